From an optimization exercise on the open Yosys and OpenROAD flow, aimed at small area; shortcuts taken in it are not production practice. Function was checked by simulation only, so behaviour that the tests miss may differ from the original. Runs are listed by start time; runs that overlapped did not see each other's results, and the first one shown may already differ from the original design. Some runs may be left out. An edit can pass the tests and still lose a function that they never use. Power figures rest on the tool's default switching activity, not on a simulated workload.

**flow/run.sh**
```bash
#!/bin/bash
# synth_recipe.tcl (not shown) runs the flow's synth.tcl, then flattens the netlist and writes it again
# the make line also repeats each setting of config.mk as NAME=value (left out here)
make -C /OpenROAD-flow-scripts/flow DESIGN_CONFIG=/design/flow/config.mk WORK_HOME=/design/flow/orfs CLKGATE_MAP_FILE= SYNTH_SCRIPT=/design/flow/synth_recipe.tcl finish
```
**flow/config.mk**
```make
export PLATFORM = sky130hd
export DESIGN_NAME = MRAM_IP
export DESIGN_NICKNAME = MRAM_IP
export VERILOG_FILES = /design/flow/design.v
export SDC_FILE = /design/flow/constraint.sdc
export NUM_CORES = 4
export LEC_CHECK = 0
export CAP_MARGIN = 20
export CORE_MARGIN = 2
export CORE_UTILIZATION = 40
export SLEW_MARGIN = 20
```
**flow/constraint.sdc**
```tcl
create_clock -name core_clock -period 10.0 [get_ports {CLK}]
set_input_delay 2.0000 -clock core_clock [delete_from_list [all_inputs] [get_ports {CLK}]]
set_output_delay 2.0000 -clock core_clock [all_outputs]
set_load 0.01 [all_outputs]
```
**flow/design.v**
```verilog
`timescale 1ns/1ps
module MRAM_IP(
  input BIST_EN,
  input BIST_HOLD_L,
  input DEBUG_Z,
  input TEST_MODE,
  output BIST_DONE,
  output BIST_FAIL,
  output SCAN_OUT_FAIL,
  input CLK,
  input RST_N,
  input [16:0] A,
  input [1:0]  NVR,
  input WEb,
  input CEb,
  input ECCBYPS,
  input [3:0] BEN,
  input [31:0] DIN,
  output [31:0] DOUT,
  output [3:0]  UE,
  output [3:0]  ERRF,
  output WRC,
  input  [51:0]  BK_DOUT,
  input  [4:0]   BK_WRC,
  output [9:0]   BK_ADDR,
  output [129:0] BK_CEB,
  output         BK_WEB,
  output [3:0]   BK_BEN,
  output [51:0]  BK_DIN
);
  localparam T_START = 3'd0, T_WUP = 3'd1, T_RWRIU = 3'd3, T_RWRU = 3'd2,
             T_RWRID = 3'd6, T_RWRD = 3'd7, T_RD = 3'd5, T_DONE = 3'd4;
  reg         bist_en_1, bist_en_2;
  reg  [2:0]  tstate;
  reg  [2:0]  rw_state;
  reg  [17:0] addr_reg;
  reg         tst_done_reg;
  reg         rslt_reg;
  reg         fail_mon;
  reg         hold_update_reg;
  localparam CS_IDLE = 3'd0, CS_SCAN = 3'd1, CS_HSCAN = 3'd2, CS_FF2 = 3'd3,
             CS_KEEP = 3'd4, CS_HKEEP = 3'd5, CS_HREC = 3'd6, CS_REC = 3'd7;
  localparam DS_IDLE = 3'd0, DS_FINAL = 3'd1, DS_SHIFT = 3'd2, DS_END1 = 3'd3,
             DS_END2 = 3'd4, DS_START2 = 3'd5;
  reg  [2:0]  cont_state;
  reg         start_diag, start_diag_1, start_diag_2;
  reg         diag_done, diag_done_1, diag_done_2;
  reg  [2:0]  diag_state;
  reg  [5:0]  shift_count;
  reg         dout_tmp;
  reg  [52:0] scan_sig;
  wire st_start = (tstate == T_START);
  wire st_w     = (tstate == T_WUP);
  wire st_r     = (tstate == T_RD);
  wire st_rwr   = tstate[1];
  wire st_done  = (tstate == T_DONE);
  wire pat      = (tstate == T_RWRIU) | (tstate == T_RWRID);
  wire dir_up   = ~tstate[2] & (tstate[1] | tstate[0]);
  wire dir_dn   =  tstate[2] & (tstate[1] | tstate[0]);
  wire wen_state = st_w | (st_rwr & (rw_state == 3'd3));
  wire cen_state = ~st_start;
  reg  [16:0] latch_a1;
  reg  [1:0]  latch_nvr;
  reg         latch_web, latch_ceb, latch_bypass;
  reg  [3:0]  latch_ben;
  reg  [31:0] latch_d;
  always @(posedge CLK or negedge RST_N) begin
    if (!RST_N) begin
      latch_a1     <= 17'd0;
      latch_nvr    <= 2'd0;
      latch_web    <= 1'b0;
      latch_ceb    <= 1'b0;
      latch_bypass <= 1'b0;
      latch_ben    <= 4'd0;
      latch_d      <= 32'd0;
    end else begin
      latch_a1     <= BIST_EN ? addr_reg[16:0] : A;
      latch_nvr    <= BIST_EN ? {addr_reg[17], addr_reg[10]} : NVR;
      latch_web    <= BIST_EN ? ~wen_state : WEb;
      latch_ceb    <= BIST_EN ? ~cen_state : CEb;
      latch_d      <= BIST_EN ? {32{pat}} : DIN;
      latch_bypass <= ECCBYPS;
      latch_ben    <= ~BEN;
    end
  end
  function [4:0] ecc_enc;    
    input [7:0] d;
    input       byp;
    reg   [4:1] p;
    begin
      p[1] = d[0]^d[1]^d[3]^d[4]^d[6];
      p[2] = d[0]^d[2]^d[3]^d[5]^d[6];
      p[3] = d[1]^d[2]^d[3]^d[7];
      p[4] = d[4]^d[5]^d[6]^d[7];
      ecc_enc = byp ? 5'd0 : {p[4:1], d[0]^d[1]^d[2]^d[4]^d[5]^d[7]};
    end
  endfunction
  wire [4:0] pe0 = ecc_enc(latch_d[7:0],   latch_bypass);
  wire [4:0] pe1 = ecc_enc(latch_d[15:8],  latch_bypass);
  wire [4:0] pe2 = ecc_enc(latch_d[23:16], latch_bypass);
  wire [4:0] pe3 = ecc_enc(latch_d[31:24], latch_bypass);
  assign BK_DIN  = {latch_d[24], pe3[3:0], pe2, pe1, pe0,
                    latch_d[31:25], pe3[4], latch_d[23:0]};
  assign BK_ADDR = latch_a1[9:0];
  assign BK_WEB  = latch_web;
  assign BK_BEN  = latch_ben;
  wire main_en = ~latch_ceb & ~latch_nvr[1];
  wire nvr_en  = ~latch_ceb &  latch_nvr[1];
  wire [7:0]  dec_lo;
  wire [15:0] dec_hi;
  genvar gi;
  generate
    for (gi = 0; gi < 8; gi = gi + 1) begin : g_lo
      assign dec_lo[gi] = main_en & (latch_a1[12:10] == gi);
    end
    for (gi = 0; gi < 16; gi = gi + 1) begin : g_hi
      assign dec_hi[gi] = (latch_a1[16:13] == gi);
    end
    for (gi = 0; gi < 128; gi = gi + 1) begin : g_ceb
      assign BK_CEB[gi] = ~(dec_hi[gi/8] & dec_lo[gi%8]);
    end
  endgenerate
  assign BK_CEB[128] = ~(nvr_en & ~latch_nvr[0]);
  assign BK_CEB[129] = ~(nvr_en &  latch_nvr[0]);
  assign WRC = dec_hi[0] & |(BK_WRC & dec_lo[4:0]);
  wire rd_en = ~latch_ceb & latch_web;
  function [9:0] ecc_dec;
    input [7:0] d;
    input [4:0] p;
    input       byp;
    reg   [3:0] s;
    reg         e1, e0;
    reg   [7:0] c;
    begin
      s[0] = (~byp & p[1]) ^ d[0]^d[1]^d[3]^d[4]^d[6];
      s[1] = (~byp & p[2]) ^ d[0]^d[2]^d[3]^d[5]^d[6];
      s[2] = (~byp & p[3]) ^ d[1]^d[2]^d[3]^d[7];
      s[3] = (~byp & p[4]) ^ d[4]^d[5]^d[6]^d[7];
      e1   = ~byp & (^{p, d});
      e0   = |s;
      c[0] = (s == 4'd3);
      c[1] = (s == 4'd5);
      c[2] = (s == 4'd6);
      c[3] = (s == 4'd7);
      c[4] = (s == 4'd9);
      c[5] = (s == 4'd10);
      c[6] = (s == 4'd11);
      c[7] = (s == 4'd12);
      ecc_dec = {~e1 & e0, e1 | e0, d ^ (c & {8{e1}})};
    end
  endfunction
  wire [9:0] dl0 = ecc_dec(BK_DOUT[7:0],   BK_DOUT[36:32], latch_bypass);
  wire [9:0] dl1 = ecc_dec(BK_DOUT[15:8],  BK_DOUT[41:37], latch_bypass);
  wire [9:0] dl2 = ecc_dec(BK_DOUT[23:16], BK_DOUT[46:42], latch_bypass);
  wire [9:0] dl3 = ecc_dec({BK_DOUT[31:25], BK_DOUT[51]},
                           {BK_DOUT[24], BK_DOUT[50:47]}, latch_bypass);
  wire [3:0] lane_en = {4{rd_en}} & latch_ben;
  wire [31:0] rd_data = {dl3[7:0] & {8{lane_en[3]}}, dl2[7:0] & {8{lane_en[2]}},
                         dl1[7:0] & {8{lane_en[1]}}, dl0[7:0] & {8{lane_en[0]}}};
  assign ERRF = lane_en & {dl3[8], dl2[8], dl1[8], dl0[8]};
  assign UE   = lane_en & {dl3[9], dl2[9], dl1[9], dl0[9]};
  wire [31:0] bp_reg;
  assign bp_reg[3:0]  = latch_a1[3:0];
  generate
    for (gi = 0; gi < 6; gi = gi + 1) begin : g_bpa
      assign bp_reg[4+gi] = latch_a1[4+2*gi] ^ latch_a1[5+2*gi];
    end
    for (gi = 0; gi < 12; gi = gi + 1) begin : g_bpd
      assign bp_reg[19+gi] = latch_d[8+2*gi] ^ latch_d[9+2*gi];
    end
  endgenerate
  assign bp_reg[10]    = latch_a1[16];
  assign bp_reg[18:11] = latch_d[7:0];
  assign bp_reg[31]    = latch_web ^ latch_ceb;
  assign DOUT = TEST_MODE ? bp_reg : rd_data;
  wire hold_flag = (cont_state == CS_SCAN) | (cont_state == CS_HSCAN) |
                   (cont_state == CS_KEEP) | (cont_state == CS_HKEEP);
  wire recovery  = (cont_state == CS_HREC) | (cont_state == CS_REC);
  wire int_hold  = DEBUG_Z & (cont_state != CS_IDLE) & (cont_state != CS_FF2);
  wire hold_update = BIST_HOLD_L & ~int_hold;
  wire is_cmp   = ((st_r | st_rwr) & (rw_state == 3'd1)) | (st_rwr & (rw_state == 3'd5));
  wire exp_ones = st_rwr & (((rw_state == 3'd1) & ~pat) | ((rw_state == 3'd5) & pat));
  wire mismatch = exp_ones ? ~(&DOUT) : (|DOUT);
  wire failure  = bist_en_2 & is_cmp & mismatch;
  wire step     = bist_en_2 & ~st_done & hold_update;
  wire end_addr = st_start | st_w | (st_r & (rw_state == 3'd2)) | (st_rwr & (rw_state == 3'd6));
  wire last     = st_start | (dir_up & addr_reg[17] & (&addr_reg[10:0])) |
                  (dir_dn & ~(|addr_reg));
  wire start_hi = (tstate == T_RWRU) | (tstate == T_RWRID) | (tstate == T_RWRD);
  reg  [2:0] next_t;
  always @(*) begin
    case (tstate)
      T_START: next_t = T_WUP;
      T_WUP:   next_t = T_RWRIU;
      T_RWRIU: next_t = T_RWRU;
      T_RWRU:  next_t = T_RWRID;
      T_RWRID: next_t = T_RWRD;
      T_RWRD:  next_t = T_RD;
      default: next_t = T_DONE;
    endcase
  end
  wire [17:0] addr_step = dir_up ? addr_reg + 18'd1 : addr_reg - 18'd1;
  wire upd      = bist_en_2 & ~st_done & hold_update_reg;
  wire upd_b    = upd & (is_cmp | st_w);
  always @(posedge CLK or negedge RST_N) begin
    if (!RST_N) begin
      bist_en_1       <= 1'b0;
      bist_en_2       <= 1'b0;
      tstate          <= T_START;
      rw_state        <= 3'd0;
      addr_reg        <= 18'h207ff;
      tst_done_reg    <= 1'b0;
      rslt_reg        <= 1'b0;
      fail_mon        <= 1'b0;
      hold_update_reg <= 1'b0;
    end else begin
      bist_en_1       <= BIST_EN;
      bist_en_2       <= bist_en_1;
      tst_done_reg    <= st_done & ~hold_flag;
      hold_update_reg <= hold_update;
      if (step) begin
        if (end_addr)
          rw_state <= 3'd0;
        else
          rw_state <= rw_state + 3'd1;
        if (end_addr) begin
          if (last) begin
            addr_reg <= start_hi ? 18'h207ff : 18'h00000;
            tstate   <= next_t;
          end else
            addr_reg <= addr_step;
        end
      end
      if (upd & failure)
        rslt_reg <= 1'b1;
      if (!hold_flag) begin
        if (recovery) begin
          if (upd_b | ~upd)
            fail_mon <= 1'b0;
        end else if (upd_b)
          fail_mon <= failure;
      end
    end
  end
  assign BIST_DONE = tst_done_reg;
  assign BIST_FAIL = DEBUG_Z ? (~tst_done_reg & fail_mon) : rslt_reg;
  wire enable = DEBUG_Z;
  always @(posedge CLK or negedge RST_N) begin
    if (!RST_N) begin
      start_diag  <= 1'b0;
      diag_done_1 <= 1'b0;
      diag_done_2 <= 1'b0;
      cont_state  <= CS_IDLE;
    end else begin
      diag_done_1 <= diag_done;
      diag_done_2 <= diag_done_1;
      if (enable) begin
        case (cont_state)
          CS_IDLE:
            if (failure) begin
              start_diag <= 1'b1;
              cont_state <= CS_SCAN;
            end
          CS_SCAN:
            if (failure)
              cont_state <= CS_HSCAN;
            else if (diag_done_2) begin
              start_diag <= 1'b0;
              cont_state <= CS_KEEP;
            end
          CS_KEEP:
            if (failure)
              cont_state <= diag_done_2 ? CS_HKEEP : CS_HREC;
            else if (!diag_done_2)
              cont_state <= CS_REC;
          CS_HSCAN:
            if (diag_done_2) begin
              start_diag <= 1'b0;
              cont_state <= CS_HKEEP;
            end
          CS_HKEEP:
            if (!diag_done_2)
              cont_state <= CS_HREC;
          CS_HREC:
            if (!diag_done_2)
              cont_state <= CS_FF2;
          CS_FF2:
            if (!diag_done_2) begin
              start_diag <= 1'b0;
              cont_state <= CS_IDLE;
            end
          default:  
            if (failure)
              cont_state <= CS_FF2;
            else if (!diag_done_2)
              cont_state <= CS_IDLE;
        endcase
      end else
        start_diag <= 1'b0;
    end
  end
  wire capture = enable & (((cont_state == CS_IDLE) & failure) |
                           ((cont_state == CS_HREC) & ~diag_done_2) |
                           ((cont_state == CS_REC) & failure));
  always @(posedge CLK) begin
    if (capture)
      scan_sig <= {DOUT, addr_reg, tstate};
  end
  always @(posedge CLK or negedge RST_N) begin
    if (!RST_N) begin
      shift_count  <= 6'd52;
      diag_done    <= 1'b0;
      start_diag_1 <= 1'b0;
      start_diag_2 <= 1'b0;
      diag_state   <= DS_IDLE;
      dout_tmp     <= 1'b0;
    end else begin
      start_diag_1 <= start_diag;
      start_diag_2 <= start_diag_1;
      if (enable) begin
        case (diag_state)
          DS_IDLE: begin
            diag_done <= 1'b0;
            dout_tmp  <= start_diag_2;
            if (start_diag_2)
              diag_state <= DS_START2;
          end
          DS_START2: begin
            diag_state <= DS_SHIFT;
            dout_tmp   <= 1'b1;
          end
          DS_SHIFT: begin
            dout_tmp <= scan_sig[shift_count];
            if (shift_count == 6'd0) begin
              diag_state  <= DS_END1;
              diag_done   <= 1'b1;
              shift_count <= 6'd52;
            end else
              shift_count <= shift_count - 6'd1;
          end
          DS_END1: begin
            diag_state <= DS_END2;
            dout_tmp   <= 1'b1;
          end
          DS_END2: begin
            diag_state <= DS_FINAL;
            diag_done  <= 1'b1;
            dout_tmp   <= 1'b1;
          end
          DS_FINAL: begin
            dout_tmp <= 1'b0;
            if (!start_diag_2) begin
              diag_state <= DS_IDLE;
              diag_done  <= 1'b0;
            end
          end
          default: begin
            shift_count <= 6'd52;
            diag_done   <= 1'b0;
            diag_state  <= DS_IDLE;
            dout_tmp    <= 1'b0;
          end
        endcase
      end else
        diag_done <= 1'b0;
    end
  end
  assign SCAN_OUT_FAIL = dout_tmp;
endmodule
```
==> Implementation_results.wiki, run 1 <==
{| class="wikitable"
! Metric !! Value
|-
| Run status || complete, no violations
|-
| Setup crit start kind || primary input
|-
| Detail-routed via count per cell || between 5 and 6
|-
| Total area of multi-input combinational cells || 6810 um2
|-
| Site Rows || 62
|-
| Crit path DAT || 5.47 ns
|-
| Synth area leader || sky130_fd_sc_hd__dfrtp_1
|-
| Overall die height || around 180 um
|-
| Initial cell density of the core || 40.7%
|-
| Largest net degree at the start of global routing || 58
|-
| Maximum net fanout on the critical path || 9
|-
| Post-route antenna net violation count || 0
|-
| Endpoint of the worst-slack reg-to-reg timing path || scan_sig[37]
|-
| Switching power || approximately 680 uW
|-
| GR Util All Layers || approximately a quarter
|-
| Num CTS Buffers || 17
|-
| Placement-stage cell area || between 15000 and 20000 um2
|-
| Sequential share of the synthesized area || 36.6%
|-
| Number of warnings reported in the yosys synthesis log || 1
|-
| DRC marker count from the first detailed-route iteration || 656
|-
| Clock tree from TritonCTS || done
|-
| RD Place Congestion || 0.919
|-
| Worst min-delay path category || reg -> reg
|-
| Delay of the slowest cell on the worst path || 0.70 ns
|-
| Worst r2r path cells || 15
|-
| Tightest slew margin relative to the limit || 28.6%
|-
| Total of cells resized after clock tree synthesis || 0
|-
| Post-Layout Inst Area || around 16000 um2
|-
| Final WS setup || ~2.5 ns
|-
| Post-layout min period || 7.47 ns
|-
| Count of vias placed by the detailed router || between 10000 and 15000
|-
| Core area || approximately 29000 um2
|-
| RR Startpoint || latch_bypass
|-
| Fraction of layout instances using a drive strength above 1 || 8.57%
|-
| Finished Layout Cells || 1996
|-
| # placed instances || 1963
|-
| Residual DRC count || 0
|-
| Horizontal die dimension || around 180 um
|-
| Source of the worst hold timing path || start_diag_1
|-
| Count of final max-slew check failures || 0
|-
| Number of buffers inserted for hold repair after clock tree synthesis || 0
|-
| Upper clock frequency limit || 0.134 GHz
|-
| Class of the most critical setup path || in -> out
|-
| Clock latency on the worst-skew pair || around 0.43 ns
|-
| Die area || 30600 um2
|-
| Most used standard cells in the synthesized netlist || sky130_fd_sc_hd__nand2_1, sky130_fd_sc_hd__xnor2_1, sky130_fd_sc_hd__dfrtp_1
|-
| Static leakage power || 0.00636 uW
|-
| Clk_skew || 0.0142 ns
|-
| P&R area growth vs syn || 38.4%
|-
| Cell-internal power || 1410 uW
|-
| Number of sinks driven by the clock tree || 160
|-
| Worst hold path endpoint || start_diag_2
|-
| Data required time at the worst endpoint || 8.00 ns
|-
| Relative contribution of sequential cells to total power || 37.9%
|-
| Count of cells along the worst hold path || 0
|-
| Power per unit of standard cell area || 129 nW/um2
|-
| Vias in the first global route || 10406
|-
| Port bufs || 361
|-
| CTS clk-pin slew, worst paths || 0.07 ns
|-
| Top-level I/O count || 362
|-
| Share of the clock period used by the worst path || 74.7%
|-
| Number of standard cells after synthesis || 1279
|-
| Endpoint kind of the worst setup timing path || output port
|-
| Peak VDD IR || between 0.0001 and 0.00015 V
|-
| Combinational Power Share || roughly 30%
|-
| Fillers || 2632
|-
| Sequential standard cell area || 4290 um2
|-
| Detailed placement HPWL || 31900 um
|-
| Clock share of power || 32.5%
|-
| Register bit count reported by yosys || 160
|-
| Number of buffers on the longest clock path || 2
|-
| Slew of the pin with the lowest slew margin || around 1.1 ns
|-
| Net count of the mapped netlist || approximately 1400
|-
| Buffers & Inverters on Critical Path || 2
|-
| Series of cell instances along the critical path || clkdlybuf4s50_1, xor2_2, xnor2_1, xnor3_1, nand2b_1, and3b_1, xnor2_1, o21ai_0, clkdlybuf4s50_1
|-
| Fraction of registers with async set or reset after synthesis || 66.9%
|-
| Initial antenna violation count || 1
|-
| Avg Synthesized Cell Area || 9.15 um2
|-
| Largest cells by area after synthesis || sky130_fd_sc_hd__dfrtp_1, sky130_fd_sc_hd__edfxtp_1, sky130_fd_sc_hd__xnor2_1
|-
| Maximum level of the CTS H-tree || 4
|-
| Placement-stage worst setup slack || between 2 and 3 ns
|-
| Summed negative setup slack over all endpoints || 0 ns
|-
| Proportion of total power due to net switching || 32.4%
|-
| Post-CTS setup buffers || 0
|-
| Share of the synthesized area in the top cell type || between 10% and 20%
|-
| Hold Fails Final Rpt || 0
|-
| Reg2reg setup slack || 4.52 ns
|-
| First-pass detailed-route iteration total || 5
|-
| Number of unique standard cell types used by synthesis || 86
|-
| Summed instance area of the synthesized netlist || 11700 um2
|-
| Number of nets in the layout || between 1500 and 2000
|-
| Root Buffer || sky130_fd_sc_hd__clkbuf_16
|-
| Most used standard cell by instance count after synthesis || sky130_fd_sc_hd__nand2_1
|-
| Number of flops mapped to enable cells by yosys || 53
|-
| Post-Route WL || approximately 41000 um
|-
| Wire length of the first global-routing pass || about 62000 um
|-
| Unrepaired setup endpoints after global routing || false
|-
| Final setup violation count || 0
|-
| Leftover overflow at the end of global routing || 0
|-
| Kind of cell adding the most delay to the critical path || buffers and inverters
|-
| Maximum Capacitance Violations || 0
|-
| Leading register cell type out of synthesis || sky130_fd_sc_hd__dfrtp_1
|-
| Max reg flops || 53
|-
| Routed length per placed instance || 20.3 um
|-
| Slowest stage cell, crit path || sky130_fd_sc_hd__clkdlybuf4s50_1
|}
==> per-layer routing <==
metal	vias to the layer above	wire length, um	track usage [%]
met1	5039	15500	30.8
met4	0	1780	12.3
met3	78	2660	4.83
li1	5035	-	-
met5	-	0	0
met2	427	20600	47.0
==> how the worst max path moves through the flow <==
stage / slack, ns / cells after the start / from / endpoint
after floorplan: 3.43 / 15 / BK_DOUT[2] / scan_sig[0]
after global placement: 2.58 / 9 / BK_DOUT[8] / DOUT[12]
after detailed placement: 2.53 / 15 / BK_DOUT[14] / scan_sig[24]
after CTS: 2.55 / 9 / BK_DOUT[14] / DOUT[12]
after global routing: 2.42 / 9 / BK_DOUT[14] / DOUT[12]
final: 2.53 / 9 / BK_DOUT[14] / DOUT[12]
==> through the flow <==
stage,utilization (%),hold WS [ns],total power (uW)
finish,56.3,0.349,2090
global route,56.3,0.360,2190
CTS,56.3,0.351,2110
detailed placement,54.1,0.336,1420
global placement,54.1,0.332,1420
floorplan,-,0.331,1170
==> power by group through the flow <==
stage	Combinational (uW)	Sequential, uW	Clock, uW
5_1_grt	673	801	715
6_report	621	792	679
3_3_place_gp	614	806	0
3_5_place_dp	618	805	0
4_1_cts	622	793	692
2_1_floorplan	399	770	0
==> cells in the final DEF, fill, tap and decap left out, drive strengths merged, types with 31 or more instances in the layout <==
cell,instances
nor2,86
inv,75
xor2,54
edfxtp,53
a21oi,41
dfrtp,92
ha,31
clkdlybuf4s50,359
o21ai,92
nand2,241
xnor2,115
==> cell families after synthesis <==
kind of cell,after synthesis,synth area share [%]
adders and majority gates,32,3.49
buffers and inverters,147,5.43
DFF,160,36.6
muxes,38,5.27
and+or+nand+nor,494,20.4
xor gates and xnor gates,190,17.0
AOI/OAI and AO/OA,218,11.8
==> layout make-up <==
type / count / area share, %
Inverter: 69 / 1.60
Timing Repair Buffer: 378 / 23.1
Multi-Input combinational cell: 972 / 42.1
Sequential cell: 160 / 26.5
Clock buffer: 18 / 2.71
Antenna cell: 1 / 0.0155
Tap cell: 384 / 2.97
Clock inverter: 14 / 1.09
==> run 2, diff against run 1 <==
--- a/flow/design.v
+++ b/flow/design.v
@@ -31,7 +31,8 @@
   localparam T_START = 3'd0, T_WUP = 3'd1, T_RWRIU = 3'd3, T_RWRU = 3'd2,
              T_RWRID = 3'd6, T_RWRD = 3'd7, T_RD = 3'd5, T_DONE = 3'd4;
   reg         bist_en_1, bist_en_2;
-  reg  [2:0]  tstate;
+  reg  [2:0]  tcount;
+  wire [2:0]  tstate = tcount ^ {1'b0, tcount[2:1]};
   reg  [2:0]  rw_state;
   reg  [17:0] addr_reg;
   reg         tst_done_reg;
@@ -52,21 +53,22 @@
   wire st_start = (tstate == T_START);
   wire st_w     = (tstate == T_WUP);
   wire st_r     = (tstate == T_RD);
-  wire st_rwr   = tstate[1];
   wire st_done  = (tstate == T_DONE);
   wire pat      = (tstate == T_RWRIU) | (tstate == T_RWRID);
   wire dir_up   = ~tstate[2] & (tstate[1] | tstate[0]);
   wire dir_dn   =  tstate[2] & (tstate[1] | tstate[0]);
-  wire wen_state = st_w | (st_rwr & (rw_state == 3'd3));
+  wire wen_state = st_w | (tstate[1] & (rw_state == 3'd3));
   wire cen_state = ~st_start;
-  reg  [16:0] latch_a1;
+  reg  [9:0]  latch_ba;
+  reg  [6:0]  latch_bk;
   reg  [1:0]  latch_nvr;
   reg         latch_web, latch_ceb, latch_bypass;
   reg  [3:0]  latch_ben;
   reg  [31:0] latch_d;
   always @(posedge CLK or negedge RST_N) begin
     if (!RST_N) begin
-      latch_a1     <= 17'd0;
+      latch_ba     <= 10'd0;
+      latch_bk     <= 7'd0;
       latch_nvr    <= 2'd0;
       latch_web    <= 1'b0;
       latch_ceb    <= 1'b0;
@@ -74,7 +76,8 @@
       latch_ben    <= 4'd0;
       latch_d      <= 32'd0;
     end else begin
-      latch_a1     <= BIST_EN ? addr_reg[16:0] : A;
+      latch_ba     <= BIST_EN ? addr_reg[9:0] : A[9:0];
+      latch_bk     <= BIST_EN ? addr_reg[16:10] : A[16:10];
       latch_nvr    <= BIST_EN ? {addr_reg[17], addr_reg[10]} : NVR;
       latch_web    <= BIST_EN ? ~wen_state : WEb;
       latch_ceb    <= BIST_EN ? ~cen_state : CEb;
@@ -101,7 +104,7 @@
   wire [4:0] pe3 = ecc_enc(latch_d[31:24], latch_bypass);
   assign BK_DIN  = {latch_d[24], pe3[3:0], pe2, pe1, pe0,
                     latch_d[31:25], pe3[4], latch_d[23:0]};
-  assign BK_ADDR = latch_a1[9:0];
+  assign BK_ADDR = latch_ba;
   assign BK_WEB  = latch_web;
   assign BK_BEN  = latch_ben;
   wire main_en = ~latch_ceb & ~latch_nvr[1];
@@ -111,10 +114,10 @@
   genvar gi;
   generate
     for (gi = 0; gi < 8; gi = gi + 1) begin : g_lo
-      assign dec_lo[gi] = main_en & (latch_a1[12:10] == gi);
+      assign dec_lo[gi] = main_en & (latch_bk[2:0] == gi);
     end
     for (gi = 0; gi < 16; gi = gi + 1) begin : g_hi
-      assign dec_hi[gi] = (latch_a1[16:13] == gi);
+      assign dec_hi[gi] = (latch_bk[6:3] == gi);
     end
     for (gi = 0; gi < 128; gi = gi + 1) begin : g_ceb
       assign BK_CEB[gi] = ~(dec_hi[gi/8] & dec_lo[gi%8]);
@@ -159,78 +162,74 @@
                          dl1[7:0] & {8{lane_en[1]}}, dl0[7:0] & {8{lane_en[0]}}};
   assign ERRF = lane_en & {dl3[8], dl2[8], dl1[8], dl0[8]};
   assign UE   = lane_en & {dl3[9], dl2[9], dl1[9], dl0[9]};
-  wire [31:0] bp_reg;
-  assign bp_reg[3:0]  = latch_a1[3:0];
+  wire [5:0]  bp_a;    
+  wire [11:0] bp_d;    
   generate
-    for (gi = 0; gi < 6; gi = gi + 1) begin : g_bpa
-      assign bp_reg[4+gi] = latch_a1[4+2*gi] ^ latch_a1[5+2*gi];
+    for (gi = 0; gi < 3; gi = gi + 1) begin : g_bpa
+      assign bp_a[gi]   = latch_ba[4+2*gi] ^ latch_ba[5+2*gi];
+      assign bp_a[3+gi] = latch_bk[2*gi] ^ latch_bk[1+2*gi];
     end
     for (gi = 0; gi < 12; gi = gi + 1) begin : g_bpd
-      assign bp_reg[19+gi] = latch_d[8+2*gi] ^ latch_d[9+2*gi];
+      assign bp_d[gi] = latch_d[8+2*gi] ^ latch_d[9+2*gi];
     end
   endgenerate
-  assign bp_reg[10]    = latch_a1[16];
-  assign bp_reg[18:11] = latch_d[7:0];
-  assign bp_reg[31]    = latch_web ^ latch_ceb;
-  assign DOUT = TEST_MODE ? bp_reg : rd_data;
+  assign DOUT = TEST_MODE ? {latch_web ^ latch_ceb, bp_d, latch_d[7:0], latch_bk[6], bp_a, latch_ba[3:0]}
+                          : rd_data;
   wire hold_flag = (cont_state == CS_SCAN) | (cont_state == CS_HSCAN) |
                    (cont_state == CS_KEEP) | (cont_state == CS_HKEEP);
   wire recovery  = (cont_state == CS_HREC) | (cont_state == CS_REC);
   wire int_hold  = DEBUG_Z & (cont_state != CS_IDLE) & (cont_state != CS_FF2);
   wire hold_update = BIST_HOLD_L & ~int_hold;
-  wire is_cmp   = ((st_r | st_rwr) & (rw_state == 3'd1)) | (st_rwr & (rw_state == 3'd5));
-  wire exp_ones = st_rwr & (((rw_state == 3'd1) & ~pat) | ((rw_state == 3'd5) & pat));
+  wire is_cmp   = ((st_r | tstate[1]) & (rw_state == 3'd1)) | (tstate[1] & (rw_state == 3'd5));
+  wire exp_ones = tstate[1] & (((rw_state == 3'd1) & ~pat) | ((rw_state == 3'd5) & pat));
   wire mismatch = exp_ones ? ~(&DOUT) : (|DOUT);
   wire failure  = bist_en_2 & is_cmp & mismatch;
   wire step     = bist_en_2 & ~st_done & hold_update;
-  wire end_addr = st_start | st_w | (st_r & (rw_state == 3'd2)) | (st_rwr & (rw_state == 3'd6));
+  wire end_addr = st_start | st_w | (st_r & (rw_state == 3'd2)) | (tstate[1] & (rw_state == 3'd6));
   wire last     = st_start | (dir_up & addr_reg[17] & (&addr_reg[10:0])) |
                   (dir_dn & ~(|addr_reg));
   wire start_hi = (tstate == T_RWRU) | (tstate == T_RWRID) | (tstate == T_RWRD);
-  reg  [2:0] next_t;
-  always @(*) begin
-    case (tstate)
-      T_START: next_t = T_WUP;
-      T_WUP:   next_t = T_RWRIU;
-      T_RWRIU: next_t = T_RWRU;
-      T_RWRU:  next_t = T_RWRID;
-      T_RWRID: next_t = T_RWRD;
-      T_RWRD:  next_t = T_RD;
-      default: next_t = T_DONE;
-    endcase
+  wire [17:0] cnt_t = addr_reg ^ {18{~dir_up}};
+  wire [18:0] cnt_c;
+  assign cnt_c[0] = step & end_addr & ~last;
+  generate
+    for (gi = 0; gi < 18; gi = gi + 1) begin : g_cnt
+      assign cnt_c[gi+1] = cnt_c[gi] & cnt_t[gi];
+    end
+  endgenerate
+  wire addr_load = step & end_addr & last;
+  wire t_adv = step & end_addr & last;
+  always @(posedge CLK or negedge RST_N) begin
+    if (!RST_N)
+      tcount <= 3'd0;
+    else if (t_adv)
+      tcount <= tcount + 3'd1;
   end
-  wire [17:0] addr_step = dir_up ? addr_reg + 18'd1 : addr_reg - 18'd1;
   wire upd      = bist_en_2 & ~st_done & hold_update_reg;
   wire upd_b    = upd & (is_cmp | st_w);
   always @(posedge CLK or negedge RST_N) begin
     if (!RST_N) begin
       bist_en_1       <= 1'b0;
       bist_en_2       <= 1'b0;
-      tstate          <= T_START;
       rw_state        <= 3'd0;
       addr_reg        <= 18'h207ff;
       tst_done_reg    <= 1'b0;
       rslt_reg        <= 1'b0;
       fail_mon        <= 1'b0;
-      hold_update_reg <= 1'b0;
     end else begin
       bist_en_1       <= BIST_EN;
       bist_en_2       <= bist_en_1;
       tst_done_reg    <= st_done & ~hold_flag;
-      hold_update_reg <= hold_update;
       if (step) begin
         if (end_addr)
           rw_state <= 3'd0;
         else
           rw_state <= rw_state + 3'd1;
-        if (end_addr) begin
-          if (last) begin
-            addr_reg <= start_hi ? 18'h207ff : 18'h00000;
-            tstate   <= next_t;
-          end else
-            addr_reg <= addr_step;
-        end
       end
+      if (addr_load)
+        addr_reg <= start_hi ? 18'h207ff : 18'h00000;
+      else
+        addr_reg <= addr_reg ^ cnt_c[17:0];
       if (upd & failure)
         rslt_reg <= 1'b1;
       if (!hold_flag) begin
@@ -245,15 +244,20 @@
   assign BIST_DONE = tst_done_reg;
   assign BIST_FAIL = DEBUG_Z ? (~tst_done_reg & fail_mon) : rslt_reg;
   wire enable = DEBUG_Z;
+  always @(posedge CLK) begin
+    hold_update_reg <= hold_update;
+    diag_done_1     <= diag_done;
+    diag_done_2     <= diag_done_1;
+    if (diag_state != DS_SHIFT)
+      shift_count <= 6'd52;
+    else if (enable)
+      shift_count <= shift_count - 6'd1;
+  end
   always @(posedge CLK or negedge RST_N) begin
     if (!RST_N) begin
       start_diag  <= 1'b0;
-      diag_done_1 <= 1'b0;
-      diag_done_2 <= 1'b0;
       cont_state  <= CS_IDLE;
     end else begin
-      diag_done_1 <= diag_done;
-      diag_done_2 <= diag_done_1;
       if (enable) begin
         case (cont_state)
           CS_IDLE:
@@ -308,7 +312,6 @@
   end
   always @(posedge CLK or negedge RST_N) begin
     if (!RST_N) begin
-      shift_count  <= 6'd52;
       diag_done    <= 1'b0;
       start_diag_1 <= 1'b0;
       start_diag_2 <= 1'b0;
@@ -334,9 +337,7 @@
             if (shift_count == 6'd0) begin
               diag_state  <= DS_END1;
               diag_done   <= 1'b1;
-              shift_count <= 6'd52;
-            end else
-              shift_count <= shift_count - 6'd1;
+            end
           end
           DS_END1: begin
             diag_state <= DS_END2;
@@ -355,7 +356,6 @@
             end
           end
           default: begin
-            shift_count <= 6'd52;
             diag_done   <= 1'b0;
             diag_state  <= DS_IDLE;
             dout_tmp    <= 1'b0;
==> flow/flow/run.sh (new file) <==
#!/bin/bash
# The standard layout (standard.sh), with two changes:
#  * synthesis maps the logic with an area-oriented ABC script (flow/synth.tcl);
#  * the port buffers are the smallest buffer cell (buf_1).
# The make output (every ORFS step, each of which also keeps its own log under
# orfs/logs/) goes to flow_make.log in the work folder.
set -euo pipefail
W=$(pwd)
export AREA_ABC_SCRIPT=$W/flow/area.script
bash standard.sh SYNTH_SCRIPT=$W/flow/synth.tcl \
  'BUFFER_PORTS_ARGS=-buffer_cell sky130_fd_sc_hd__buf_1' finish > $W/flow_make.log 2>&1
==> flow/flow/area.script (new file) <==
&get -n
&st
&dch -f
&nf -R 1000
&st
&dch -f
&nf -R 1000
&put
==> flow/flow/synth.tcl (new file) <==
# The standard synthesis script (synth_recipe.tcl), with ABC's
# combinational mapping run with an area-oriented script (flow/area.script).
# Registers are mapped before ABC runs, so they are the same as the standard
# synthesis's.
proc synth {args} { yosys synth -nofsm -noshare {*}$args }
proc abc {args} {
  set i [lsearch -exact $args -script]
  if { $i >= 0 } { lset args [expr {$i + 1}] $::env(AREA_ABC_SCRIPT) }
  yosys abc {*}$args
}
source $::env(SCRIPTS_DIR)/synth.tcl
# left out here: clear keep_hierarchy, flatten, clean up, hide names made inside functions, write 1_2_yosys.v
==> flow/standard.sh (new file) <==
#!/bin/bash
# synth_recipe.tcl (not shown) runs the flow's synth.tcl, then flattens the netlist and writes it again
# the make line also repeats each setting of config.mk as NAME=value (left out here)
make -C /OpenROAD-flow-scripts/flow DESIGN_CONFIG=/design/flow/config.mk WORK_HOME=/design/flow/orfs CLKGATE_MAP_FILE= SYNTH_SCRIPT=/design/flow/synth_recipe.tcl "${@:-finish}"
--- a/flow/config.mk
+++ b/flow/config.mk
@@ -8,4 +8,5 @@
 export CAP_MARGIN = 20
 export CORE_MARGIN = 2
 export CORE_UTILIZATION = 40
+export CTS_BUF_LIST = sky130_fd_sc_hd__clkbuf_8
 export SLEW_MARGIN = 20
removed: flow/run.sh
==> run 2 against run 1 <==
Net effect: clock power fell by 28%; first-iteration DRC count fell by 4.1%; die area fell by 13%; critical path depth rose by 2; via count fell by 10%; synthesized area fell by 14%; power fell by 19%; synthesized cell count fell by 13%; highest routed layer unchanged; largest cell class unchanged.
==> Implementation_results.wiki, run 2 <==
{| class="wikitable"
! Metric !! Value
|-
| Site Rows || 58
|-
| Largest cells by area after synthesis || sky130_fd_sc_hd__dfrtp_1, sky130_fd_sc_hd__edfxtp_1, sky130_fd_sc_hd__xnor2_1
|-
| Fraction of layout instances using a drive strength above 1 || 5.12%
|-
| Maximum level of the CTS H-tree || 4
|-
| Reg2reg setup slack || 4.89 ns
|-
| Run status || complete, no violations
|-
| Detailed placement HPWL || 24500 um
|-
| Vias in the first global route || ~8800
|-
| Crit path DAT || roughly 4.8 ns
|-
| Data required time at the worst endpoint || 8.00 ns
|-
| Fin util || approximately half
|-
| Hold Fails Final Rpt || 0
|-
| Num CTS Buffers || 17
|-
| Static leakage power || 0.00424 uW
|-
| Fillers || roughly 2400
|-
| Count of vias placed by the detailed router || 9525
|-
| Post-Route WL || 31300 um
|-
| Synth area leader || sky130_fd_sc_hd__dfrtp_1
|-
| Sequential standard cell area || 4240 um2
|-
| Maximum Capacitance Violations || 0
|-
| Post-route antenna net violation count || 0
|-
| Avg Synthesized Cell Area || between 9 and 10 um2
|-
| Net count of the mapped netlist || 1248
|-
| Tightest slew margin relative to the limit || around 43%
|-
| Number of buffers on the longest clock path || 2
|-
| CTS clk-pin slew, worst paths || about 0.09 ns
|-
| Commonest non-fill, non-tap cell in the layout || sky130_fd_sc_hd__buf_1
|-
| Residual DRC count || 0
|-
| Endpoint kind of the worst setup timing path || output port
|-
| Number of sinks driven by the clock tree || 160
|-
| Overall die height || 163 um
|-
| Number of buffers inserted for hold repair after clock tree synthesis || 0
|-
| Unrepaired setup endpoints after global routing || false
|-
| Slew of the pin with the lowest slew margin || between 0.8 and 0.9 ns
|-
| Final WS setup || 3.20 ns
|-
| Final setup violation count || 0
|-
| Clock latency on the worst-skew pair || 0.47 ns
|-
| Max reg flops || 53
|-
| Most used standard cell by instance count after synthesis || sky130_fd_sc_hd__nand2_1
|-
| Total of cells resized after clock tree synthesis || 0
|-
| P&R area growth vs syn || 22.9%
|-
| Peak VDD IR || 0.0000860 V
|-
| GR Util All Layers || between 20% and 30%
|-
| Post-CTS setup buffers || 0
|-
| Clk_skew || around 0.013 ns
|-
| Initial cell density of the core || 40.4%
|-
| Upper clock frequency limit || 0.147 GHz
|-
| Leading register cell type out of synthesis || sky130_fd_sc_hd__dfrtp_1
|-
| First-pass detailed-route iteration total || 5
|-
| Summed instance area of the synthesized netlist || between 10000 and 15000 um2
|-
| Core area || roughly 25000 um2
|-
| Number of standard cells after synthesis || roughly 1100
|-
| DRC marker count from the first detailed-route iteration || about 630
|-
| Number of unique standard cell types used by synthesis || 51
|-
| Class of the most critical setup path || in -> out
|-
| Post-layout min period || 6.80 ns
|-
| Summed negative setup slack over all endpoints || 0 ns
|-
| Power per unit of standard cell area || 137 nW/um2
|-
| Number of nets in the layout || between 1500 and 2000
|-
| Sequential share of the synthesized area || 42.0%
|-
| Detail-routed via count per cell || approximately 5
|-
| Worst min-delay path category || reg -> reg
|-
| RD Place Congestion || just over 0.9
|-
| Horizontal die dimension || ~160 um
|-
| Setup crit start kind || primary input
|-
| Leftover overflow at the end of global routing || 0
|-
| Fraction of registers with async set or reset after synthesis || roughly three fifths
|-
| Clock tree from TritonCTS || done
|-
| Wire length of the first global-routing pass || 47600 um
|-
| Register bit count reported by yosys || 160
|-
| Count of final max-slew check failures || 0
|-
| Top-level I/O count || 362
|-
| Total area of multi-input combinational cells || 5580 um2
|-
| Share of the synthesized area in the top cell type || 21.3%
|-
| Placement-stage worst setup slack || around 3.2 ns
|-
| Initial antenna violation count || 2
|-
| Share of the clock period used by the worst path || between 60% and 70%
|-
| Root Buffer || sky130_fd_sc_hd__clkbuf_8
|-
| Port bufs || ~360
|-
| Maximum net fanout on the critical path || 8
|-
| Number of warnings reported in the yosys synthesis log || 1
|-
| Routed length per placed instance || 16.9 um
|-
| Number of flops mapped to enable cells by yosys || 53
|-
| Top library cells by usage in the layout, fill and taps aside || sky130_fd_sc_hd__buf_1, sky130_fd_sc_hd__nand2_1, sky130_fd_sc_hd__xnor2_1, sky130_fd_sc_hd__dfrtp_1, sky130_fd_sc_hd__xor2_1
|-
| Most used standard cells in the synthesized netlist || sky130_fd_sc_hd__nand2_1, sky130_fd_sc_hd__xnor2_1, sky130_fd_sc_hd__dfrtp_1
|-
| Die area || 26500 um2
|-
| Largest net degree at the start of global routing || 55
|}
run 2: cell count changes after synthesis, moves of 14 or more:
cell,previous run,this run
sky130_fd_sc_hd__clkinv_1,0,75
sky130_fd_sc_hd__inv_1,69,0
sky130_fd_sc_hd__clkbuf_1,48,0
sky130_fd_sc_hd__nand2_1,241,204
sky130_fd_sc_hd__xor2_1,52,83
sky130_fd_sc_hd__buf_4,19,0
sky130_fd_sc_hd__mux2_1,0,19
sky130_fd_sc_hd__mux2_2,19,0
sky130_fd_sc_hd__ha_1,31,13
sky130_fd_sc_hd__nand3_1,24,38
sky130_fd_sc_hd__xnor3_1,14,0
run 2: metal layers:
layer | wire length (um) | GRT usage [%] | up-vias | part of all wire, %
met2 | 15200 | 40.5 | 355 | 49
li1 | - | - | 4627 | -
met5 | 0 | 0 | - | 0
met3 | 1990 | 4.84 | 73 | 6.3
met1 | 12900 | 27.8 | 4470 | 41
met4 | 1140 | 10.1 | 0 | 3.6
run 2: final timing paths:
check	end	depth (start not counted)	from
worst max-delay path	DOUT[26]	11	BK_DOUT[27]
worst min-delay path	bist_en_2	0	bist_en_1
worst max register to register	addr_reg[17]	23	tcount[2]
worst min register to register	bist_en_2	0	bist_en_1
max in group asynchronous	latch_bk[0]	2	RST_N
min in group asynchronous	latch_bypass	1	RST_N
run 2: through the flow:
step | hold WS (ns) | cells | total power, uW | area [um2]
5_1_grt | 0.374 | 1853 | 1790 | 12400
3_3_place_gp | 0.316 | 1820 | 1210 | 12000
2_1_floorplan | 0.310 | 1114 | 1060 | 10100
4_1_cts | 0.358 | 1852 | 1710 | 12400
6_report | 0.355 | 1854 | 1700 | 12400
3_5_place_dp | 0.320 | 1820 | 1220 | 12000
run 2: power by group:
group          internal [uW]  total (uW)  leakage, uW  switching [uW]
clock                    232         492     0.000199             260
sequential               714         757      0.00174            42.1
combinational            169         448      0.00231             279
run 2: cells by family after synthesis:
group                      synth area share (%)
adders and majority gates                  1.61
xor gates and xnor gates                   17.7
muxes                                      5.12
DFF                                        42.0
AOI/OAI and AO/OA                          11.4
buffers and inverters                      2.79
and+or+nand+nor                            19.4
run 2: cell type report:
type / count / area share [%]
antenna: 2 / 0.0404
clock buffer: 18 / 2.00
clock inverter: 14 / 1.23
inverter: 75 / 2.27
multi-input combinational: 879 / 45.0
sequential: 160 / 34.2
tap: 330 / 3.33
timing repair buffer: 376 / 11.9
run 2: critical path, stage by stage:
cell and delay (ns):
sky130_fd_sc_hd__buf_1 0.18, sky130_fd_sc_hd__xor2_1 0.37, sky130_fd_sc_hd__xnor2_1 0.14, sky130_fd_sc_hd__xor2_1 0.17, sky130_fd_sc_hd__a21oi_1 0.16, sky130_fd_sc_hd__o21a_1 0.31
sky130_fd_sc_hd__nor3b_1 0.34, sky130_fd_sc_hd__nand3_1 0.15, sky130_fd_sc_hd__xor2_1 0.16, sky130_fd_sc_hd__o21ai_0 0.58, sky130_fd_sc_hd__buf_1 0.24
==> run 3, diff against run 2 <==
==> flow/run.sh (new file) <==
#!/bin/bash
# synth_recipe.tcl (not shown) runs the flow's synth.tcl, then flattens the netlist and writes it again
# the make line also repeats each setting of config.mk as NAME=value (left out here)
make -C /OpenROAD-flow-scripts/flow DESIGN_CONFIG=/design/flow/config.mk WORK_HOME=/design/flow/orfs CLKGATE_MAP_FILE= SYNTH_SCRIPT=/design/flow/synth_recipe.tcl finish
removed: flow/flow/run.sh
removed: flow/flow/area.script
removed: flow/flow/synth.tcl
removed: flow/standard.sh
==> run 3 against run 2 <==
Net effect: clock-buffer cell count up 1; routed wire length up 21%; critical endpoint is now DOUT[31]; design area up 26%; sequential power up 9.1%.
==> Implementation_results.wiki, run 3 <==
{| class="wikitable"
! Metric !! Value
|-
| Run status || complete, no violations
|-
| Worst min-delay path category || reg -> reg
|-
| Number of buffers on the longest clock path || 2
|-
| Overall die height || 171 um
|-
| Most used standard cells in the synthesized netlist || sky130_fd_sc_hd__nand2_1, sky130_fd_sc_hd__xnor2_1, sky130_fd_sc_hd__dfrtp_1
|-
| Largest cells by area after synthesis || sky130_fd_sc_hd__dfrtp_1, sky130_fd_sc_hd__edfxtp_1, sky130_fd_sc_hd__xnor2_1
|-
| Clk_skew || between 0.015 and 0.02 ns
|-
| Core area || roughly 28000 um2
|-
| Share of the clock period used by the worst path || 74.6%
|-
| Delay of the slowest cell on the worst path || 0.66 ns
|-
| Commonest non-fill, non-tap cell in the layout || sky130_fd_sc_hd__clkdlybuf4s50_1
|-
| Initial antenna violation count || 1
|-
| Endpoint kind of the worst setup timing path || output port
|-
| Maximum net fanout on the critical path || 5
|-
| Max reg flops || 53
|-
| Setup crit start kind || primary input
|-
| Initial cell density of the core || 40.4%
|-
| Number of standard cells after synthesis || between 1000 and 1500
|-
| Peak VDD IR || 0.0000912 V
|-
| Class of the most critical setup path || in -> out
|-
| Post-route antenna net violation count || 0
|-
| Num CTS Buffers || 17
|-
| Sequential share of the synthesized area || about 38%
|-
| Horizontal die dimension || 171 um
|-
| Buffers & Inverters on Critical Path || 2
|-
| DRC marker count from the first detailed-route iteration || 892
|-
| Placement-stage worst setup slack || 2.62 ns
|-
| Most used standard cell by instance count after synthesis || sky130_fd_sc_hd__nand2_1
|-
| Static leakage power || 0.00582 uW
|-
| Synth area leader || sky130_fd_sc_hd__dfrtp_1
|-
| Fraction of registers with async set or reset after synthesis || 61.3%
|-
| Site Rows || slightly above 60
|-
| Leftover overflow at the end of global routing || 0
|-
| Hold Fails Final Rpt || 0
|-
| Routed length per placed instance || 19.4 um
|-
| Placement-stage cell area || 15200 um2
|-
| Leading register cell type out of synthesis || sky130_fd_sc_hd__dfrtp_1
|-
| Summed instance area of the synthesized netlist || 11200 um2
|-
| Register bit count reported by yosys || 160
|-
| Largest net degree at the start of global routing || 59
|-
| Number of nets in the layout || 1698
|-
| Wire length of the first global-routing pass || approximately 57000 um
|-
| Port bufs || 361
|-
| Count of final max-slew check failures || 0
|-
| Slowest stage cell, crit path || sky130_fd_sc_hd__clkdlybuf4s50_1
|-
| Series of cell instances along the critical path || clkdlybuf4s50_1, xnor3_2, xor2_2, xor3_1, a2111oi_1, xnor2_1, o22ai_1, clkdlybuf4s50_1
|-
| Count of vias placed by the detailed router || 10284
|-
| Fillers || 2551
|-
| Post-Route Hold Slack || 0.335 ns
|-
| Clock tree from TritonCTS || done
|-
| Fraction of layout instances using a drive strength above 1 || 7.74%
|-
| Number of warnings reported in the yosys synthesis log || 1
|-
| Residual DRC count || 0
|-
| Share of the synthesized area in the top cell type || 19.3%
|-
| Number of buffers inserted for hold repair after clock tree synthesis || 0
|-
| Dominant cell type by count on the critical path || sky130_fd_sc_hd__clkdlybuf4s50_1
|-
| Post-Route WL || 38000 um
|-
| RD Place Congestion || 0.923
|-
| Crit path DAT || 5.46 ns
|-
| Upper clock frequency limit || between 0.1 and 0.15 GHz
|-
| Net count of the mapped netlist || 1364
|-
| CTS clk-pin slew, worst paths || 0.09 ns
|-
| Vias in the first global route || 9733
|-
| Total of cells resized after clock tree synthesis || 0
|-
| Top library cells by usage in the layout, fill and taps aside || sky130_fd_sc_hd__clkdlybuf4s50_1, sky130_fd_sc_hd__nand2_1, sky130_fd_sc_hd__xnor2_1, sky130_fd_sc_hd__dfrtp_1, sky130_fd_sc_hd__nor2_1
|-
| Clock latency on the worst-skew pair || 0.46 ns
|-
| Data required time at the worst endpoint || 8.00 ns
|-
| Number of sinks driven by the clock tree || 160
|-
| Post-Layout Inst Area || 15600 um2
|-
| Maximum level of the CTS H-tree || 4
|-
| Detail-routed via count per cell || 5.26
|-
| Power per unit of standard cell area || 133 nW/um2
|-
| GR Util All Layers || 25.6%
|-
| Number of flops mapped to enable cells by yosys || 53
|-
| Avg Synthesized Cell Area || 9.08 um2
|-
| Final setup violation count || 0
|-
| Number of unique standard cell types used by synthesis || 80
|-
| Post-CTS setup buffers || 0
|-
| Post-layout min period || approximately 7.5 ns
|-
| Final WS setup || roughly 2.5 ns
|-
| Maximum Capacitance Violations || 0
|-
| Tightest slew margin relative to the limit || roughly 32%
|-
| Summed negative setup slack over all endpoints || 0 ns
|-
| Top-level I/O count || ~360
|-
| Unrepaired setup endpoints after global routing || false
|-
| First-pass detailed-route iteration total || 5
|-
| P&R area growth vs syn || 39.8%
|-
| Kind of cell adding the most delay to the critical path || XOR/XNOR gates
|-
| Detailed placement HPWL || 29200 um
|-
| Die area || 29300 um2
|-
| Slew of the pin with the lowest slew margin || 1.01 ns
|-
| Root Buffer || sky130_fd_sc_hd__clkbuf_8
|}
-- run 3: path summary, 6_finish.rpt --
kind                       cells after the start         start  slack [ns]      endpoint
setup / recovery                               8   BK_DOUT[25]        2.54      DOUT[31]
hold / removal                                 0   diag_done_1        0.34   diag_done_2
max in group asynchronous                      2         RST_N        7.24  latch_bypass
setup reg to reg                              14  latch_bypass        4.96   scan_sig[1]
hold reg to reg                                0   diag_done_1        0.34   diag_done_2
min in group asynchronous                      1         RST_N        1.52  latch_nvr[0]
-- run 3: cells by family after synthesis --
logic type | after synthesis | share of synthesized area [%]
simple gates | 477 | 20.5
xor+xnor | 211 | 18.4
compound gates | 202 | 11.6
flops | 160 | 37.9
buf+inv | 123 | 4.15
mux | 44 | 5.95
fa+ha+maj | 13 | 1.46
-- run 3: layout make-up --
class                           count  area, um2  area share [%]
Multi-Input combinational cell    947       6510            41.7
Inverter                           58        218            1.39
Tap cell                          378        473            3.03
Sequential cell                   160       4240            27.2
Antenna cell                        1       2.50          0.0160
Clock inverter                     13        158            1.01
Timing Repair Buffer              380       3750            24.0
Clock buffer                       19        262            1.67
-- run 3: layer usage --
metal / vias up / routed length, um / GRT usage (%)
li1: 4939 / - / -
met5: - / 0 / 0
met2: 351 / 17500 / 39.8
met4: 0 / 514 / 5.38
met3: 34 / 2220 / 4.90
met1: 4960 / 17800 / 37.2
-- run 3: through the flow --
step           power, uW  utilization (%)  instances
2_1_floorplan       1270                -       1230
3_3_place_gp        1560             55.0       1923
3_5_place_dp        1570             55.0       1923
4_1_cts             2090             56.5       1955
5_1_grt             2190             56.5       1956
6_report            2080             56.5       1956
-- run 3: power by group --
| part | internal (uW) | total (uW) | switching (uW) |
|---|---|---|---|
| logic | 356 | 733 | 377 |
| clock network | 261 | 518 | 257 |
| registers | 748 | 826 | 78.3 |
| total | 1360 | 2080 | 712 |
==> run 4, diff against run 3 <==
==> flow/flow/run.sh (new file) <==
#!/bin/bash
# The standard layout (standard.sh), with two changes:
#  * synthesis maps the logic with an area-oriented ABC script (flow/synth.tcl);
#  * the port buffers are the smallest buffer cell (buf_1).
# The make output (every ORFS step, each of which also keeps its own log under
# orfs/logs/) goes to flow_make.log in the work folder.
set -euo pipefail
W=$(pwd)
export AREA_ABC_SCRIPT=$W/flow/area.script
bash standard.sh SYNTH_SCRIPT=$W/flow/synth.tcl \
  'BUFFER_PORTS_ARGS=-buffer_cell sky130_fd_sc_hd__buf_1' finish > $W/flow_make.log 2>&1
==> flow/flow/area.script (new file) <==
&get -n
&st
&dch -f
&nf -R 1000
&st
&dch -f
&nf -R 1000
&put
==> flow/flow/synth.tcl (new file) <==
# The standard synthesis script (synth_recipe.tcl), with ABC's
# combinational mapping run with an area-oriented script (flow/area.script).
# Registers are mapped before ABC runs, so they are the same as the standard
# synthesis's.
proc synth {args} { yosys synth -nofsm -noshare {*}$args }
proc abc {args} {
  set i [lsearch -exact $args -script]
  if { $i >= 0 } { lset args [expr {$i + 1}] $::env(AREA_ABC_SCRIPT) }
  yosys abc {*}$args
}
source $::env(SCRIPTS_DIR)/synth.tcl
# left out here: clear keep_hierarchy, flatten, clean up, hide names made inside functions, write 1_2_yosys.v
==> flow/standard.sh (new file) <==
#!/bin/bash
# synth_recipe.tcl (not shown) runs the flow's synth.tcl, then flattens the netlist and writes it again
# the make line also repeats each setting of config.mk as NAME=value (left out here)
make -C /OpenROAD-flow-scripts/flow DESIGN_CONFIG=/design/flow/config.mk WORK_HOME=/design/flow/orfs CLKGATE_MAP_FILE= SYNTH_SCRIPT=/design/flow/synth_recipe.tcl "${@:-finish}"
--- a/flow/config.mk
+++ b/flow/config.mk
@@ -7,6 +7,6 @@
 export LEC_CHECK = 0
 export CAP_MARGIN = 20
 export CORE_MARGIN = 2
-export CORE_UTILIZATION = 40
+export CORE_UTILIZATION = 60
 export CTS_BUF_LIST = sky130_fd_sc_hd__clkbuf_8
 export SLEW_MARGIN = 20
removed: flow/run.sh
==> run 4 against run 3 <==
Net effect: non-clock buffer count shrank 3; setup slack gained 0.54 ns; combinational power shrank 37%; synthesized cell count shrank 9.4%; largest power group unchanged; register-to-register slack lost 0.06 ns; via count shrank 3.2%; clock-buffer cell count shrank 1; sequential power shrank 8.6%; routed wire length shrank 14%; cell count shrank 11%.
==> Implementation_results.wiki, run 4 <==
{| class="wikitable"
! Metric !! Value
|-
| Summed instance area of the synthesized netlist || between 10000 and 15000 um2
|-
| Largest net degree at the start of global routing || 65
|-
| Fin util || 74.3%
|-
| Static leakage power || 0.00426 uW
|-
| P&R area growth vs syn || 21.7%
|-
| RD Place Congestion || around 1
|-
| Maximum level of the CTS H-tree || 4
|-
| Switching power || 574 uW
|-
| Most used standard cells in the synthesized netlist || sky130_fd_sc_hd__nand2_1, sky130_fd_sc_hd__xnor2_1, sky130_fd_sc_hd__dfrtp_1
|-
| Maximum net fanout on the critical path || 8
|-
| Detail-routed via count per cell || 5.71
|-
| Worst min-delay path category || reg -> reg
|-
| Source of the worst hold timing path || diag_done_1
|-
| Post-CTS setup buffers || 0
|-
| Power per unit of standard cell area || 139 nW/um2
|-
| Worst r2r path cells || 23
|-
| Avg Synthesized Cell Area || 9.05 um2
|-
| Tightest slew margin relative to the limit || 35.3%
|-
| Slew of the pin with the lowest slew margin || roughly 0.96 ns
|-
| Summed negative setup slack over all endpoints || 0 ns
|-
| Clock latency on the worst-skew pair || 0.46 ns
|-
| Net count of the mapped netlist || 1248
|-
| Die area || about 18000 um2
|-
| Unrepaired setup endpoints after global routing || false
|-
| Largest cells by area after synthesis || sky130_fd_sc_hd__dfrtp_1, sky130_fd_sc_hd__edfxtp_1, sky130_fd_sc_hd__xnor2_1
|-
| Peak VDD IR || 0.000103 V
|-
| Ant. Diodes || 0
|-
| Post-Layout Inst Area || between 10000 and 15000 um2
|-
| Post-Route WL || 32800 um
|-
| Core area || 16500 um2
|-
| Data required time at the worst endpoint || 8.00 ns
|-
| Share of the clock period used by the worst path || 69.2%
|-
| Leading register cell type out of synthesis || sky130_fd_sc_hd__dfrtp_1
|-
| Number of sinks driven by the clock tree || 160
|-
| Hold Fails Final Rpt || 0
|-
| Setup crit start kind || primary input
|-
| Vias in the first global route || just over 9000
|-
| # placed instances || 1711
|-
| Number of buffers inserted for hold repair after clock tree synthesis || 0
|-
| Number of nets in the layout || 1644
|-
| Worst hold path endpoint || diag_done_2
|-
| Upper clock frequency limit || 0.144 GHz
|-
| Class of the most critical setup path || in -> out
|-
| Cell-internal power || 1140 uW
|-
| Initial antenna violation count || 1
|-
| Share of the synthesized area in the top cell type || 21.3%
|-
| Max reg flops || between 50 and 60
|-
| Horizontal die dimension || ~130 um
|-
| Overall die height || 134 um
|-
| Total of cells resized after clock tree synthesis || 0
|-
| CTS clk-pin slew, worst paths || roughly 0.080 ns
|-
| Number of standard cells after synthesis || around 1100
|-
| Endpoint kind of the worst setup timing path || output port
|-
| Endpoint of the worst-slack reg-to-reg timing path || addr_reg[17]
|-
| Clock tree from TritonCTS || done
|-
| RR Startpoint || tcount[2]
|-
| Run status || complete, no violations
|-
| Crit path DAT || 4.92 ns
|-
| Number of unique standard cell types used by synthesis || 51
|-
| Fraction of registers with async set or reset after synthesis || 61.3%
|-
| Combinational Power Share || 26.9%
|-
| Finished Layout Cells || 1743
|-
| Detailed placement HPWL || between 20000 and 30000 um
|-
| Number of buffers on the longest clock path || 2
|-
| Register bit count reported by yosys || 160
|-
| Final setup violation count || 0
|-
| First-pass detailed-route iteration total || 5
|-
| Number of warnings reported in the yosys synthesis log || 1
|-
| Routed length per placed instance || between 15 and 20 um
|-
| Num CTS Buffers || 17
|-
| Clk_skew || 0.0150 ns
|-
| Clock share of power || about 29%
|-
| Sequential share of the synthesized area || 42.0%
|-
| Count of cells along the worst hold path || 0
|-
| Placement-stage cell area || 11900 um2
|-
| Wire length of the first global-routing pass || 49200 um
|-
| Synth area leader || sky130_fd_sc_hd__dfrtp_1
|-
| Relative contribution of sequential cells to total power || 44.1%
|-
| Fraction of layout instances using a drive strength above 1 || 5.06%
|-
| Port bufs || 361
|-
| Commonest non-fill, non-tap cell in the layout || sky130_fd_sc_hd__buf_1
|-
| Reg2reg setup slack || 4.90 ns
|-
| Count of final max-slew check failures || 0
|-
| Top library cells by usage in the layout, fill and taps aside || sky130_fd_sc_hd__buf_1, sky130_fd_sc_hd__nand2_1, sky130_fd_sc_hd__xnor2_1, sky130_fd_sc_hd__dfrtp_1, sky130_fd_sc_hd__xor2_1
|-
| Site Rows || 47
|-
| Top-level I/O count || 362
|-
| Number of flops mapped to enable cells by yosys || 53
|-
| Most used standard cell by instance count after synthesis || sky130_fd_sc_hd__nand2_1
|-
| Count of vias placed by the detailed router || 9957
|-
| Post-layout min period || a little under 7 ns
|-
| Root Buffer || sky130_fd_sc_hd__clkbuf_8
|-
| Post-route antenna net violation count || 0
|-
| Initial cell density of the core || 61.0%
|-
| Residual DRC count || 0
|-
| Proportion of total power due to net switching || between 30 and 40%
|-
| Leftover overflow at the end of global routing || 0
|-
| DRC marker count from the first detailed-route iteration || slightly above 800
|-
| GR Util All Layers || around 36%
|-
| Maximum Capacitance Violations || 0
|}
[run 4: power groups by stage]
stage | Combinational (uW) | Clock (uW) | Sequential, uW
detailed placement | 454 | 0 | 768
global route | 507 | 528 | 760
floorplan | 293 | 0 | 765
global placement | 446 | 0 | 767
finish | 460 | 496 | 755
CTS | 456 | 499 | 755
[run 4: critical path, stage by stage]
cell and delay, ns:
sky130_fd_sc_hd__buf_1 0.20, sky130_fd_sc_hd__xor2_1 0.35, sky130_fd_sc_hd__xnor2_1 0.14, sky130_fd_sc_hd__xor2_1 0.17, sky130_fd_sc_hd__a21oi_1 0.19, sky130_fd_sc_hd__o21a_1 0.30, sky130_fd_sc_hd__nor3b_1 0.38, sky130_fd_sc_hd__nand2_1 0.11
sky130_fd_sc_hd__xor2_1 0.15, sky130_fd_sc_hd__o21ai_0 0.70, sky130_fd_sc_hd__buf_1 0.22
[run 4: final cells by class]
class | count | area, um2
flip-flops and latches | 160 | 4240
multi-input cells | 879 | 5580
well taps | 220 | 275
fillers | 1355 | 4250
repair buffers | 377 | 1490
clock inverters | 14 | 164
clock buffers | 18 | 248
inverters | 75 | 282
[run 4: how the worst max path moves through the flow]
stage                           start           to  slack [ns]  cells past startpoint
final                     BK_DOUT[27]     DOUT[27]        3.08                     11
after CTS                 BK_DOUT[27]     DOUT[27]        3.19                     11
after floorplan           BK_DOUT[27]  scan_sig[0]        3.59                     15
after global routing      BK_DOUT[27]     DOUT[27]        2.87                     11
after detailed placement  BK_DOUT[27]     DOUT[27]        3.21                     11
after global placement     BK_DOUT[3]      DOUT[3]        3.26                     11
[run 4: per-layer routing]
layer	GRT usage, %	share of wire [%]	up-vias
li1	-	-	4649
met5	0	0	-
met2	60.1	48	577
met4	20.9	5.3	0
met3	8.71	9.1	108
met1	43.4	37	4623
[run 4: kinds of logic (layout without fill, tap and decap cells)]
group	Yosys count	count (layout)	share of synthesized area, %
compound gates	195	195	11.4
xor+xnor	204	204	17.7
fa+ha+maj	13	13	1.61
buf+inv	75	484	2.79
flops	160	160	42.0
mux	33	33	5.12
simple gates	434	434	19.4
[run 4: metrics by stage]
step / setup WS, ns / hold slack (ns) / total power (uW)
after floorplan: 3.59 / 0.310 / 1060
after global placement: 3.26 / 0.333 / 1210
after detailed placement: 3.21 / 0.358 / 1220
after CTS: 3.19 / 0.379 / 1710
after global routing: 2.87 / 0.385 / 1790
final: 3.08 / 0.378 / 1710
==> run 5, diff against run 4 <==
==> flow/config.mk (replaced) <==
export PLATFORM = sky130hd
export DESIGN_NAME = MRAM_IP
export DESIGN_NICKNAME = MRAM_IP
export VERILOG_FILES = /design/flow/design.v
export SDC_FILE = /design/flow/constraint.sdc
export NUM_CORES = 4
export LEC_CHECK = 0
export CAP_MARGIN = 0
export CORE_MARGIN = 2
export CORE_UTILIZATION = 40
export CTS_BUF_LIST = sky130_fd_sc_hd__clkbuf_8
export SLEW_MARGIN = 0
==> run 5 against run 4 <==
Net effect: still clean on timing, DRC and antenna; sequential share of layout area is 0.55 points lower; critical path depth stayed put; sequential power hardly changed; register-to-register slack hardly changed; cell count is 6.4% higher; core utilization is 24 points lower; clock-buffer cell count is 1 lower; first-iteration DRC count is 34% lower; combinational power is 3% lower; largest power group unchanged; highest routed layer unchanged.
==> Implementation_results.wiki, run 5 <==
{| class="wikitable"
! Metric !! Value
|-
| Clk_skew || 0.0119 ns
|-
| Buffers & Inverters on Critical Path || 2
|-
| Largest cells by area after synthesis || sky130_fd_sc_hd__dfrtp_1, sky130_fd_sc_hd__edfxtp_1, sky130_fd_sc_hd__xnor2_1
|-
| Post-Route WL || 31200 um
|-
| P&R area growth vs syn || 23.7%
|-
| Final WS setup || 3.25 ns
|-
| Port bufs || 361
|-
| Overall die height || approximately 160 um
|-
| Total area of multi-input combinational cells || roughly 5600 um2
|-
| Clock latency on the worst-skew pair || 0.46 ns
|-
| Number of buffers on the longest clock path || 2
|-
| Crit path launch || BK_DOUT[27]
|-
| Initial cell density of the core || 40.4%
|-
| Sequential standard cell area || 4240 um2
|-
| Run status || complete, no violations
|-
| Number of warnings reported in the yosys synthesis log || 1
|-
| Detail-routed via count per cell || about 5
|-
| Most used standard cell by instance count after synthesis || sky130_fd_sc_hd__nand2_1
|-
| Number of standard cells after synthesis || 1114
|-
| Kind of cell adding the most delay to the critical path || compound AO/OA/AOI/OAI gates
|-
| Finished Layout Cells || approximately 1900
|-
| Fillers || 2414
|-
| Top-level I/O count || ~360
|-
| Final setup violation count || 0
|-
| Total of cells resized after clock tree synthesis || 0
|-
| Vias in the first global route || roughly 8700
|-
| Data required time at the worst endpoint || 8.00 ns
|-
| Share of the synthesized area in the top cell type || 21.3%
|-
| Clock tree from TritonCTS || done
|-
| Largest net degree at the start of global routing || 55
|-
| Clock share of power || 33.1%
|-
| Max reg flops || 53
|-
| Leading register cell type out of synthesis || sky130_fd_sc_hd__dfrtp_1
|-
| Source of the worst hold timing path || diag_done_1
|-
| Number of buffers inserted for hold repair after clock tree synthesis || 0
|-
| Initial antenna violation count || 2
|-
| Avg Synthesized Cell Area || 9.05 um2
|-
| Slowest stage cell, crit path || sky130_fd_sc_hd__o21ai_0
|-
| Commonest non-fill, non-tap cell in the layout || sky130_fd_sc_hd__buf_1
|-
| Static leakage power || 0.00429 uW
|-
| Power per unit of standard cell area || 144 nW/um2
|-
| CTS clk-pin slew, worst paths || 0.08 ns
|-
| Tightest slew margin relative to the limit || between 10% and 20%
|-
| Routed length per placed instance || 16.8 um
|-
| Count of vias placed by the detailed router || roughly 9500
|-
| Worst min-delay path category || reg -> reg
|-
| Post-route antenna net violation count || 0
|-
| Class of the most critical setup path || in -> out
|-
| Top library cells by usage in the layout, fill and taps aside || sky130_fd_sc_hd__buf_1, sky130_fd_sc_hd__nand2_1, sky130_fd_sc_hd__xnor2_1, sky130_fd_sc_hd__dfrtp_1, sky130_fd_sc_hd__xor2_1
|-
| Post-Route Hold Slack || about 0.35 ns
|-
| Switching power || 569 uW
|-
| Detailed placement HPWL || 24500 um
|-
| Num CTS Buffers || 17
|-
| DRC marker count from the first detailed-route iteration || 544
|-
| Total Power || 1800 uW
|-
| Post-CTS setup buffers || 0
|-
| Count of final max-slew check failures || 0
|-
| Endpoint kind of the worst setup timing path || output port
|-
| Core area || 25000 um2
|-
| Number of flops mapped to enable cells by yosys || 53
|-
| Synth area leader || sky130_fd_sc_hd__dfrtp_1
|-
| Maximum level of the CTS H-tree || 4
|-
| Post-layout min period || 6.75 ns
|-
| Cell-internal power || 1230 uW
|-
| Number of nets in the layout || approximately 1600
|-
| Maximum net fanout on the critical path || 8
|-
| # placed instances || about 1800
|-
| Site Rows || 58
|-
| First-pass detailed-route iteration total || 6
|-
| Most used standard cells in the synthesized netlist || sky130_fd_sc_hd__nand2_1, sky130_fd_sc_hd__xnor2_1, sky130_fd_sc_hd__dfrtp_1
|-
| Hold Fails Final Rpt || 0
|-
| Number of unique standard cell types used by synthesis || 51
|-
| GR Util All Layers || between 20% and 30%
|-
| Number of sinks driven by the clock tree || 160
|-
| Share of the clock period used by the worst path || 67.5%
|-
| Die area || ~27000 um2
|-
| Slew of the pin with the lowest slew margin || 1.28 ns
|-
| Setup crit start kind || primary input
|-
| Unrepaired setup endpoints after global routing || false
|-
| Peak VDD IR || 0.0000839 V
|-
| Upper clock frequency limit || 0.148 GHz
|-
| Root Buffer || sky130_fd_sc_hd__clkbuf_8
|-
| RD Place Congestion || 0.914
|-
| Summed instance area of the synthesized netlist || 10100 um2
|-
| Wire length of the first global-routing pass || 47700 um
|-
| Leftover overflow at the end of global routing || 0
|-
| Dominant cell type by count on the critical path || sky130_fd_sc_hd__xor2_1
|-
| Register bit count reported by yosys || 160
|-
| Summed negative setup slack over all endpoints || 0 ns
|-
| Crit path DAT || 4.75 ns
|-
| Maximum Capacitance Violations || 0
|-
| Sequential share of the synthesized area || between 40% and 50%
|-
| Delay of the slowest cell on the worst path || 0.52 ns
|-
| Relative contribution of sequential cells to total power || 42.1%
|-
| Residual DRC count || 0
|-
| Combinational Power Share || between 20 and 25%
|-
| Series of cell instances along the critical path || buf_1, xor2_1, xnor2_1, xor2_1, a21oi_1, o21a_1, nor3b_1, nand3_1, xor2_1, o21ai_0, buf_1
|-
| Horizontal die dimension || 163 um
|-
| RR Startpoint || latch_bypass
|-
| Fraction of layout instances using a drive strength above 1 || 4.86%
|-
| Net count of the mapped netlist || approximately 1200
|-
| Placement-stage worst setup slack || 3.18 ns
|-
| Proportion of total power due to net switching || 31.6%
|-
| Fraction of registers with async set or reset after synthesis || 61.3%
|}
==> run 5: kinds of logic (layout without fill, tap and decap cells) <==
logic type / after synthesis / after routing / synth area share [%]
AO/OA/AOI/OAI: 195 / 195 / 11.4
XOR/XNOR: 204 / 204 / 17.7
adder cells (fa/ha/maj): 13 / 13 / 1.61
buffers and inverters: 75 / 483 / 2.79
flip-flops: 160 / 160 / 42.0
multiplexers: 33 / 33 / 5.12
other: 0 / 2 / 0
AND/OR/NAND/NOR: 434 / 434 / 19.4
==> run 5: power groups by stage <==
stage / logic [uW] / registers, uW / clock network [uW]
detailed placement: 446 / 771 / 0
global placement: 443 / 771 / 0
floorplan: 293 / 765 / 0
finish: 447 / 757 / 596
CTS: 448 / 757 / 604
global route: 497 / 762 / 635
==> run 5: layout make-up <==
class / count / area share (%)
multi-input cells: 879 / 44.6
flip-flops and latches: 160 / 34.0
repair buffers: 376 / 11.8
well taps: 330 / 3.31
inverters: 75 / 2.26
clock inverters: 15 / 2.11
clock buffers: 17 / 1.88
diodes: 2 / 0.0401
==> run 5: stage by stage <==
step                      instance area, um2  utilization (%)
final                                  12500             50.0
after global placement                 12000             48.0
after CTS                              12500             50.0
after detailed placement               12000             48.0
after floorplan                        10100                -
after global routing                   12500             50.0
==> run 5: layer usage <==
layer  track usage (%)  up-vias  wire length [um]  part of all wire (%)
met5                 0        -                 0                     0
met4              8.93        0              1030                   3.3
met3              4.97       60              1950                   6.2
met2              40.5      359             15400                    49
met1              28.2     4462             12800                    41
li1                  -     4633                 -                     -
==> run 5: path summary, 6_finish.rpt <==
path                            endpoint  slack [ns]  cells after the start
setup / recovery                DOUT[26]        3.25                     11
min in group asynchronous    latch_d[28]        1.56                      1
setup reg to reg           cont_state[2]        4.90                     15
hold / removal               diag_done_2        0.35                      0
max in group asynchronous     latch_d[7]        7.21                      2
hold reg to reg              diag_done_2        0.35                      0
==> run 6, diff against run 5 <==
==> flow/config.mk (replaced) <==
export PLATFORM = sky130hd
export DESIGN_NAME = MRAM_IP
export DESIGN_NICKNAME = MRAM_IP
export VERILOG_FILES = /design/flow/design.v
export SDC_FILE = /design/flow/constraint.sdc
export NUM_CORES = 4
export LEC_CHECK = 0
export CAP_MARGIN = 20
export CORE_MARGIN = 2
export CORE_UTILIZATION = 40
export CTS_BUF_LIST = sky130_fd_sc_hd__clkbuf_8 sky130_fd_sc_hd__clkbuf_16
export CTS_CLUSTER_DIAMETER = 150
export CTS_CLUSTER_SIZE = 24
export SLEW_MARGIN = 20
==> run 6 against run 5 <==
Net effect: sequential share of layout area decreased by 0.28 points; cell count unchanged; design area up 0.84%; critical path type unchanged; largest power group unchanged; highest routed layer unchanged.
==> Implementation_results.wiki, run 6 <==
{| class="wikitable"
! Metric !! Value
|-
| Sequential share of the synthesized area || 42.0%
|-
| Largest cells by area after synthesis || sky130_fd_sc_hd__dfrtp_1, sky130_fd_sc_hd__edfxtp_1, sky130_fd_sc_hd__xnor2_1
|-
| Delay of the slowest cell on the worst path || around 0.54 ns
|-
| Synth area leader || sky130_fd_sc_hd__dfrtp_1
|-
| Die area || 26500 um2
|-
| Relative contribution of sequential cells to total power || 40.9%
|-
| Number of buffers inserted for hold repair after clock tree synthesis || 0
|-
| Largest net degree at the start of global routing || 55
|-
| Max reg flops || 53
|-
| Port bufs || 361
|-
| Clk_skew || 0.0104 ns
|-
| Number of buffers on the longest clock path || 2
|-
| Top-level I/O count || 362
|-
| Upper clock frequency limit || 0.148 GHz
|-
| Core area || 25000 um2
|-
| Number of nets in the layout || 1643
|-
| Maximum net fanout on the critical path || 8
|-
| First-pass detailed-route iteration total || 5
|-
| Avg Synthesized Cell Area || 9.05 um2
|-
| Most used standard cell by instance count after synthesis || sky130_fd_sc_hd__nand2_1
|-
| Post-Route WL || 31400 um
|-
| Number of warnings reported in the yosys synthesis log || 1
|-
| P&R area growth vs syn || 24.7%
|-
| Hold Fails Final Rpt || 0
|-
| Clock share of power || between 30% and 40%
|-
| Endpoint kind of the worst setup timing path || output port
|-
| Leftover overflow at the end of global routing || 0
|-
| Cell-internal power || 1250 uW
|-
| Peak VDD IR || 0.000123 V
|-
| Run status || complete, no violations
|-
| Horizontal die dimension || 163 um
|-
| Clock latency on the worst-skew pair || 0.43 ns
|-
| Summed negative setup slack over all endpoints || 0 ns
|-
| Final WS setup || 3.23 ns
|-
| Vias in the first global route || a little under 9000
|-
| Placement-stage worst setup slack || 3.19 ns
|-
| Summed instance area of the synthesized netlist || 10100 um2
|-
| Count of vias placed by the detailed router || ~9600
|-
| Most used standard cells in the synthesized netlist || sky130_fd_sc_hd__nand2_1, sky130_fd_sc_hd__xnor2_1, sky130_fd_sc_hd__dfrtp_1
|-
| Count of final max-slew check failures || 0
|-
| Fraction of registers with async set or reset after synthesis || around three fifths
|-
| Proportion of total power due to net switching || 32.4%
|-
| Post-CTS setup buffers || 0
|-
| Initial cell density of the core || 40.4%
|-
| Combinational Power Share || 24.2%
|-
| Static leakage power || 0.00433 uW
|-
| Wire length of the first global-routing pass || 47600 um
|-
| DRC marker count from the first detailed-route iteration || roughly 560
|-
| Slowest stage cell, crit path || sky130_fd_sc_hd__o21ai_0
|-
| Leading register cell type out of synthesis || sky130_fd_sc_hd__dfrtp_1
|-
| Routed length per placed instance || ~17 um
|-
| CTS clk-pin slew, worst paths || roughly 0.07 ns
|-
| Residual DRC count || 0
|-
| Series of cell instances along the critical path || buf_1, xor2_1, xnor2_1, xor2_1, a21oi_1, o21a_1, nor3b_1, nand3_1, xor2_1, o21ai_0, buf_1
|-
| Post-layout min period || 6.77 ns
|-
| Class of the most critical setup path || in -> out
|-
| Commonest non-fill, non-tap cell in the layout || sky130_fd_sc_hd__buf_1
|-
| Tightest slew margin relative to the limit || 44.5%
|-
| Switching power || 601 uW
|-
| Net count of the mapped netlist || ~1200
|-
| Dominant cell type by count on the critical path || sky130_fd_sc_hd__xor2_1
|-
| Share of the synthesized area in the top cell type || 21.3%
|-
| Initial antenna violation count || 2
|-
| Register bit count reported by yosys || between 150 and 200
|-
| Post-Route Hold Slack || 0.348 ns
|-
| Kind of cell adding the most delay to the critical path || compound AO/OA/AOI/OAI gates
|-
| Clock tree from TritonCTS || done
|-
| Detail-routed via count per cell || 5.17
|-
| Maximum level of the CTS H-tree || 4
|-
| Data required time at the worst endpoint || 8.00 ns
|-
| Total of cells resized after clock tree synthesis || 0
|-
| Maximum Capacitance Violations || 0
|-
| Num CTS Buffers || 17
|-
| Unrepaired setup endpoints after global routing || false
|-
| Setup crit start kind || primary input
|-
| Top library cells by usage in the layout, fill and taps aside || sky130_fd_sc_hd__buf_1, sky130_fd_sc_hd__nand2_1, sky130_fd_sc_hd__xnor2_1, sky130_fd_sc_hd__dfrtp_1, sky130_fd_sc_hd__xor2_1
|-
| Number of flops mapped to enable cells by yosys || 53
|-
| Root Buffer || sky130_fd_sc_hd__clkbuf_16
|-
| Overall die height || ~160 um
|-
| Crit path DAT || 4.77 ns
|-
| Final setup violation count || 0
|-
| Share of the clock period used by the worst path || about two thirds
|-
| GR Util All Layers || 23.3%
|-
| Fin util || 50.4%
|-
| Fraction of layout instances using a drive strength above 1 || under 10%
|-
| RD Place Congestion || between 0.9 and 1
|-
| Worst min-delay path category || reg -> reg
|-
| Number of standard cells after synthesis || approximately 1100
|-
| Power per unit of standard cell area || between 100 and 150 nW/um2
|-
| Detailed placement HPWL || about 25000 um
|-
| Number of unique standard cell types used by synthesis || 51
|-
| Buffers & Inverters on Critical Path || 2
|-
| Number of sinks driven by the clock tree || 160
|-
| Site Rows || 58
|-
| Slew of the pin with the lowest slew margin || 0.827 ns
|-
| Total Power || between 1500 and 2000 uW
|-
| Post-route antenna net violation count || 0
|}
run 6: cell count changes in the layout (fill, tap and decap cells not counted), sizes merged:
cell	delta
clkinvlp	+2
clkinv	-2
clkbuf	+2
inv	+4
bufinv	-6
run 6: cell families (layout without fill, tap and decap cells):
| kind of cell | after synthesis | count (layout) | share of synthesized area [%] |
|---|---|---|---|
| compound gates | 195 | 195 | 11.4 |
| xor+xnor | 204 | 204 | 17.7 |
| fa+ha+maj | 13 | 13 | 1.61 |
| buf+inv | 75 | 483 | 2.79 |
| flops | 160 | 160 | 42.0 |
| mux | 33 | 33 | 5.12 |
| other cells | 0 | 2 | 0 |
| simple gates | 434 | 434 | 19.4 |
run 6: power groups by stage:
stage / clock network, uW / logic, uW / registers, uW
after floorplan: 0 / 293 / 765
after global placement: 0 / 443 / 771
after detailed placement: 0 / 446 / 771
after CTS: 659 / 449 / 758
after global routing: 689 / 497 / 763
final: 648 / 448 / 758
run 6: per-layer routing:
| layer | track usage, % | up-vias | wire [um] | share of wire [%] |
|---|---|---|---|---|
| li1 | - | 4629 | - | - |
| met1 | 28.0 | 4519 | 12900 | 41 |
| met2 | 40.7 | 371 | 15400 | 49 |
| met3 | 4.58 | 69 | 1920 | 6.1 |
| met4 | 9.69 | 0 | 1100 | 3.5 |
| met5 | 0 | - | 0 | 0 |
run 6: stage by stage:
step | instance area (um2) | cells
after floorplan | 10100 | 1114
after global placement | 12000 | 1820
after detailed placement | 12000 | 1820
after CTS | 12600 | 1852
after global routing | 12600 | 1853
final | 12600 | 1854
run 6: path summary, 6_finish.rpt:
path | startpoint | to | slack, ns | depth (start not counted)
worst max-delay path | BK_DOUT[27] | DOUT[26] | 3.23 | 11
worst min-delay path | diag_done_1 | diag_done_2 | 0.35 | 0
worst max register to register | tcount[2] | addr_reg[17] | 4.84 | 23
worst min register to register | diag_done_1 | diag_done_2 | 0.35 | 0
max in group asynchronous | RST_N | latch_d[2] | 7.18 | 2
min in group asynchronous | RST_N | latch_bypass | 1.60 | 1
run 6: final cells by class:
class	count	area (um2)
antenna	2	5.00
clock buffer	19	464
tap	330	413
inverter	75	282
timing repair buffer	376	1470
sequential	160	4240
fill	2400	12400
clock inverter	13	123
multi-input combinational	879	5580
==> run 7, diff against run 6 <==
--- a/flow/config.mk
+++ b/flow/config.mk
@@ -8,7 +8,7 @@
 export CAP_MARGIN = 20
 export CORE_MARGIN = 2
 export CORE_UTILIZATION = 40
-export CTS_BUF_LIST = sky130_fd_sc_hd__clkbuf_8 sky130_fd_sc_hd__clkbuf_16
-export CTS_CLUSTER_DIAMETER = 150
-export CTS_CLUSTER_SIZE = 24
+export CTS_BUF_LIST = sky130_fd_sc_hd__clkbuf_16
+export CTS_CLUSTER_DIAMETER = 200
+export CTS_CLUSTER_SIZE = 30
 export SLEW_MARGIN = 20
==> run 7 against run 6 <==
Net effect: register-to-register slack about the same; clock-buffer cell count down 1; design area about the same; critical path depth unchanged; setup slack better by 0.0034 ns; sequential power about the same; worst hold slack about the same; via count about the same; sequential share of layout area about the same; synthesized area unchanged; global-route usage about the same; critical path type unchanged; largest power group unchanged.
==> Implementation_results.wiki, run 7 <==
{| class="wikitable"
! Metric !! Value
|-
| Run status || complete, no violations
|-
| Detailed placement HPWL || 24500 um
|-
| Die area || 26500 um2
|-
| Clock tree from TritonCTS || done
|-
| Total of cells resized after clock tree synthesis || 0
|-
| Number of sinks driven by the clock tree || 160
|-
| Final setup violation count || 0
|-
| Number of standard cells after synthesis || 1114
|-
| Avg Synthesized Cell Area || 9.05 um2
|-
| Share of the clock period used by the worst path || roughly two thirds
|-
| Share of the synthesized area in the top cell type || 21.3%
|-
| Data required time at the worst endpoint || 8.00 ns
|-
| # placed instances || 1820
|-
| Number of warnings reported in the yosys synthesis log || 1
|-
| Largest cells by area after synthesis || sky130_fd_sc_hd__dfrtp_1, sky130_fd_sc_hd__edfxtp_1, sky130_fd_sc_hd__xnor2_1
|-
| Number of nets in the layout || between 1500 and 2000
|-
| Fin util || 50.4%
|-
| Core area || around 25000 um2
|-
| Number of flops mapped to enable cells by yosys || 53
|-
| Setup crit start kind || primary input
|-
| Combinational Power Share || 24.3%
|-
| Fraction of registers with async set or reset after synthesis || 61.3%
|-
| Largest net degree at the start of global routing || 55
|-
| Summed instance area of the synthesized netlist || 10100 um2
|-
| Port bufs || about 360
|-
| Clock share of power || 34.7%
|-
| Maximum Capacitance Violations || 0
|-
| Post-Layout Inst Area || 12600 um2
|-
| Post-CTS setup buffers || 0
|-
| Top library cells by usage in the layout, fill and taps aside || sky130_fd_sc_hd__buf_1, sky130_fd_sc_hd__nand2_1, sky130_fd_sc_hd__xnor2_1, sky130_fd_sc_hd__dfrtp_1, sky130_fd_sc_hd__xor2_1
|-
| Horizontal die dimension || 163 um
|-
| Finished Layout Cells || 1854
|-
| Net count of the mapped netlist || 1248
|-
| Cell-internal power || 1250 uW
|-
| Root Buffer || sky130_fd_sc_hd__clkbuf_16
|-
| Initial cell density of the core || 40.4%
|-
| Most used standard cell by instance count after synthesis || sky130_fd_sc_hd__nand2_1
|-
| Proportion of total power due to net switching || between 30% and 40%
|-
| Count of vias placed by the detailed router || approximately 9600
|-
| Crit path DAT || 4.77 ns
|-
| Placement-stage cell area || 12000 um2
|-
| Leftover overflow at the end of global routing || 0
|-
| Power per unit of standard cell area || roughly 150 nW/um2
|-
| Register bit count reported by yosys || 160
|-
| Post-layout min period || 6.77 ns
|-
| Number of buffers on the longest clock path || 2
|-
| Worst min-delay path category || reg -> reg
|-
| Summed negative setup slack over all endpoints || 0 ns
|-
| Routed length per placed instance || 16.9 um
|-
| Commonest non-fill, non-tap cell in the layout || sky130_fd_sc_hd__buf_1
|-
| Unrepaired setup endpoints after global routing || false
|-
| Maximum net fanout on the critical path || 8
|-
| Switching power || 602 uW
|-
| Count of final max-slew check failures || 0
|-
| Post-route antenna net violation count || 0
|-
| First-pass detailed-route iteration total || 5
|-
| Num CTS Buffers || 17
|-
| Fraction of layout instances using a drive strength above 1 || under 10%
|-
| Residual DRC count || 0
|-
| DRC marker count from the first detailed-route iteration || 560
|-
| Most used standard cells in the synthesized netlist || sky130_fd_sc_hd__nand2_1, sky130_fd_sc_hd__xnor2_1, sky130_fd_sc_hd__dfrtp_1
|-
| Clk_skew || ~0.0094 ns
|-
| Leading register cell type out of synthesis || sky130_fd_sc_hd__dfrtp_1
|-
| CTS clk-pin slew, worst paths || 0.07 ns
|-
| P&R area growth vs syn || 24.6%
|-
| Sequential share of the synthesized area || between 40% and 50%
|-
| Peak VDD IR || 0.000123 V
|-
| Static leakage power || 0.00432 uW
|-
| Upper clock frequency limit || 0.148 GHz
|-
| Initial antenna violation count || 2
|-
| Relative contribution of sequential cells to total power || 41.0%
|-
| Synth area leader || sky130_fd_sc_hd__dfrtp_1
|-
| Vias in the first global route || 8830
|-
| Wire length of the first global-routing pass || about 48000 um
|-
| Post-Route WL || 31400 um
|-
| Detail-routed via count per cell || 5.17
|-
| Hold Fails Final Rpt || 0
|-
| Max reg flops || 53
|-
| Top-level I/O count || 362
|-
| Number of unique standard cell types used by synthesis || 51
|-
| Site Rows || 58
|-
| Slew of the pin with the lowest slew margin || about 0.83 ns
|-
| RD Place Congestion || 0.914
|-
| Maximum level of the CTS H-tree || 4
|-
| Overall die height || between 150 and 200 um
|-
| GR Util All Layers || 23.3%
|-
| Number of buffers inserted for hold repair after clock tree synthesis || 0
|-
| Class of the most critical setup path || in -> out
|-
| Tightest slew margin relative to the limit || 44.2%
|-
| Clock latency on the worst-skew pair || 0.43 ns
|-
| Endpoint kind of the worst setup timing path || output port
|}
-- run 7: cell counts after synthesis --
Identical to the previous run, type by type.
-- run 7: kinds of logic after synthesis --
kind of cell	Yosys count	synth area share, %
and+or+nand+nor	434	19.4
xor gates and xnor gates	204	17.7
AOI/OAI and AO/OA	195	11.4
DFF	160	42.0
buffers and inverters	75	2.79
muxes	33	5.12
adders and majority gates	13	1.61
-- run 7: stage by stage --
step                setup WS, ns  power [uW]  hold WS (ns)
floorplan                   3.59        1060         0.310
global placement            3.28        1210         0.316
detailed placement          3.19        1220         0.320
CTS                         3.26        1860         0.353
global route                2.95        1940         0.368
finish                      3.23        1850         0.348
-- run 7: area by class of cell --
type / instances / area, um2
Fill cell: 2401 / 12400
Multi-Input combinational cell: 879 / 5580
Sequential cell: 160 / 4240
Timing Repair Buffer: 376 / 1470
Clock buffer: 18 / 450
Tap cell: 330 / 413
Inverter: 75 / 282
Clock inverter: 14 / 126
Antenna cell: 2 / 5.00
-- run 7: critical path, stage by stage --
cell                      delay (ns)
sky130_fd_sc_hd__buf_1          0.19
sky130_fd_sc_hd__xor2_1         0.36
sky130_fd_sc_hd__xnor2_1        0.14
sky130_fd_sc_hd__xor2_1         0.17
sky130_fd_sc_hd__a21oi_1        0.16
sky130_fd_sc_hd__o21a_1         0.31
sky130_fd_sc_hd__nor3b_1        0.35
sky130_fd_sc_hd__nand3_1        0.15
sky130_fd_sc_hd__xor2_1         0.16
sky130_fd_sc_hd__o21ai_0        0.54
sky130_fd_sc_hd__buf_1          0.24
-- run 7: path summary, 6_finish.rpt --
check | endpoint | start | cells after the start | slack [ns]
hold / removal | diag_done_2 | diag_done_1 | 0 | 0.35
setup / recovery | DOUT[26] | BK_DOUT[27] | 11 | 3.23
hold reg to reg | diag_done_2 | diag_done_1 | 0 | 0.35
max in group asynchronous | latch_d[2] | RST_N | 2 | 7.18
setup reg to reg | addr_reg[17] | tcount[2] | 23 | 4.85
min in group asynchronous | latch_bypass | RST_N | 1 | 1.61
-- run 7: power groups by stage --
stage | clock network [uW] | registers [uW] | logic (uW)
after CTS | 651 | 758 | 449
after global routing | 681 | 763 | 497
final | 641 | 758 | 448
after detailed placement | 0 | 771 | 446
after floorplan | 0 | 765 | 293
after global placement | 0 | 771 | 443
-- run 7: per-layer routing --
metal	vias up	track usage, %	part of all wire [%]
met5	-	0	0
met4	0	9.94	3.6
met3	68	4.58	6.1
met2	371	40.6	49
met1	4507	28.1	41
li1	4634	-	-

[what the ideal ports hide]
How much do the figures lean on ideal ports? The routed layouts below were timed once more, with nothing changed but the port constraints. Step 1 assumes that a clkbuf_16 drives the clock port and a buf_2 every other input. Step 2 also shifts input and output timing later by t, the mid clock arrival at the registers, as if the neighbouring blocks saw the same clock. Slacks: no drivers / after step 1 / after step 2; pairs: no drivers / after step 1.
| run | shift t [ns] | slack for setup (ns) | latest minus earliest clock arrival (ns) |
|---|---|---|---|
| run 1 | 0.467 | 2.535 / 2.506 / 2.506 | 0.014 / 0.015 |
| run 2 | 0.502 | 3.205 / 3.165 / 3.165 | 0.013 / 0.013 |
| run 3 | 0.495 | 2.538 / 2.502 / 2.502 | 0.017 / 0.017 |
| run 4 | 0.497 | 3.079 / 3.050 / 3.050 | 0.015 / 0.015 |
| run 5 | 0.491 | 3.253 / 3.215 / 3.215 | 0.012 / 0.012 |
| run 6 | 0.470 | 3.230 / 3.191 / 3.191 | 0.010 / 0.011 |
| run 7 | 0.468 | 3.233 / 3.195 / 3.195 | 0.010 / 0.010 |
After both steps every run listed still meets setup and hold. For run 2, which loses most, drivers alone change the setup slack by -0.040 ns; drivers and shift together by -0.040 ns.
